Context: an optimization exercise on an open-source flow, tuned for a short achievable clock period and few clock cycles. The choices shown serve that exercise and are no tape-out recipe. RTL that was checked went through simulation tests only; none was proved equivalent to the original. Order is by start time. A run may have started before the one above it ended, and the first run may already hold edits. The series may have gaps, and a smaller design here may also do less where the tests do not look. Only the layout flow was run in run 2; the RTL was not checked for function there. Power and IR drop assume default switching activity.

==> design/flow/design.v <==
module Mux(Out,I0,I1,Sel);
output [31:0] Out;
input  [31:0] I0,I1;
input  Sel;
assign Out=(~Sel)?I0:I1;
endmodule
module Mux5(Out,I0,I1,Sel);
output [4:0] Out;
input  [4:0] I0,I1;
input  Sel;
assign Out=(~Sel)?I0:I1;
endmodule
module Mux6(Out,I0,I1,Sel);
output [5:0] Out;
input  [5:0] I0,I1;
input  Sel;
assign Out=(~Sel)?I0:I1;
endmodule
module SignExt(Out,In);
output [31:0] Out;
input  [15:0] In;
assign Out=In[15]?{16'hFFFF,In}:{16'h0000,In};
endmodule
module Shft2(Out,In);
output [31:0] Out;
input  [31:0] In;
assign Out={In[29:0],2'b00};
endmodule
module Shft2Jump(Out,In);
output [27:0] Out;
input  [25:0] In;
assign Out={In[25:0],2'b00};
endmodule
module ALU(Zero,ALUresult,A,B,Shamt,AluOp);
output			Zero;
output	reg	[31:0]	ALUresult; 
input  		[31:0]	A,B;
input  		[ 4:0]	Shamt;
input 		[ 3:0]	AluOp;
assign Zero = (ALUresult==0);
always@(*)
	begin
		case (AluOp)
			4'b0000 : ALUresult = A&B;   	 	 
			4'b0001 : ALUresult = A|B;		 
			4'b0010 : ALUresult = A+B;			 
			4'b0110 : ALUresult = A-B;		 
			4'b0111 : ALUresult = ($signed(A)<$signed(B))?32'd1:32'd0;	 
			4'b1100 : ALUresult = ~(A|B);	 
			4'b1101 : ALUresult = B<<Shamt; 	 
			4'b1110 : ALUresult = B>>Shamt;			 
			4'b1000 : ALUresult = $unsigned($signed(B)>>>Shamt);	 
			default : ALUresult = 32'd0;
		endcase
	end
endmodule
module Add(Result,A,B);
	output      [31:0] Result;
	input 		[31:0] A,B;
assign Result=A+B;
endmodule
module Control(Instruction,ALUsrc,RegWrite,MemWrite,ALUOp,MemtoReg,MemRead,RegDst,Branch,Jump);
output 	reg ALUsrc,RegWrite,MemWrite,MemtoReg,MemRead,RegDst,Branch,Jump;
output [1:0] ALUOp;
input  [5:0] Instruction;
reg ALUOp1,ALUOp0;
assign ALUOp= {ALUOp1,ALUOp0};
	always@(*)
	begin
		RegDst 		= 1'b1;
		ALUsrc 		= 1'b0;
		MemtoReg	= 1'b0;
		RegWrite 	= 1'b0;
		MemRead 	= 1'b0;
		MemWrite	= 1'b0;
		Branch		= 1'b0;
		Jump 		= 1'b0;
		ALUOp1		= 1'b1;
		ALUOp0		= 1'b0;
		case(Instruction)
			6'b000000 : 	 
				begin
					RegDst 		= 1'b1;	
					MemtoReg	= 1'b1;
					RegWrite 	= 1'b1;
				end
			6'b001000, 	 
			6'b001100, 	 
			6'b001101, 	 
			6'b001010 : 	 
				begin
					RegDst 		= 1'b0;		 
					ALUsrc 		= 1'b1;
					MemtoReg	= 1'b1;
					RegWrite 	= 1'b1;
					ALUOp1		= 1'b1;
					ALUOp0		= 1'b1;							
				end
			6'b000010 : 	 
				begin									
					Jump 		= 1'b1;
				end
			6'b100011 :	 
				begin
					RegDst 		= 1'b0;
					ALUsrc 		= 1'b1;
					MemtoReg	= 1'b0;
					RegWrite 	= 1'b1;
					MemRead 	= 1'b1;
					ALUOp1		= 1'b0;
					ALUOp0		= 1'b0;							
				end
			6'b101011 :  
				begin
					ALUsrc 		= 1'b1;
					MemWrite	= 1'b1;
					ALUOp1		= 1'b0;
					ALUOp0		= 1'b0;
				end
			6'b000100,  
			6'b000101 :  
				begin
					Branch		= 1'b1;
					ALUOp1		= 1'b0;
					ALUOp0		= 1'b1;
				end
			default: ;
		endcase		
	end			
endmodule
module ALUControl(ALUCnt,AluOp,Funct,Imm);		 
output reg 	[3:0] ALUCnt;
input  		[5:0] Funct,Imm;
input  		[1:0] AluOp;
	always@(*)
		begin
		case(AluOp)
			2'b00 :  
				ALUCnt = 4'b0010;
			2'b01 :  
				ALUCnt = 4'b0110;
			2'b10 :  
				begin
					case(Funct)
						6'b000000 :   
							ALUCnt = 4'b1101;
						6'b000010 :   
							ALUCnt = 4'b1110;
						6'b000011 :   
							ALUCnt = 4'b1000;
						6'b100000 :	 
							ALUCnt = 4'b0010;
						6'b100010 :  
							ALUCnt = 4'b0110;
						6'b100100 :  
							ALUCnt = 4'b0000;
						6'b100101 :  
							ALUCnt = 4'b0001;
						6'b100111 :  
							ALUCnt = 4'b1100;
						6'b101010 :  
							ALUCnt = 4'b0111;
						default: 
							ALUCnt = 4'b1111;	 
					endcase
				end
			default :  
				begin
					case(Imm)
						6'b001100 :  
							ALUCnt = 4'b0000;
						6'b001101 :  
							ALUCnt = 4'b0001;
						6'b001010 :  
							ALUCnt = 4'b0111;
						default:	 
							ALUCnt = 4'b0010;
					endcase
				end
			endcase
		end
endmodule
module HazardUnit(hazard,flush,EX_Rd,MEM_Rd,ID_Rt,ID_Rs,EX_regWen,EX_memRead,MEM_regWen,branch,jump);
	output	reg			hazard;
	output  reg 		flush;
	input 		[4:0] 	EX_Rd,MEM_Rd,ID_Rs,ID_Rt;
	input       		EX_regWen,MEM_regWen,EX_memRead;
	input				branch,jump;
always@(*)
	begin
		flush = (jump||branch);
	end
always@(*)
	begin	
		hazard = 1'b0;
		if(EX_regWen && (EX_Rd != 5'd0) && ((EX_Rd==ID_Rs)||(EX_Rd==ID_Rt)))		 
			hazard = 1'b1;
		if(MEM_regWen && (MEM_Rd != 5'd0) && ((MEM_Rd==ID_Rs)||(MEM_Rd==ID_Rt)))	 
			hazard = 1'b1;
		if(EX_memRead && (EX_Rd != 5'd0) && ((EX_Rd==ID_Rs)||(EX_Rd==ID_Rt)))		 
			hazard = 1'b1;
	end  
endmodule
module pipeRegControl(nop,stall,flushIF,hazard,flush);
	output 	reg 	[4:0] 	stall;			 
	output 	reg 			nop;			 
	output 					flushIF;		 
	input 					hazard;
	input					flush;		 
assign flushIF	= flush;
always@(*)
	begin 
		if(hazard)	 
			begin
				nop 		= 1'b1;
				stall[0]	= 1'b1; 	 
	 			stall[1]	= 1'b1;	 
	 			stall[2]	= 1'b0;	 
	 			stall[3]	= 1'b0;	 
	 			stall[4]	= 1'b0;	 
	 		end
		else	 
			begin
				nop 		= 1'b0;
				stall		= 5'b00000;
			end
	end
endmodule
module RegisterFile(data1,data2,read1,read2,writeReg,writeData,Clk,regWen);
	output      [31:0] data1,data2;
	input 		[31:0] writeData;
	input      	[ 4:0] read1,read2,writeReg;
	input 	    	  Clk,regWen;
	reg       	 [31:0] registerbank [1:31];
	assign data1 = (read1==5'd0) ? 32'd0 : (regWen && writeReg==read1) ? writeData : registerbank[read1];
	assign data2 = (read2==5'd0) ? 32'd0 : (regWen && writeReg==read2) ? writeData : registerbank[read2];
	always @(posedge Clk) 
	begin
		if(regWen && writeReg!=5'd0)
			registerbank[writeReg] <= writeData;
	end
endmodule
module PipelinedMIPS(Clk,Rst,imem_addr,imem_rdata,dmem_addr,dmem_wdata,dmem_we,dmem_rdata);
input Clk,Rst;
output [31:0] imem_addr;		 
input  [31:0] imem_rdata;		 
output [31:0] dmem_addr;		 
output [31:0] dmem_wdata;		 
output        dmem_we;			 
input  [31:0] dmem_rdata;		 
reg  [ 63:0] IF_ID_pipereg; 
reg  [119:0] ID_EX_pipereg;
reg  [ 72:0] EX_MEM_pipereg;
reg  [ 70:0] MEM_WB_pipereg;
reg  [ 31:0] PC_reg;
wire [ 31:0] Instruction,inc4_PC,PCout,DO,PCin;
wire [ 31:0] data1,data2,writeData,Extdata,SExtdata;
wire [ 31:0] ALUresult,B,ImOffset,Offset_add;
wire [ 31:0] JuOffset32,JA_BA; 
wire [ 27:0] JuOffset28;
wire [  7:0] ControlWire1;
wire [  3:0] ControlWire2;
wire [  5:0] opCode,opCode_nop;
wire [  4:0] writeReg,writeReg2,writeReg3;
wire [  4:0] rsSel,rtSel,rdSel,stall;
wire [  3:0] ALUCnt;
wire [  1:0] ALUOp;
wire [  1:0] ControlWire3;
wire 	     ALUsrc,regWrite,memWrite,memtoreg,memRead,regDst,branch,PCsrc,jump,zero_eqdet,branch_zero,Zero,zeroExt;
wire 		 MEM_memRead,MEM_memWrite;
wire 		 flush,flushIF; 
wire 		 nop,hazard;
	HazardUnit 			HazUnit 			(hazard,flush,writeReg ,writeReg2,rtSel,rsSel,ControlWire2[3],ControlWire2[0],ControlWire3[1],branch_zero,jump);
	pipeRegControl 		pipRegCntrl 		(nop,stall,flushIF,hazard,flush);
always @(posedge Clk)
 	begin
 		if(Rst)
 			PC_reg	<= 32'd0;				 
 		else if(stall[0]==1'b0)                    
			PC_reg	<= PCin ;				 
		else
			PC_reg	<= PC_reg;				 
end
assign PCout=PC_reg;						 
assign imem_addr=PC_reg;
assign Instruction=imem_rdata;
	Mux 					PCSelect 			(PCin,inc4_PC,JA_BA,PCsrc); 
	Add 			  		PCAddressIncrement	(inc4_PC,PCout,32'd4);		 
always@(posedge Clk)
	begin 
		if(Rst || flushIF==1'b1)
		 		IF_ID_pipereg 	<= {32'd0,6'd63,26'd0};	 
		else if(stall[1]==1'b0)					 
		 begin
			IF_ID_pipereg[31: 0] <= Instruction;		 
			IF_ID_pipereg[63:32] <= inc4_PC;			 
		 end
	 	else
	 		IF_ID_pipereg	<= IF_ID_pipereg;
	end
assign rsSel  	 = IF_ID_pipereg[25:21];    
assign rtSel  	 = IF_ID_pipereg[20:16];	 
assign rdSel  	 = IF_ID_pipereg[15:11];	 
assign opCode 	 = IF_ID_pipereg[31:26];	 
assign writeReg3 = MEM_WB_pipereg[68:64];    
assign JuOffset32={IF_ID_pipereg[63:60],JuOffset28};	 
assign PCsrc 	 = flush;   
assign ControlWire1	={ALUsrc,regWrite,memWrite,ALUOp,memtoreg,memRead,regDst};   
assign zero_eqdet= ~(|(data1^data2));
assign branch_zero= (branch&&(zero_eqdet^IF_ID_pipereg[26])); 
assign zeroExt   = (opCode==6'b001100) || (opCode==6'b001101);	 
assign Extdata   = zeroExt ? {16'd0,IF_ID_pipereg[15:0]} : SExtdata;
	RegisterFile		Registers 			(data1,data2,rsSel,rtSel,writeReg3,writeData,Clk,MEM_WB_pipereg[70]);
	SignExt 			SignExtend 			(SExtdata,IF_ID_pipereg[15:0]);
	Shft2Jump 			Shiftby2Jump		(JuOffset28,IF_ID_pipereg[25:0]);
	Shft2 				Shiftby2 			(ImOffset,SExtdata); 
	Add  				ImmAddressAdder		(Offset_add,IF_ID_pipereg[63:32],ImOffset);
	Mux 				JumpAddressSel 		(JA_BA,JuOffset32,Offset_add,branch);
	Control 			CUnit 				(opCode_nop ,ALUsrc,regWrite,memWrite,ALUOp,memtoreg,memRead,regDst,branch,jump);			 
	Mux6 				NOPinsert 			(opCode_nop,opCode,6'b111111,nop); 
always@(posedge Clk)
	begin 
		if(Rst)
		 		ID_EX_pipereg	<= {6'd63,8'd0,5'd0,5'd0,32'd0,32'd0,32'd0};  
		else if(stall[2]==1'b0)		 
		 begin
			ID_EX_pipereg[ 31:  0] <= data1;			 
			ID_EX_pipereg[ 63: 32] <= data2;			 
			ID_EX_pipereg[ 95: 64] <= Extdata;			 
			ID_EX_pipereg[105: 96] <= {rtSel,rdSel};	 
			ID_EX_pipereg[113:106] <= ControlWire1;		 
			ID_EX_pipereg[119:114] <= opCode_nop;		 
		 end
		else
		 		ID_EX_pipereg	<= ID_EX_pipereg;
	end
assign ControlWire2={ID_EX_pipereg[112:111],ID_EX_pipereg[108:107]}; 
	ALU 			ALU0 					(Zero,ALUresult,ID_EX_pipereg[31:0],B,ID_EX_pipereg[74:70],ALUCnt);		
	ALUControl 		ALU1 					(ALUCnt,ID_EX_pipereg[110:109],ID_EX_pipereg[69:64],ID_EX_pipereg[119:114]);
	Mux 			InputSelectALU 			(B,ID_EX_pipereg[63:32],ID_EX_pipereg[95:64],ID_EX_pipereg[113]); 	
	Mux5 			RdRtSelRF 				(writeReg,ID_EX_pipereg[105:101],ID_EX_pipereg[100:96],ID_EX_pipereg[106]); 
always@(posedge Clk)
	begin
		if(Rst)
				EX_MEM_pipereg			<= 73'd0;
		else if(stall[3]==1'b0)
		 begin
			EX_MEM_pipereg[ 31:  0] <= ALUresult;	 
			EX_MEM_pipereg[ 63: 32] <= ID_EX_pipereg[63:32];  
			EX_MEM_pipereg[ 67: 64] <= ControlWire2; 
			EX_MEM_pipereg[ 72: 68] <= writeReg;	 
		 end
		else
				EX_MEM_pipereg			<=EX_MEM_pipereg;
	end
assign MEM_memRead  = EX_MEM_pipereg[64];
assign MEM_memWrite = EX_MEM_pipereg[66];
assign ControlWire3 = {EX_MEM_pipereg[67],EX_MEM_pipereg[65]};  
assign writeReg2    =  EX_MEM_pipereg[72:68];
assign dmem_addr  = EX_MEM_pipereg[31:0];
assign dmem_wdata = EX_MEM_pipereg[63:32];
assign dmem_we    = MEM_memWrite;
assign DO         = dmem_rdata;
always@(posedge Clk)
	begin
		if(Rst)
			MEM_WB_pipereg		<= 71'd0;
		else if(stall[4]==1'b0)
		 begin
			MEM_WB_pipereg[ 31:  0]  <= DO;						 
			MEM_WB_pipereg[ 63: 32]  <= EX_MEM_pipereg[ 31: 0];	 
			MEM_WB_pipereg[ 68: 64]  <= writeReg2;   
			MEM_WB_pipereg[ 70: 69]  <= ControlWire3;			 
		end
		else
			MEM_WB_pipereg		<= MEM_WB_pipereg;
	end
	Mux 					MemorySelMux 			(writeData,MEM_WB_pipereg[31:0],MEM_WB_pipereg[63:32],MEM_WB_pipereg[69]);
endmodule
==> design/flow/run.sh <==
#!/bin/bash
# synth_recipe.tcl (not shown) runs the flow's synth.tcl, then flattens the netlist and writes it again
# the make line also repeats each setting of config.mk as NAME=value (left out here)
make -C /OpenROAD-flow-scripts/flow DESIGN_CONFIG=/design/flow/config.mk WORK_HOME=/design/flow/orfs CLKGATE_MAP_FILE= SYNTH_SCRIPT=/design/flow/synth_recipe.tcl finish
==> design/flow/config.mk <==
export PLATFORM = sky130hd
export DESIGN_NAME = PipelinedMIPS
export DESIGN_NICKNAME = PipelinedMIPS
export VERILOG_FILES = /design/flow/design.v
export SDC_FILE = /design/flow/constraint.sdc
export NUM_CORES = 4
export LEC_CHECK = 0
export CAP_MARGIN = 40
export CORE_MARGIN = 2
export CORE_UTILIZATION = 40
export SLEW_MARGIN = 40
==> design/flow/constraint.sdc <==
create_clock -name core_clock -period 10.0 [get_ports {Clk}]
set_input_delay 2.0000 -clock core_clock [delete_from_list [all_inputs] [get_ports {Clk}]]
set_output_delay 2.0000 -clock core_clock [all_outputs]
set_load 0.01 [all_outputs]
==> results of run 1 <==
==> stage by stage <==
stage	hold WS, ps	std cells	power [mW]	setup WS (ps)	area [µm²]
after floorplan	403	5516	7.41	5310	69800
after global placement	428	7651	8.09	3080	73100
after detailed placement	434	7660	8.10	3470	73400
after CTS	444	7927	13.6	3460	78300
after global routing	456	7931	14.0	3340	78400
final	443	7932	13.6	3240	78400
==> final cells by class <==
| cell class | count | area, µm² | area share (%) |
|---|---|---|---|
| antenna | 1 | 2.50 | 0.00319 |
| clock buffer | 186 | 4040 | 5.15 |
| clock inverter | 81 | 862 | 1.10 |
| inverter | 159 | 597 | 0.761 |
| multi-input combinational | 3531 | 30200 | 38.5 |
| sequential | 1341 | 36800 | 46.9 |
| tap | 2325 | 2910 | 3.71 |
| timing repair buffer | 308 | 3040 | 3.87 |
==> layer usage <==
metal / up-vias / GRT usage (%) / part of all wire, % / wire length (µm)
met5: - / 0 / 0.034 / 88
met4: 12 / 17.2 / 7.0 / 18000
met3: 752 / 7.59 / 11 / 29200
met2: 3237 / 43.6 / 45 / 116000
met1: 25700 / 35.9 / 37 / 95000
li1: 21300 / - / - / -
==> worst max-delay path: cells and delay by family (launching register included) <==
| kind | cells | cell delay (ps) |
|---|---|---|
| mux | 1 | 230 |
| buf+inv | 2 | 1270 |
| simple gates | 4 | 2260 |
| flops | 1 | 750 |
| compound gates | 6 | 1710 |
| xor+xnor | 1 | 260 |
==> where the power goes <==
part	switching (mW)	internal [mW]
sequential	0.146	6.05
combinational	1.18	0.661
clock	2.33	3.23
total	3.66	9.95
==> synth_stat cells, types with 93 or more instances <==
cell      number
clkbuf_1     256
buf_4         93
o22ai_1      114
edfxtp_1     992
dfxtp_1      349
ha_1         126
nand2_1      250
mux4_2       407
nor2_1       495
a22oi_1      101
o21ai_0      187
nor2b_1      154
inv_1        153
a21oi_1      274
mux2i_1      266
a211oi_1     127
==> cell families (layout without fill, tap and decap cells) <==
| logic type | Yosys count | in the layout |
|---|---|---|
| DFF | 1341 | 1341 |
| and+or+nand+nor | 1283 | 1283 |
| AOI/OAI and AO/OA | 1282 | 1282 |
| muxes | 721 | 721 |
| buffers and inverters | 644 | 734 |
| adders and majority gates | 129 | 129 |
| xor gates and xnor gates | 116 | 116 |
| other | 0 | 1 |
==> path summary, 6_finish.rpt <==
check                        to                from  cells after the start  slack, ps
max                  PC_reg[11]           flip-flop                     14       3240
min          MEM_WB_pipereg[69]  EX_MEM_pipereg[65]                      1        440
max reg2reg          PC_reg[11]           flip-flop                     14       3240
min reg2reg  MEM_WB_pipereg[69]  EX_MEM_pipereg[65]                      1        440
==> results.sh, run 1 <==
export IMPL_outcome="no timing/DRC/antenna violations"
export IMPL_dp_hpwl_mm=168
export IMPL_mostFrequentLayoutCell="edfxtp_1"
export IMPL_final_cell_mix="edfxtp_1, nor2_1, mux4_2, dfxtp_1, a21oi_1"
export IMPL_netlist_top_cells_area="edfxtp_1, mux4_2, dfxtp_1, mux2i_1, nor2_1"
export IMPL_drt_first_pass_iters=9
export IMPL_grt_use_total_pct=28.4
export IMPL_yosysWarnings=7
export IMPL_clk_latency_ps=810
export IMPL_wl_per_cell_um=32.6
export IMPL_fillers=15500
export IMPL_drc=0
export IMPL_hold_violations=0
export IMPL_leakagePower_nw=26.9
export IMPL_place_congestion=0.998
export IMPL_io_pins=163
export IMPL_layout_nets=5682
export IMPL_maxCapViolCount=0
export IMPL_hold_path_class="reg2reg"
export IMPL_fin_crit_sh_pct=67.6
export IMPL_yosysSeqAreaShare_pct=52.7
export IMPL_p_per_area_nw_per_um2=173
export IMPL_post_cts_setup_buffer_count=0
export IMPL_die_h_um=422
export IMPL_synthCells=5516
export IMPL_drtIter0Drc=7486
export IMPL_path_max_fanout=80
export IMPL_synth_seq_cells=1341
export IMPL_cts_tree="yes"
export IMPL_synth_distinct_cells=88
export IMPL_coreArea_um2=174000
export IMPL_largestRegisters="Registers.registerbank: 992 flops, ID_EX_pipereg: 100 flops, EX_MEM_pipereg: 72 flops"
export IMPL_drive_gt1_share_pct=17.1
export IMPL_vias=51000
export IMPL_initial_core_util_pct=40.2
export IMPL_synth_ff_type="edfxtp_1"
export IMPL_path_cells="buf_4, nand2_1, o22ai_1, o31ai_1, o21ai_0, xor2_1, nor4_2, nand4_1, nor3_2, mux2i_1, o21ai_4, buf_4, a41oi_1, o311ai_0"
export IMPL_ir_drop_mv=0.194
export IMPL_cts_hold_buffers_added=0
export IMPL_slowest_delay_ps=760
export IMPL_grt_ovfl_total=0
export IMPL_path_class="reg2reg"
export IMPL_crit_arrival_ps=7440
export IMPL_h_tree_depth=4
export IMPL_rsz0062_at_grt="no"
export IMPL_die_w_um=422
export IMPL_cts_buffers=146
export IMPL_synthAdderAreaFrac_pct=2.35
export IMPL_post_synth_cell_area_avg_um2=12.7
export IMPL_max_slew_worst_pin_slew_ps=950
export IMPL_slew_violations=0
export IMPL_post_route_min_period_ps=6760
export IMPL_synth_edf_count=992
export IMPL_row_count=153
export IMPL_port_buffers=162
export IMPL_clk_path_buf_depth=3
export IMPL_crit_path_frequent_cell="buf_4"
export IMPL_critPathCaptureType="flip-flop"
export IMPL_tns_ps=0
export IMPL_netlist_area_leader_share_pct=42.7
export IMPL_worstPathRequired_ps=10680
export IMPL_synth_simple_area_share_pct=8.68
export IMPL_first_global_vias=48900
export IMPL_ys_async_sr_fraction_pct=0
export IMPL_clk_pin_slew_ps=60
export IMPL_setup_viol=0
export IMPL_crit_path_top_delay_cell="nor4_2"
export IMPL_fin_util_pct=45.2
export IMPL_grt_max_degree=103
export IMPL_cts_sinks=1341
export IMPL_cts_root_buf="clkbuf_16"
export IMPL_fmax_mhz=148
export IMPL_slew_limit_headroom_pct=36.7
export IMPL_largest_register="Registers.registerbank"
export IMPL_synth_mux_area_share_pct=17.7
export IMPL_viasPerCell=6.42
export IMPL_synth_compound_area_share_pct=12.4
export IMPL_synthXorXnorAreaFrac_pct=1.46
export IMPL_largest_reg_flops=992
export IMPL_antenna_found_initial=12
export IMPL_grt_pass1_wl_mm=364
export IMPL_wl_mm=259
export IMPL_clock_skew_ps=30.8
export IMPL_syn_cell_area_um2=69800
export IMPL_synth_top_family_by_area="multiplexers"
export IMPL_ant_nets=0
export IMPL_cp_start_kind="flip-flop"
export IMPL_dieArea_um2=178000
export IMPL_post_cts_resized=0
export IMPL_area_delta_synth_final_pct=12.4
export IMPL_yosys_area_top_type="edfxtp_1"
Testbench counts, summed over its fixed seeds: cycles 41,230.
==> inputs of run 2 (changes only) <==
==> design/flow/design.v (replaced) <==
module PipelinedMIPS(Clk,Rst,imem_addr,imem_rdata,dmem_addr,dmem_wdata,dmem_we,dmem_rdata);
input Clk,Rst;
output [31:0] imem_addr;
input  [31:0] imem_rdata;
output [31:0] dmem_addr;
output [31:0] dmem_wdata;
output        dmem_we;
input  [31:0] dmem_rdata;
localparam BI = 6;                  
localparam BN = 1 << BI;
reg  [31:2] pc;
reg  [BN-1:0] btb_v;
reg  [11:BI+2] btb_tag [0:BN-1];
reg  [11:2]    btb_tgt [0:BN-1];
reg  [1:0]     btb_ctr [0:BN-1];
reg         d_v;
reg  [31:0] d_ins;
reg  [31:2] d_pc4;
reg  [11:2] d_pcl;
reg         d_pt, d_hit;
reg  [1:0]  d_ctr;
reg  [31:2] d_ptgt;
reg         e_v;
reg  [31:0] e_a, e_b, e_sd;
reg         e_fa, e_fb, e_fs;
reg         e_add, e_sub, e_and, e_or, e_nor, e_slt, e_sll, e_srl, e_sra;
reg  [4:0]  e_sh;
reg  [4:0]  e_dst;
reg         e_rw, e_ld, e_st, e_beq, e_bne, e_j;
reg  [31:2] e_pc4, e_tgt;
reg  [11:2] e_pcl;
reg         e_pt, e_tmis, e_hit;
reg  [1:0]  e_ctr;
reg  [31:0] m_res, m_sd;
reg  [4:0]  m_dst;
reg         m_rw, m_ld, m_we;
reg  [31:0] rf [1:31];
wire [BI-1:0] f_idx = pc[BI+1:2];
wire          f_hit = btb_v[f_idx] && (btb_tag[f_idx] == pc[11:BI+2]);
wire [1:0]    f_ctr = btb_ctr[f_idx];
wire          f_pt  = f_hit && f_ctr[1];
wire [31:2]   f_ptgt = {pc[31:12], btb_tgt[f_idx]};
wire [31:2]   f_pc4 = pc + 30'd1;
assign imem_addr = {pc, 2'b00};
wire [5:0]  op  = d_ins[31:26];
wire [4:0]  rs  = d_ins[25:21];
wire [4:0]  rt  = d_ins[20:16];
wire [4:0]  rd  = d_ins[15:11];
wire [5:0]  fn  = d_ins[5:0];
wire [15:0] imm = d_ins[15:0];
wire is_r    = (op == 6'h00);
wire is_addi = (op == 6'h08);
wire is_slti = (op == 6'h0A);
wire is_andi = (op == 6'h0C);
wire is_ori  = (op == 6'h0D);
wire is_lw   = (op == 6'h23);
wire is_sw   = (op == 6'h2B);
wire is_beq  = (op == 6'h04);
wire is_bne  = (op == 6'h05);
wire is_j    = (op == 6'h02);
wire is_ialu = is_addi | is_slti | is_andi | is_ori;
wire is_shift = is_r && (fn == 6'h00 || fn == 6'h02 || fn == 6'h03);
wire uses_rs = (is_r && !is_shift) || is_ialu || is_lw || is_sw || is_beq || is_bne;
wire uses_rt = is_r || is_sw || is_beq || is_bne;
wire use_imm = is_ialu || is_lw || is_sw;
wire [4:0] d_dst = is_r ? rd : (is_ialu || is_lw) ? rt : 5'd0;
wire       d_rw  = (d_dst != 5'd0);
wire [31:0] sext = {{16{imm[15]}}, imm};
wire [31:0] zext = {16'd0, imm};
wire [31:0] d_imm = (is_andi || is_ori) ? zext : sext;
wire [31:0] m_val = m_ld ? dmem_rdata : m_res;
wire [31:0] rs_val = (rs == 5'd0) ? 32'd0 : (m_rw && m_dst == rs) ? m_val : rf[rs];
wire [31:0] rt_val = (rt == 5'd0) ? 32'd0 : (m_rw && m_dst == rt) ? m_val : rf[rt];
wire fwd_s = e_v && e_rw && (e_dst == rs);
wire fwd_t = e_v && e_rw && (e_dst == rt);
wire stall = d_v && e_ld && ((uses_rs && fwd_s) || (uses_rt && fwd_t));
wire [31:2] d_jtgt = {d_pc4[31:28], d_ins[25:0]};
wire [31:2] d_btgt = d_pc4 + {{14{imm[15]}}, imm};
wire [31:2] d_tgt  = is_j ? d_jtgt : d_btgt;
wire        d_tmis = d_pt && (d_ptgt != d_tgt);
wire        d_redir = d_v && is_j && (!d_pt || d_tmis);
wire [31:0] A  = e_fa ? m_res : e_a;
wire [31:0] B  = e_fb ? m_res : e_b;
wire [31:0] SD = e_fs ? m_res : e_sd;
wire [31:0] sum  = A + B;
wire [31:0] diff = A - B;
wire        lt   = (A[31] != B[31]) ? A[31] : diff[31];
wire [31:0] shl  = B << e_sh;
wire [63:0] shx  = {{32{e_sra & B[31]}}, B} >> e_sh;
wire [31:0] shr  = shx[31:0];
wire [31:0] res = ({32{e_add}} & sum) | ({32{e_sub}} & diff) | ({32{e_and}} & (A & B)) |
                  ({32{e_or}} & (A | B)) | ({32{e_nor}} & ~(A | B)) | ({32{e_slt}} & {31'd0, lt}) |
                  ({32{e_sll}} & shl) | ({32{e_srl | e_sra}} & shr);
wire        eq     = (A == B);
wire        taken  = e_j || (e_beq && eq) || (e_bne && !eq);
wire        e_mis  = e_v && (e_pt ? (!taken || e_tmis) : taken);
wire [31:2] e_rtgt = taken ? e_tgt : e_pc4;
wire        e_ctl  = e_v && (e_beq || e_bne || e_j);
assign dmem_addr  = m_res;
assign dmem_wdata = m_sd;
assign dmem_we    = m_we;
always @(posedge Clk) begin
  if (Rst)
    pc <= 30'd0;
  else if (e_mis)
    pc <= e_rtgt;
  else if (stall)
    pc <= pc;
  else if (d_redir)
    pc <= d_jtgt;
  else
    pc <= f_pt ? f_ptgt : f_pc4;
end
always @(posedge Clk) begin
  if (Rst || e_mis || (d_redir && !stall))
    d_v <= 1'b0;
  else if (!stall)
    d_v <= 1'b1;
  if (!stall) begin
    d_ins  <= imem_rdata;
    d_pc4  <= f_pc4;
    d_pcl  <= pc[11:2];
    d_pt   <= f_pt;
    d_hit  <= f_hit;
    d_ctr  <= f_ctr;
    d_ptgt <= f_ptgt;
  end
end
always @(posedge Clk) begin
  if (Rst || e_mis || stall)
    e_v <= 1'b0;
  else
    e_v <= d_v;
  e_a   <= rs_val;
  e_b   <= use_imm ? d_imm : rt_val;
  e_sd  <= rt_val;
  e_fa  <= fwd_s;
  e_fb  <= fwd_t && !use_imm;
  e_fs  <= fwd_t;
  e_add <= (is_r && fn == 6'h20) || is_addi || is_lw || is_sw;
  e_sub <= is_r && fn == 6'h22;
  e_and <= (is_r && fn == 6'h24) || is_andi;
  e_or  <= (is_r && fn == 6'h25) || is_ori;
  e_nor <= is_r && fn == 6'h27;
  e_slt <= (is_r && fn == 6'h2A) || is_slti;
  e_sll <= is_r && fn == 6'h00;
  e_srl <= is_r && fn == 6'h02;
  e_sra <= is_r && fn == 6'h03;
  e_sh  <= d_ins[10:6];
  e_dst <= d_dst;
  e_rw  <= d_rw;
  e_ld  <= is_lw;
  e_st  <= is_sw;
  e_beq <= is_beq;
  e_bne <= is_bne;
  e_j   <= is_j;
  e_pc4 <= d_pc4;
  e_tgt <= d_tgt;
  e_pcl <= d_pcl;
  e_pt  <= d_pt || d_redir;
  e_tmis <= d_tmis && !d_redir;
  e_hit <= d_hit;
  e_ctr <= d_ctr;
end
always @(posedge Clk) begin
  if (Rst) begin
    m_rw <= 1'b0;
    m_we <= 1'b0;
  end else begin
    m_rw <= e_v && e_rw;
    m_we <= e_v && e_st;
  end
  m_ld  <= e_ld;
  m_res <= res;
  m_sd  <= SD;
  m_dst <= e_dst;
end
always @(posedge Clk) begin
  if (m_rw)
    rf[m_dst] <= m_val;
end
wire [BI-1:0] u_idx = e_pcl[BI+1:2];
always @(posedge Clk) begin
  if (Rst)
    btb_v <= {BN{1'b0}};
  else if (e_ctl && (e_hit || taken))
    btb_v[u_idx] <= 1'b1;
end
always @(posedge Clk) begin
  if (e_ctl && (e_hit || taken)) begin
    btb_tag[u_idx] <= e_pcl[11:BI+2];
    btb_tgt[u_idx] <= e_tgt[11:2];
    if (e_j)
      btb_ctr[u_idx] <= 2'b11;
    else if (!e_hit)
      btb_ctr[u_idx] <= 2'b10;
    else if (taken)
      btb_ctr[u_idx] <= (e_ctr == 2'b11) ? 2'b11 : e_ctr + 2'd1;
    else
      btb_ctr[u_idx] <= (e_ctr == 2'b00) ? 2'b00 : e_ctr - 2'd1;
  end
end
endmodule
--- a/design/flow/config.mk
+++ b/design/flow/config.mk
@@ -5,7 +5,9 @@
 export SDC_FILE = /design/flow/constraint.sdc
 export NUM_CORES = 4
 export LEC_CHECK = 0
+export ABC_CLOCK_PERIOD_IN_PS = 2500
 export CAP_MARGIN = 40
 export CORE_MARGIN = 2
 export CORE_UTILIZATION = 40
+export SETUP_SLACK_MARGIN = 5
 export SLEW_MARGIN = 40
==> results.sh, run 2 <==
export IMPL_maxCapViolCount=0
export IMPL_ant_nets=0
export IMPL_viasPerCell=6.18
export IMPL_power_frac_seq_pct=47.3
export IMPL_leakagePower_nw=44.1
export IMPL_syn_cell_area_um2=114000
export IMPL_cp_start_kind="flip-flop"
export IMPL_rsz0062_at_grt="yes"
export IMPL_netlist_area_leader_share_pct=56.0
export IMPL_wl_mm=364
export IMPL_critPathCaptureType="flip-flop"
export IMPL_mostFrequentLayoutCell="edfxtp_1"
export IMPL_grt_busiest_layer="met2"
export IMPL_dieArea_um2=289000
export IMPL_grt_pass1_wl_mm=512
export IMPL_coreArea_um2=283000
export IMPL_cts_tree="yes"
export IMPL_p_comb_share_pct=12.0
export IMPL_path_class="reg2reg"
export IMPL_grtUsageMet3_pct=3.59
export IMPL_grt_ovfl_total=0
export IMPL_outcome="no timing/DRC/antenna violations"
export IMPL_grt_use_total_pct=24.7
export IMPL_vias=69800
export IMPL_drt_first_pass_iters=8
export IMPL_multi_input_area_um2=40500
export IMPL_yosys_area_top_type="edfxtp_1"
export IMPL_crit_arrival_ps=5510
export IMPL_h_tree_depth=5
export IMPL_final_cell_mix="edfxtp_1, mux4_2, nor2_1, mux2i_1, nand2_1"
export IMPL_place_congestion=0.948
export IMPL_use_met2_pct=39.0
export IMPL_slew_violations=0
export IMPL_power_internal_mw=18.9
export IMPL_row_count=195
export IMPL_post_route_min_period_ps=4970
export IMPL_grt_max_degree=112
export IMPL_io_pins=163
export IMPL_yosysSeqAreaShare_pct=62.7
export IMPL_synth_edf_count=2122
export IMPL_drtIter0Drc=8842
export IMPL_dp_hpwl_mm=225
export IMPL_yosysWarnings=1
export IMPL_netlist_top_cells_area="edfxtp_1, mux4_2, dfxtp_1, mux2i_1, nor2_1"
export IMPL_largest_register="rf"
export IMPL_use_met1_pct=33.5
export IMPL_ys_async_sr_fraction_pct=0
export IMPL_max_slew_worst_pin_slew_ps=976
export IMPL_largest_reg_flops=992
export IMPL_hold_path_class="reg2reg"
export IMPL_slew_limit_headroom_pct=34.3
export IMPL_fmax_mhz=201
export IMPL_totalPowerFinal_mw=25.4
export IMPL_initial_core_util_pct=40.2
export IMPL_synth_ff_type="edfxtp_1"
export IMPL_cts_buffers=275
export IMPL_drc=0
export IMPL_first_global_vias=68400
export IMPL_drive_gt1_share_pct=24.6
export IMPL_clk_latency_ps=910
export IMPL_clock_skew_ps=58.0
export IMPL_port_buffers=160
export IMPL_hold_violations=0
export IMPL_fin_crit_sh_pct=49.7
export IMPL_clk_pin_slew_ps=60
export IMPL_post_synth_cell_area_avg_um2=16.0
export IMPL_synthCells=7105
export IMPL_area_delta_synth_final_pct=15.1
export IMPL_ir_drop_mv=0.159
export IMPL_tns_ps=0
export IMPL_wl_per_cell_um=32.2
export IMPL_antenna_found_initial=21
export IMPL_power_switching_mw=6.47
export IMPL_synth_seq_cells=2500
export IMPL_die_w_um=537
export IMPL_clk_path_buf_depth=4
export IMPL_synth_distinct_cells=95
export IMPL_p_per_area_nw_per_um2=194
export IMPL_largestRegisters="rf: 992 flops, btb_tgt: 640 flops, btb_tag: 256 flops"
export IMPL_reg2reg_depth=16
export IMPL_yosysMostFrequentCell="edfxtp_1"
export IMPL_worstPathRequired_ps=10540
export IMPL_layout_nets=7507
export IMPL_setup_viol=0
export IMPL_holdPathStages=0
export IMPL_p_clk_share_pct=40.8
export IMPL_cts_root_buf="clkbuf_16"
export IMPL_netlist_top_cells_count="edfxtp_1, mux4_2, nor2_1, mux2i_1, dfxtp_1"
export IMPL_path_max_fanout=19
export IMPL_cts_sinks=2500
export IMPL_swShare_pct=25.5
export IMPL_fillers=24200
export IMPL_die_h_um=537
export IMPL_seq_area_um2=71400
[run 2: cell types whose count changed after synthesis, sizes merged, moves of 33 or more]
cell	change
nor2b	-112
a22oi	-92
nor2	+58
buf	-40
nand2	+106
edfxtp	+1130
mux2i	+168
mux4	+437
o22ai	-47
a211o	-33
clkbuf	+84
a21oi	+37
mux2	+59
[run 2: repair_timing]
action / 4_1_cts / 5_1_grt
gates cloned: 5 / 0
resized for setup: 55 / 48
hold buffers: 0 / 0
pin swaps: 5 / 4
endpoints found under the setup margin: 1195 / 265
setup buffers: 26 / 7
[run 2: worst paths after layout]
| kind | startpoint | endpoint | slack [ps] |
|---|---|---|---|
| min | d_pcl[9] | e_pcl[9] | 340 |
| min reg2reg | d_pcl[9] | e_pcl[9] | 340 |
| max | e_fb | btb_tgt[41][1] | 5030 |
| max reg2reg | e_fb | btb_tgt[41][1] | 5030 |
[run 2: area by class of cell]
cell class,instances,share of cell area (%)
inverters,136,0.395
clock buffers,365,5.80
multi-input cells,3941,31.0
diodes,18,0.0344
repair buffers,454,3.47
flip-flops and latches,2500,54.5
clock inverters,134,1.21
well taps,3743,3.58
[run 2: cells by family after synthesis]
family | Yosys count | share of synthesized area (%)
compound gates | 1051 | 6.09
xor+xnor | 101 | 0.803
fa+ha+maj | 133 | 1.49
buf+inv | 665 | 2.39
flops | 2500 | 62.7
mux | 1385 | 21.6
other cells | 1 | 0.00330
simple gates | 1269 | 4.94
[run 2: per-stage QoR]
| step | utilization [%] | cells | setup slack (ps) | area (µm²) | hold WS [ps] |
|---|---|---|---|---|---|
| floorplan | - | 7106 | 5000 | 114000 | 323 |
| global placement | 42.5 | 10700 | 3270 | 120000 | 327 |
| detailed placement | 42.7 | 10700 | 3710 | 121000 | 328 |
| CTS | 46.2 | 11300 | 4980 | 130000 | 335 |
| global route | 46.3 | 11300 | 4860 | 131000 | 348 |
| finish | 46.3 | 11300 | 5030 | 131000 | 340 |
[run 2: worst max-delay path: stages (launching register included)]
cell	delay [ps]
dfxtp_4	440
buf_12	150
buf_4	130
mux2_2	370
inv_1	110
ha_1	400
nor4_4	520
nand4_1	240
nor3_2	360
mux2i_1	150
nand2b_2	90
buf_6	270
o21a_4	300
nand4_1	250
buf_4	300
nor2_1	180
buf_4	290
[run 2: per-layer routing]
| metal | wire length (µm) | part of all wire [%] |
|---|---|---|
| met1 | 145000 | 40 |
| met2 | 170000 | 47 |
| met3 | 28500 | 7.8 |
| met4 | 20300 | 5.6 |
| met5 | 55 | 0.015 |
[run 2: power groups by stage]
stage	clock network [mW]	logic [mW]	registers, mW
2_1_floorplan	0	1.76	12.1
3_3_place_gp	0	2.81	12.3
3_5_place_dp	0	2.86	12.3
4_1_cts	10.5	2.93	12.1
5_1_grt	10.9	3.21	12.0
6_report	10.4	3.04	12.0
==> inputs of run 3 (changes only) <==
==> design/flow/design.v (replaced) <==
module KSAdd #(parameter W = 32) (S, CO, A, B, CI);
output [W-1:0] S;
output         CO;
input  [W-1:0] A, B;
input          CI;
wire [W-1:0] p0 = A ^ B;
wire [W:0]   gl [0:6];
wire [W:0]   pl [0:6];
assign gl[0] = {A & B, CI};
assign pl[0] = {p0, 1'b0};
genvar l, i;
generate
  for (l = 0; l < 6; l = l + 1) begin : lev
    for (i = 0; i <= W; i = i + 1) begin : bit_
      if (i >= (1 << l)) begin : comb
        assign gl[l+1][i] = gl[l][i] | (pl[l][i] & gl[l][i - (1 << l)]);
        assign pl[l+1][i] = pl[l][i] & pl[l][i - (1 << l)];
      end else begin : pass
        assign gl[l+1][i] = gl[l][i];
        assign pl[l+1][i] = pl[l][i];
      end
    end
  end
endgenerate
assign S  = p0 ^ gl[6][W-1:0];
assign CO = gl[6][W];
endmodule
module PipelinedMIPS(Clk,Rst,imem_addr,imem_rdata,dmem_addr,dmem_wdata,dmem_we,dmem_rdata);
input Clk,Rst;
output [31:0] imem_addr;
input  [31:0] imem_rdata;
output [31:0] dmem_addr;
output [31:0] dmem_wdata;
output        dmem_we;
input  [31:0] dmem_rdata;
localparam BI = 6;                  
localparam BN = 1 << BI;
reg  [31:2] pc;
reg  [BN-1:0] bp_v;                 
reg  [BN-1:0] bp_t;                 
reg         d_v;
reg  [31:0] d_ins;
reg  [31:1] d_rso, d_rto;           
reg  [31:2] d_pc4;
reg  [BI-1:0] d_pci;
reg         d_pred;                 
reg         d_late;                 
reg         e_v;
reg  [31:0] e_a, e_b, e_sd;
reg         e_fa, e_fb, e_fs;
reg         e_add, e_sub, e_and, e_or, e_nor, e_slt, e_sll, e_srl, e_sra;
reg  [4:0]  e_sh;
reg  [4:0]  e_dst;
reg         e_rw, e_ld, e_st, e_br, e_beq, e_meq, e_mne;
reg  [31:2] e_rtgt;
reg  [BI-1:0] e_pci;
reg  [31:0] m_res, m_sd;
reg  [4:0]  m_dst;
reg         m_rw, m_ld, m_we;
reg  [31:0] rf [1:31];
integer k;
wire [31:0] fi = imem_rdata;
wire        f_j  = (fi[31:26] == 6'h02);
wire        f_br = (fi[31:27] == 5'b00010);           
wire [31:2] pc4  = pc + 30'd1;
wire [31:2] f_jtgt = {pc4[31:28], fi[25:0]};
reg  [31:2] f_near;
always @(*) begin
  f_near = pc4;
  for (k = 1; k < 8; k = k + 1)
    if (fi[2:0] == k) f_near = pc4 + k;
end
wire        f_short = (fi[15:3] == 13'd0);
wire [BI-1:0] f_pci = pc[BI+1:2];
wire        f_pred = f_br && (bp_v[f_pci] ? bp_t[f_pci] : fi[15]);
wire [31:2] f_npc = f_j ? f_jtgt : (f_pred && f_short) ? f_near : pc4;
reg  [31:1] f_rso, f_rto;
always @(*) begin
  for (k = 1; k < 32; k = k + 1) begin
    f_rso[k] = (fi[25:21] == k);
    f_rto[k] = (fi[20:16] == k);
  end
end
wire [5:0]  op  = d_ins[31:26];
wire [4:0]  rs  = d_ins[25:21];
wire [4:0]  rt  = d_ins[20:16];
wire [4:0]  rd  = d_ins[15:11];
wire [5:0]  fn  = d_ins[5:0];
wire [15:0] imm = d_ins[15:0];
wire is_r    = (op == 6'h00);
wire is_addi = (op == 6'h08);
wire is_slti = (op == 6'h0A);
wire is_andi = (op == 6'h0C);
wire is_ori  = (op == 6'h0D);
wire is_lw   = (op == 6'h23);
wire is_sw   = (op == 6'h2B);
wire is_beq  = (op == 6'h04);
wire is_bne  = (op == 6'h05);
wire is_br   = is_beq | is_bne;
wire is_ialu = is_addi | is_slti | is_andi | is_ori;
wire is_shift = is_r && (fn == 6'h00 || fn == 6'h02 || fn == 6'h03);
wire uses_rs = (is_r && !is_shift) || is_ialu || is_lw || is_sw || is_br;
wire uses_rt = is_r || is_sw || is_br;
wire use_imm = is_ialu || is_lw || is_sw;
wire [4:0] d_dst = is_r ? rd : (is_ialu || is_lw) ? rt : 5'd0;
wire [31:0] sext  = {{16{imm[15]}}, imm};
wire [31:0] d_imm = (is_andi || is_ori) ? {16'd0, imm} : sext;
wire [31:0] m_val = m_ld ? dmem_rdata : m_res;
reg  [31:0] rs_rf, rt_rf;
always @(*) begin
  rs_rf = 32'd0;
  rt_rf = 32'd0;
  for (k = 1; k < 32; k = k + 1) begin
    rs_rf = rs_rf | ({32{d_rso[k]}} & rf[k]);
    rt_rf = rt_rf | ({32{d_rto[k]}} & rf[k]);
  end
end
wire [31:0] rs_val = (m_rw && m_dst == rs) ? m_val : rs_rf;
wire [31:0] rt_val = (m_rw && m_dst == rt) ? m_val : rt_rf;
wire fwd_s = e_rw && (e_dst == rs);
wire fwd_t = e_rw && (e_dst == rt);
wire stall = d_v && e_ld && ((uses_rs && fwd_s) || (uses_rt && fwd_t));
wire [31:2] d_btgt = d_pc4 + {{14{imm[15]}}, imm};
wire        d_redir = d_v && d_late;
wire [31:0] A  = e_fa ? m_res : e_a;
wire [31:0] B  = e_fb ? m_res : e_b;
wire [31:0] SD = e_fs ? m_res : e_sd;
wire [31:0] sum, diff;
wire        sum_co, diff_co;
KSAdd #(32) add_u (sum, sum_co, A, B, 1'b0);
KSAdd #(32) sub_u (diff, diff_co, A, ~B, 1'b1);
wire        lt   = (A[31] != B[31]) ? A[31] : diff[31];
wire [31:0] shl  = B << e_sh;
wire [63:0] shx  = {{32{e_sra & B[31]}}, B} >> e_sh;
wire [31:0] shr  = shx[31:0];
wire [31:0] res = ({32{e_add}} & sum) | ({32{e_sub}} & diff) | ({32{e_and}} & (A & B)) |
                  ({32{e_or}} & (A | B)) | ({32{e_nor}} & ~(A | B)) | ({32{e_slt}} & {31'd0, lt}) |
                  ({32{e_sll}} & shl) | ({32{e_srl | e_sra}} & shr);
wire eq00  = (e_a == e_b);
wire eq10  = (m_res == e_b);
wire eq01  = (e_a == m_res);
wire eq    = e_fa ? (e_fb ? 1'b1 : eq10) : (e_fb ? eq01 : eq00);
wire e_mis = eq ? e_meq : e_mne;
wire taken = eq ? e_beq : !e_beq;
assign imem_addr  = {pc, 2'b00};
assign dmem_addr  = m_res;
assign dmem_wdata = m_sd;
assign dmem_we    = m_we;
always @(posedge Clk) begin
  if (Rst)
    pc <= 30'd0;
  else if (e_mis)
    pc <= e_rtgt;
  else if (stall)
    pc <= pc;
  else if (d_redir)
    pc <= d_btgt;
  else
    pc <= f_npc;
end
always @(posedge Clk) begin
  if (Rst || e_mis || (d_redir && !stall))
    d_v <= 1'b0;
  else if (!stall)
    d_v <= 1'b1;
  if (!stall) begin
    d_ins  <= fi;
    d_rso  <= f_rso;
    d_rto  <= f_rto;
    d_pc4  <= pc4;
    d_pci  <= f_pci;
    d_pred <= f_pred;
    d_late <= f_pred && !f_short;
  end
end
wire d_go = d_v && !e_mis && !stall && !Rst;
always @(posedge Clk) begin
  if (Rst)
    e_v <= 1'b0;
  else
    e_v <= d_go;
  e_rw  <= d_go && (d_dst != 5'd0);
  e_st  <= d_go && is_sw;
  e_br  <= d_go && is_br;
  e_meq <= d_go && is_br && (is_beq ^ d_pred);
  e_mne <= d_go && is_br && (is_bne ^ d_pred);
  e_a   <= rs_val;
  e_b   <= use_imm ? d_imm : rt_val;
  e_sd  <= rt_val;
  e_fa  <= fwd_s;
  e_fb  <= fwd_t && !use_imm;
  e_fs  <= fwd_t;
  e_add <= (is_r && fn == 6'h20) || is_addi || is_lw || is_sw;
  e_sub <= is_r && fn == 6'h22;
  e_and <= (is_r && fn == 6'h24) || is_andi;
  e_or  <= (is_r && fn == 6'h25) || is_ori;
  e_nor <= is_r && fn == 6'h27;
  e_slt <= (is_r && fn == 6'h2A) || is_slti;
  e_sll <= is_r && fn == 6'h00;
  e_srl <= is_r && fn == 6'h02;
  e_sra <= is_r && fn == 6'h03;
  e_sh  <= d_ins[10:6];
  e_dst <= d_dst;
  e_ld  <= is_lw;
  e_beq <= is_beq;
  e_rtgt <= d_pred ? d_pc4 : d_btgt;
  e_pci <= d_pci;
end
always @(posedge Clk) begin
  if (Rst) begin
    m_rw <= 1'b0;
    m_we <= 1'b0;
  end else begin
    m_rw <= e_rw;
    m_we <= e_st;
  end
  m_ld  <= e_ld;
  m_res <= res;
  m_sd  <= SD;
  m_dst <= e_dst;
end
always @(posedge Clk) begin
  if (m_rw)
    rf[m_dst] <= m_val;
end
reg          u_en, u_t;
reg [BI-1:0] u_i;
always @(posedge Clk) begin
  u_en <= !Rst && e_br;
  u_t  <= taken;
  u_i  <= e_pci;
end
always @(posedge Clk) begin
  if (Rst)
    bp_v <= {BN{1'b0}};
  else if (u_en)
    bp_v[u_i] <= 1'b1;
  if (u_en)
    bp_t[u_i] <= u_t;
end
endmodule
==> design/flow/flow/run.sh (new file) <==
#!/bin/bash
# Standard ORFS layout, with timing repair pushed past the 10 ns target (setup margin) and
# without the full-adder cell mapping, whose cells split the adders into slow ripple chains.
set -euo pipefail
bash standard.sh SETUP_SLACK_MARGIN=6.7 ADDER_MAP_FILE= finish > flow_make.log 2>&1
==> design/flow/standard.sh (new file) <==
#!/bin/bash
# synth_recipe.tcl (not shown) runs the flow's synth.tcl, then flattens the netlist and writes it again
# the make line also repeats each setting of config.mk as NAME=value (left out here)
make -C /OpenROAD-flow-scripts/flow DESIGN_CONFIG=/design/flow/config.mk WORK_HOME=/design/flow/orfs CLKGATE_MAP_FILE= SYNTH_SCRIPT=/design/flow/synth_recipe.tcl "${@:-finish}"
==> design/flow/config.mk (replaced) <==
export PLATFORM = sky130hd
export DESIGN_NAME = PipelinedMIPS
export DESIGN_NICKNAME = PipelinedMIPS
export VERILOG_FILES = /design/flow/design.v
export SDC_FILE = /design/flow/constraint.sdc
export NUM_CORES = 4
export LEC_CHECK = 0
export CAP_MARGIN = 40
export CORE_MARGIN = 2
export CORE_UTILIZATION = 40
export SLEW_MARGIN = 40
removed: design/flow/run.sh
==> results.sh, run 3 <==
export IMPL_outcome="no timing/DRC/antenna violations"
export IMPL_netlist_top_cells_area="edfxtp_1, dfxtp_1, a221oi_1, a22o_1, mux2_2"
export IMPL_netlist_top_cells_count="edfxtp_1, a221oi_1, a22o_1, nor2_1, clkbuf_1"
export IMPL_synth_distinct_cells=109
export IMPL_hold_path_class="reg2reg"
export IMPL_use_met2_pct=51.4
export IMPL_yosysMostFrequentCell="edfxtp_1"
export IMPL_p_per_area_nw_per_um2=180
export IMPL_path_max_fanout=6
export IMPL_drtIter0Drc=13600
export IMPL_layout_cells_non_filler=8856
export IMPL_hold_violations=0
export IMPL_r2r_start="e_fb"
export IMPL_critPathCaptureType="flip-flop"
export IMPL_largestRegisters="rf: 992 flops, bp_t: 64 flops, bp_v: 64 flops"
export IMPL_post_synth_cell_area_avg_um2=12.3
export IMPL_place_inst=8218
export IMPL_worstSetupStartpoint="e_fb"
export IMPL_holdCritStartpoint="e_pci[4]"
export IMPL_yosysSeqAreaShare_pct=58.3
export IMPL_cts_buffers=160
export IMPL_largest_register="rf"
export IMPL_netlist_area_leader_share_pct=49.1
export IMPL_drc=0
export IMPL_clk_pin_slew_ps=70
export IMPL_first_global_vias=60100
export IMPL_initial_core_util_pct=40.2
export IMPL_largest_reg_flops=992
export IMPL_hold_slack_ps=327
export IMPL_grtUsageMet3_pct=13.5
export IMPL_syn_cell_area_um2=72700
export IMPL_port_buffers=160
export IMPL_row_count=156
export IMPL_power_switching_mw=4.57
export IMPL_synth_edf_count=1188
export IMPL_final_cell_mix="edfxtp_1, a221oi_1, a22o_1, buf_4, nor2_1"
export IMPL_fillers=15600
export IMPL_synth_ff_type="edfxtp_1"
export IMPL_vias=64200
export IMPL_area_delta_synth_final_pct=22.5
export IMPL_max_slew_worst_pin_slew_ps=1070
export IMPL_ir_drop_mv=0.149
export IMPL_post_route_min_period_ps=4070
export IMPL_setup_viol=0
export IMPL_power_frac_seq_pct=44.7
export IMPL_p_comb_share_pct=16.8
export IMPL_wl_per_cell_um=40.1
export IMPL_clk_path_buf_depth=3
export IMPL_maxCapViolCount=0
export IMPL_drt_first_pass_iters=12
export IMPL_wl_mm=355
export IMPL_power_internal_mw=11.5
export IMPL_antenna_found_initial=13
export IMPL_yosysWarnings=2
export IMPL_ys_async_sr_fraction_pct=0
export IMPL_dieArea_um2=185000
export IMPL_ant_nets=0
export IMPL_rsz0062_at_grt="yes"
export IMPL_p_clk_share_pct=38.5
export IMPL_fmax_mhz=246
export IMPL_mostFrequentLayoutCell="edfxtp_1"
export IMPL_die_h_um=430
export IMPL_swShare_pct=28.5
export IMPL_worstPathRequired_ps=10760
export IMPL_tns_ps=0
export IMPL_clk_latency_ps=860
export IMPL_synthCells=5921
export IMPL_drive_gt1_share_pct=25.0
export IMPL_clock_skew_ps=53.6
export IMPL_cts_tree="yes"
export IMPL_cts_sinks=1524
export IMPL_dp_hpwl_mm=208
export IMPL_grt_pass1_wl_mm=479
export IMPL_die_w_um=430
export IMPL_cts_hold_buffers_added=0
export IMPL_grt_ovfl_total=0
export IMPL_grt_busiest_layer="met2"
export IMPL_fin_crit_sh_pct=40.7
export IMPL_path_class="reg2reg"
export IMPL_slew_limit_headroom_pct=26.9
export IMPL_cts_root_buf="clkbuf_16"
export IMPL_cp_start_kind="flip-flop"
export IMPL_h_tree_depth=4
export IMPL_use_met1_pct=47.6
export IMPL_yosys_area_top_type="edfxtp_1"
export IMPL_leakagePower_nw=30.5
export IMPL_crit_arrival_ps=4830
export IMPL_viasPerCell=7.25
export IMPL_place_congestion=1.02
export IMPL_io_pins=163
export IMPL_synth_seq_cells=1524
export IMPL_grt_use_total_pct=36.8
export IMPL_slew_violations=0
export IMPL_layout_nets=6412
export IMPL_coreArea_um2=181000
export IMPL_grt_max_degree=86
-- run 3: changes by cell type in the layout (fill, tap and decap cells not counted), moves of 99 or more --
cell and change:
a22o_1 +457, a221oi_1 +427, buf_4 +192, clkdlybuf4s50_1 -114, nor2_1 -192, clkbuf_16 -124
dfxtp_1 -99, xnor2_1 +109, nand4_1 +125, mux4_2 -794, a211oi_1 -111, mux2i_1 -294
ha_1 -124, edfxtp_1 -934
-- run 3: metal layers --
metal / routed length (µm) / vias up
met5: 151 / -
met4: 31400 / 10
met3: 55700 / 1736
met2: 142000 / 6501
met1: 126000 / 31200
li1: - / 24700
-- run 3: cell type report --
| cell class | count | area, µm² | area share, % |
|---|---|---|---|
| Antenna cell | 13 | 32.5 | 0.0365 |
| Clock buffer | 192 | 4220 | 4.74 |
| Clock inverter | 97 | 1090 | 1.22 |
| Inverter | 83 | 369 | 0.415 |
| Multi-Input combinational cell | 3875 | 30800 | 34.6 |
| Sequential cell | 1524 | 42700 | 47.9 |
| Tap cell | 2370 | 2970 | 3.33 |
| Timing Repair Buffer | 694 | 6780 | 7.61 |
| Timing Repair inverter | 8 | 58.8 | 0.0661 |
-- run 3: timing repair --
action | in CTS | in global routing
cloned | 20 | 9
pin swaps | 115 | 98
buffers inserted | 242 | 55
gates resized for setup | 916 | 228
endpoints found under the setup margin | 428 | 554
-- run 3: cells by family (layout without fill, tap and decap cells) --
logic type	count (synthesis)	count (layout)	share of synthesized area [%]
AOI/OAI and AO/OA	1832	1832	19.3
DFF	1524	1524	58.3
and+or+nand+nor	1314	1316	8.72
buffers and inverters	525	1074	2.91
muxes	395	395	6.68
xor gates and xnor gates	294	294	3.55
adders and majority gates	36	36	0.510
other	1	15	0.00516
-- run 3: path summary, 6_finish.rpt --
check           end  slack [ps]  cells past startpoint
min          u_i[4]         330                      0
max reg2reg  pc[27]        5930                     14
max          pc[27]        5930                     14
min reg2reg  u_i[4]         330                      0
-- run 3: stage by stage --
stage / worst slack, ps / util (%) / power [mW] / area (µm²)
2_1_floorplan: 5770 / - / 8.55 / 73200
3_3_place_gp: 4500 / 42.9 / 9.43 / 77600
3_5_place_dp: 4510 / 43.1 / 9.43 / 77900
4_1_cts: 6180 / 48.2 / 15.8 / 87200
5_1_grt: 5970 / 49.2 / 16.3 / 89000
6_report: 5930 / 49.2 / 16.0 / 89000
-- run 3: power by group through the flow --
stage,Sequential [mW],Clock (mW),Combinational [mW]
after CTS,7.16,6.16,2.43
after floorplan,7.21,0,1.33
after global routing,7.17,6.40,2.77
after global placement,7.31,0,2.12
final,7.17,6.17,2.69
after detailed placement,7.31,0,2.12
-- run 3: critical path: stages (launching register included) --
cell,delay (ps)
dfxtp_4,390
buf_12,160
buf_6,180
mux2_4,380
xnor2_4,190
nand4_1,270
nor4_2,240
nand4_1,360
o41a_1,630
mux2i_4,260
buf_12,170
and2_4,190
nand2b_4,120
o32ai_2,290
a31o_1,120
Testbench counts for the RTL of run 3, summed over its fixed seeds: cycles 30,107.
==> inputs of run 4 (changes only) <==
==> design/flow/design.v (replaced) <==
module KSAdd #(parameter W = 32) (S, CO, A, B, CI);
output [W-1:0] S;
output         CO;
input  [W-1:0] A, B;
input          CI;
wire [W-1:0] p0 = A ^ B;
wire [W:0]   gl [0:6];
wire [W:0]   pl [0:6];
assign gl[0] = {A & B, CI};
assign pl[0] = {p0, 1'b0};
genvar l, i;
generate
  for (l = 0; l < 6; l = l + 1) begin : lev
    for (i = 0; i <= W; i = i + 1) begin : bit_
      if (i >= (1 << l)) begin : comb
        PGCell pg (gl[l+1][i], pl[l+1][i], gl[l][i], pl[l][i], gl[l][i - (1 << l)], pl[l][i - (1 << l)]);
      end else begin : pass
        assign gl[l+1][i] = gl[l][i];
        assign pl[l+1][i] = pl[l][i];
      end
    end
  end
endgenerate
assign S  = p0 ^ gl[6][W-1:0];
assign CO = gl[6][W];
endmodule
module PGCell(g, p, gh, ph, gl, pl);
output g, p;
input  gh, ph, gl, pl;
assign g = gh | (ph & gl);
assign p = ph & pl;
endmodule
module PipelinedMIPS(Clk,Rst,imem_addr,imem_rdata,dmem_addr,dmem_wdata,dmem_we,dmem_rdata);
input Clk,Rst;
output [31:0] imem_addr;
input  [31:0] imem_rdata;
output [31:0] dmem_addr;
output [31:0] dmem_wdata;
output        dmem_we;
input  [31:0] dmem_rdata;
localparam BI = 6;                  
localparam BN = 1 << BI;
reg  [31:2] pc;
reg  [BN-1:0] bp_v;                 
reg  [BN-1:0] bp_t;                 
reg  [BN-1:0] bp_s;                 
reg         d_v;
reg  [31:0] d_ins;
reg  [31:1] d_rso, d_rto;           
reg  [31:2] d_pc4;
reg  [BI-1:0] d_pci;
reg         d_pred;                 
reg         d_near;                 
reg         e_v;
reg  [31:0] e_a, e_b, e_sd;
reg         e_fa, e_fb, e_fs;
reg         e_and, e_or, e_nor, e_sll, e_srl, e_sra;
reg         e_add_nn, e_add_fn, e_add_nf, e_add_ff, e_sub_nn, e_sub_fn, e_sub_nf;
reg         e_slt_nn, e_slt_fn, e_slt_nf;
reg  [4:0]  e_sh;
reg  [4:0]  e_dst;
reg         e_rw, e_ld, e_st, e_br, e_beq, e_meq, e_mne;
reg         e_fa2, e_fb2, e_short;
reg  [31:2] e_rtgt;
reg  [BI-1:0] e_pci;
reg  [31:0] m_res, m_sd;
reg  [4:0]  m_dst;
reg         m_rw, m_ld, m_we;
reg  [31:0] rf [1:31];
integer k;
wire [31:0] fi = imem_rdata;
wire        f_j  = (fi[31:26] == 6'h02);
wire        f_br = (fi[31:27] == 5'b00010);           
wire [31:5] pch  = pc[31:5];
wire [31:5] pchi = pc[31:5] + 27'd1;
wire [3:0]  pcl4 = {1'b0, pc[4:2]} + 4'd1;
wire [31:2] pc4  = {pcl4[3] ? pchi : pch, pcl4[2:0]};
wire [31:2] f_jtgt = {pc4[31:28], fi[25:0]};
wire [3:0]  nl4 = {1'b0, pc[4:2]} + {1'b0, fi[2:0]} + 4'd1;
wire [31:2] f_near = {nl4[3] ? pchi : pch, nl4[2:0]};
wire [BI-1:0] f_pci = pc[BI+1:2];
wire        f_pred = f_br && (bp_v[f_pci] ? bp_t[f_pci] : fi[15]);
wire        f_tnear = bp_v[f_pci] && bp_t[f_pci] && bp_s[f_pci];
wire [31:2] f_npc;
FetchSel fsel_u (f_npc, fi[31:26], f_jtgt, f_tnear, f_near, pc4);
reg  [31:1] f_rso, f_rto;
always @(*) begin
  for (k = 1; k < 32; k = k + 1) begin
    f_rso[k] = (fi[25:21] == k);
    f_rto[k] = (fi[20:16] == k);
  end
end
wire [5:0]  op  = d_ins[31:26];
wire [4:0]  rs  = d_ins[25:21];
wire [4:0]  rt  = d_ins[20:16];
wire [4:0]  rd  = d_ins[15:11];
wire [5:0]  fn  = d_ins[5:0];
wire [15:0] imm = d_ins[15:0];
wire is_r    = (op == 6'h00);
wire is_addi = (op == 6'h08);
wire is_slti = (op == 6'h0A);
wire is_andi = (op == 6'h0C);
wire is_ori  = (op == 6'h0D);
wire is_lw   = (op == 6'h23);
wire is_sw   = (op == 6'h2B);
wire is_beq  = (op == 6'h04);
wire is_bne  = (op == 6'h05);
wire is_br   = is_beq | is_bne;
wire is_ialu = is_addi | is_slti | is_andi | is_ori;
wire is_shift = is_r && (fn == 6'h00 || fn == 6'h02 || fn == 6'h03);
wire uses_rs = (is_r && !is_shift) || is_ialu || is_lw || is_sw || is_br;
wire uses_rt = is_r || is_sw || is_br;
wire use_imm = is_ialu || is_lw || is_sw;
wire [4:0] d_dst = is_r ? rd : (is_ialu || is_lw) ? rt : 5'd0;
wire [31:0] sext  = {{16{imm[15]}}, imm};
wire [31:0] d_imm = (is_andi || is_ori) ? {16'd0, imm} : sext;
wire [31:0] m_val = m_ld ? dmem_rdata : m_res;
reg  [31:0] rs_rf, rt_rf;
always @(*) begin
  rs_rf = 32'd0;
  rt_rf = 32'd0;
  for (k = 1; k < 32; k = k + 1) begin
    rs_rf = rs_rf | ({32{d_rso[k]}} & rf[k]);
    rt_rf = rt_rf | ({32{d_rto[k]}} & rf[k]);
  end
end
wire [31:0] rs_val = (m_rw && m_dst == rs) ? m_val : rs_rf;
wire [31:0] rt_val = (m_rw && m_dst == rt) ? m_val : rt_rf;
wire fwd_s = e_v && e_rw && (e_dst == rs);
wire fwd_t = e_v && e_rw && (e_dst == rt);
wire fwd_b = fwd_t && !use_imm;
wire d_add = (is_r && fn == 6'h20) || is_addi || is_lw || is_sw;
wire d_sub = is_r && fn == 6'h22;
wire d_slt = (is_r && fn == 6'h2A) || is_slti;
wire stall = d_v && e_ld && ((uses_rs && fwd_s) || (uses_rt && fwd_t));
wire [31:2] d_btgt;
wire        d_btgt_co;
KSAdd #(30) btgt_u (d_btgt, d_btgt_co, d_pc4, {{14{imm[15]}}, imm}, 1'b0);
wire        d_short = (imm[15:3] == 13'd0);
wire        d_redir = d_v && d_pred && !(d_near && d_short);
wire [31:0] A  = e_fa ? m_res : e_a;
wire [31:0] B  = e_fb ? m_res : e_b;
wire [31:0] SD = e_fs ? m_res : e_sd;
wire [31:0] s_nn, s_fn, s_nf, d_nn, d_fn, d_nf;
wire        c0, c1, c2, c3, c4, c5;
KSAdd #(32) add_nn (s_nn, c0, e_a,   e_b,    1'b0);
KSAdd #(32) add_fn (s_fn, c1, m_res, e_b,    1'b0);
KSAdd #(32) add_nf (s_nf, c2, e_a,   m_res,  1'b0);
KSAdd #(32) sub_nn (d_nn, c3, e_a,   ~e_b,   1'b1);
KSAdd #(32) sub_fn (d_fn, c4, m_res, ~e_b,   1'b1);
KSAdd #(32) sub_nf (d_nf, c5, e_a,   ~m_res, 1'b1);
wire lt_nn = (e_a[31]   != e_b[31])   ? e_a[31]   : d_nn[31];
wire lt_fn = (m_res[31] != e_b[31])   ? m_res[31] : d_fn[31];
wire lt_nf = (e_a[31]   != m_res[31]) ? e_a[31]   : d_nf[31];
wire [31:0] shl  = B << e_sh;
wire [63:0] shx  = {{32{e_sra & B[31]}}, B} >> e_sh;
wire [31:0] shr  = shx[31:0];
wire [31:0] res_o = ({32{e_add_ff}} & {m_res[30:0], 1'b0}) |
                    ({32{e_and}} & (A & B)) | ({32{e_or}} & (A | B)) | ({32{e_nor}} & ~(A | B)) |
                    ({32{e_sll}} & shl) | ({32{e_srl | e_sra}} & shr);
wire [31:0] res;
ResMux resmux_u (res, res_o,
                 e_add_nn, s_nn, e_add_fn, s_fn, e_add_nf, s_nf,
                 e_sub_nn, d_nn, e_sub_fn, d_fn, e_sub_nf, d_nf,
                 e_slt_nn, lt_nn, e_slt_fn, lt_fn, e_slt_nf, lt_nf);
wire eq00, eq10, eq01;
Eq32 eq00_u (eq00, e_a, e_b);
Eq32 eq10_u (eq10, m_res, e_b);
Eq32 eq01_u (eq01, e_a, m_res);
wire eq    = e_fa2 ? (e_fb2 ? 1'b1 : eq10) : (e_fb2 ? eq01 : eq00);
wire e_mis = e_v && (eq ? e_meq : e_mne);
wire taken = eq ? e_beq : !e_beq;
assign imem_addr  = {pc, 2'b00};
assign dmem_addr  = m_res;
assign dmem_wdata = m_sd;
assign dmem_we    = m_we;
wire [31:2] pc_next;
PcSel pcsel_u (pc_next, Rst, e_mis, e_rtgt, stall, pc, d_redir, d_btgt, f_npc);
always @(posedge Clk)
  pc <= pc_next;
always @(posedge Clk) begin
  if (Rst || e_mis || (d_redir && !stall))
    d_v <= 1'b0;
  else if (!stall)
    d_v <= 1'b1;
  if (!stall) begin
    d_ins  <= fi;
    d_rso  <= f_rso;
    d_rto  <= f_rto;
    d_pc4  <= pc4;
    d_pci  <= f_pci;
    d_pred <= f_pred;
    d_near <= f_tnear && f_br;
  end
end
always @(posedge Clk) begin
  if (Rst || e_mis || stall)
    e_v <= 1'b0;
  else
    e_v <= d_v;
  e_rw  <= (d_dst != 5'd0);
  e_st  <= is_sw;
  e_br  <= is_br;
  e_meq <= is_br && (is_beq ^ d_pred);
  e_mne <= is_br && (is_bne ^ d_pred);
  e_fa2 <= fwd_s && is_br;
  e_fb2 <= fwd_t && is_br;
  e_a   <= rs_val;
  e_b   <= use_imm ? d_imm : rt_val;
  e_sd  <= rt_val;
  e_fa  <= fwd_s;
  e_fb  <= fwd_b;
  e_fs  <= fwd_t;
  e_add_nn <= d_add && !fwd_s && !fwd_b;
  e_add_fn <= d_add &&  fwd_s && !fwd_b;
  e_add_nf <= d_add && !fwd_s &&  fwd_b;
  e_add_ff <= d_add &&  fwd_s &&  fwd_b;
  e_sub_nn <= d_sub && !fwd_s && !fwd_b;
  e_sub_fn <= d_sub &&  fwd_s && !fwd_b;
  e_sub_nf <= d_sub && !fwd_s &&  fwd_b;
  e_slt_nn <= d_slt && !fwd_s && !fwd_b;
  e_slt_fn <= d_slt &&  fwd_s && !fwd_b;
  e_slt_nf <= d_slt && !fwd_s &&  fwd_b;
  e_and <= (is_r && fn == 6'h24) || is_andi;
  e_or  <= (is_r && fn == 6'h25) || is_ori;
  e_nor <= is_r && fn == 6'h27;
  e_sll <= is_r && fn == 6'h00;
  e_srl <= is_r && fn == 6'h02;
  e_sra <= is_r && fn == 6'h03;
  e_sh  <= d_ins[10:6];
  e_dst <= d_dst;
  e_ld  <= is_lw;
  e_beq <= is_beq;
  e_rtgt <= d_pred ? d_pc4 : d_btgt;
  e_short <= d_short;
  e_pci <= d_pci;
end
always @(posedge Clk) begin
  if (Rst) begin
    m_rw <= 1'b0;
    m_we <= 1'b0;
  end else begin
    m_rw <= e_v && e_rw;
    m_we <= e_v && e_st;
  end
  m_ld  <= e_ld;
  m_res <= res;
  m_sd  <= SD;
  m_dst <= e_dst;
end
always @(posedge Clk) begin
  if (m_rw)
    rf[m_dst] <= m_val;
end
reg          u_en, u_t, u_s;
reg [BI-1:0] u_i;
always @(posedge Clk) begin
  u_en <= !Rst && e_v && e_br;
  u_t  <= taken;
  u_s  <= e_short;
  u_i  <= e_pci;
end
always @(posedge Clk) begin
  if (Rst)
    bp_v <= {BN{1'b0}};
  else if (u_en)
    bp_v[u_i] <= 1'b1;
  if (u_en) begin
    bp_t[u_i] <= u_t;
    bp_s[u_i] <= u_s;
  end
end
endmodule
module FetchSel(npc, op, jtgt, tnear, near, pc4);
output [31:2] npc;
input  [5:0]  op;
input  [31:2] jtgt, near, pc4;
input         tnear;
wire j  = (op == 6'h02);
wire br = (op[5:1] == 5'b00010);
assign npc = j ? jtgt : (br && tnear) ? near : pc4;
endmodule
module PcSel(npc, rst, emis, etgt, stall, pc, dredir, dtgt, fnpc);
output [31:2] npc;
input         rst, emis, stall, dredir;
input  [31:2] etgt, pc, dtgt, fnpc;
assign npc = rst ? 30'd0 : emis ? etgt : stall ? pc : dredir ? dtgt : fnpc;
endmodule
module Eq32(eq, a, b);
output eq;
input [31:0] a, b;
assign eq = (a == b);
endmodule
module ResMux(res, other, a0, s0, a1, s1, a2, s2, b0, d0, b1, d1, b2, d2, c0, l0, c1, l1, c2, l2);
output [31:0] res;
input  [31:0] other, s0, s1, s2, d0, d1, d2;
input         a0, a1, a2, b0, b1, b2, c0, c1, c2, l0, l1, l2;
assign res = other | ({32{a0}} & s0) | ({32{a1}} & s1) | ({32{a2}} & s2) |
             ({32{b0}} & d0) | ({32{b1}} & d1) | ({32{b2}} & d2) |
             {31'd0, (c0 & l0) | (c1 & l1) | (c2 & l2)};
endmodule
--- a/design/flow/config.mk
+++ b/design/flow/config.mk
@@ -9,3 +9,4 @@
 export CORE_MARGIN = 2
 export CORE_UTILIZATION = 40
 export SLEW_MARGIN = 40
+export SYNTH_HIERARCHICAL = 1
==> results.sh, run 4 <==
export IMPL_wl_mm=473
export IMPL_fin_crit_sh_pct=36.2
export IMPL_fmax_mhz=277
export IMPL_clk_pin_slew_ps=60
export IMPL_wl_per_cell_um=40.8
export IMPL_reg2reg_depth=17
export IMPL_critPathCaptureType="flip-flop"
export IMPL_use_met1_pct=46.4
export IMPL_clock_skew_ps=33.0
export IMPL_mostFrequentLayoutCell="edfxtp_1"
export IMPL_coreArea_um2=232000
export IMPL_die_w_um=487
export IMPL_cts_hold_buffers_added=0
export IMPL_final_cell_mix="edfxtp_1, a21o_1, and2_1, a22o_1, a221oi_1"
export IMPL_cts_sinks=1600
export IMPL_max_slew_worst_pin_slew_ps=1050
export IMPL_dieArea_um2=237000
export IMPL_outcome="no timing/DRC/antenna violations"
export IMPL_io_pins=163
export IMPL_grt_ovfl_total=0
export IMPL_p_comb_share_pct=26.5
export IMPL_grt_max_degree=80
export IMPL_power_switching_mw=6.09
export IMPL_row_count=177
export IMPL_cts_root_buf="clkbuf_16"
export IMPL_leakagePower_nw=45.8
export IMPL_largest_register="rf"
export IMPL_use_met2_pct=55.0
export IMPL_p_per_area_nw_per_um2=175
export IMPL_rsz0062_at_grt="yes"
export IMPL_antenna_found_initial=24
export IMPL_synthCells=7907
export IMPL_holdCritStartpoint="e_short"
export IMPL_place_congestion=1.02
export IMPL_ir_drop_mv=0.186
export IMPL_grt_busiest_layer="met2"
export IMPL_multi_input_area_um2=47700
export IMPL_power_internal_mw=13.3
export IMPL_tns_ps=0
export IMPL_grt_pass1_wl_mm=633
export IMPL_port_buffers=160
export IMPL_p_clk_share_pct=34.6
export IMPL_first_global_vias=78100
export IMPL_viasPerCell=7.14
export IMPL_crit_arrival_ps=4330
export IMPL_clk_latency_ps=860
export IMPL_path_max_fanout=8
export IMPL_drive_gt1_share_pct=21.5
export IMPL_drtIter0Drc=16600
export IMPL_fillers=20600
export IMPL_slew_limit_headroom_pct=29.7
export IMPL_layout_nets=8452
export IMPL_swShare_pct=31.5
export IMPL_initial_core_util_pct=40.2
export IMPL_maxCapViolCount=0
export IMPL_seq_area_um2=44900
export IMPL_grt_use_total_pct=38.3
export IMPL_worstSetupStartpoint="pc[6]"
export IMPL_r2r_start="pc[6]"
export IMPL_cts_buffers=169
export IMPL_place_area_um2=99500
export IMPL_h_tree_depth=4
export IMPL_syn_cell_area_um2=93300
export IMPL_drc=0
export IMPL_post_synth_cell_area_avg_um2=11.8
export IMPL_clk_path_buf_depth=3
export IMPL_hold_violations=0
export IMPL_post_route_min_period_ps=3620
export IMPL_cp_start_kind="flip-flop"
export IMPL_vias=82800
export IMPL_worstPathRequired_ps=10720
export IMPL_grtUsageMet3_pct=14.9
export IMPL_drt_first_pass_iters=14
export IMPL_ant_nets=0
export IMPL_path_class="reg2reg"
export IMPL_setup_viol=0
export IMPL_die_h_um=487
export IMPL_dp_hpwl_mm=287
export IMPL_area_delta_synth_final_pct=18.4
export IMPL_largest_reg_flops=992
export IMPL_cts_tree="yes"
export IMPL_hold_path_class="reg2reg"
export IMPL_final_area_um2=110000
export IMPL_power_frac_seq_pct=38.8
export IMPL_holdPathStages=0
export IMPL_yosysWarnings=9
export IMPL_slew_violations=0
[run 4: final cells by class]
| type | instances | share of cell area (%) |
|---|---|---|
| repair inverters | 9 | 0.0612 |
| clock inverters | 90 | 1.01 |
| inverters | 122 | 0.545 |
| flip-flops and latches | 1600 | 40.7 |
| multi-input cells | 5776 | 43.2 |
| clock buffers | 224 | 4.26 |
| repair buffers | 708 | 6.73 |
| well taps | 3043 | 3.45 |
| diodes | 26 | 0.0589 |
[run 4: repair_timing]
action,4_1_cts,5_1_grt
pin swaps,28,44
gates resized for setup,952,207
endpoints found under the setup margin,393,554
setup buffers,217,28
gates cloned,23,10
[run 4: per-layer routing]
metal	routed length, µm	part of all wire, %
met1	161000	34
met2	193000	41
met3	72400	15
met4	46100	9.7
met5	179	0.038
[run 4: final timing paths]
| path | end | slack [ps] |
|---|---|---|
| max | pc[18] | 6380 |
| min | u_s | 330 |
| max reg2reg | pc[18] | 6380 |
| min reg2reg | u_s | 330 |
[run 4: worst max-delay path, cell delays in order (launching register included)]
cell and delay [ps]:
dfxtp_4 400, buf_4 160, inv_1 170, nor2_1 410
a41oi_2 230, a22oi_2 200, o211ai_1 150, or3_4 440
nor2b_4 160, buf_12 130, nand3b_1 90, buf_6 160
buf_12 130, buf_16 150, o21ai_2 100, a31oi_1 80
mux2i_1 180, o221ai_2 130
[run 4: power by group through the flow]
stage                     combinational [mW]  clock [mW]  sequential, mW
after floorplan                         2.64           0            7.69
after CTS                               4.77        6.71            7.50
after detailed placement                4.39           0            7.69
after global routing                    5.20        6.94            7.51
final                                   5.13        6.70            7.51
after global placement                  4.39           0            7.69
[run 4: per-stage QoR]
step / total power, mW / hold slack, ps / instances / setup slack (ps) / utilization (%)
finish: 19.3 / 328 / 11600 / 6380 / 47.5
CTS: 19.0 / 331 / 11500 / 6480 / 46.9
floorplan: 10.3 / 310 / 7949 / 6050 / -
global route: 19.7 / 338 / 11600 / 6280 / 47.5
global placement: 12.1 / 313 / 10900 / 5160 / 42.7
detailed placement: 12.1 / 312 / 11000 / 5160 / 42.8
Testbench counts for the RTL of run 4, summed over its fixed seeds: cycles 30,107.
==> inputs of run 5 (changes only) <==
--- a/design/flow/design.v
+++ b/design/flow/design.v
@@ -1,34 +1,46 @@
-module KSAdd #(parameter W = 32) (S, CO, A, B, CI);
+module KSAdd #(parameter W = 32) (S, CM, A, B, CI);
 output [W-1:0] S;
-output         CO;
+output         CM;                 
 input  [W-1:0] A, B;
 input          CI;
+localparam L = (W > 32) ? 6 : (W > 16) ? 5 : (W > 8) ? 4 : 3;
 wire [W-1:0] p0 = A ^ B;
-wire [W:0]   gl [0:6];
-wire [W:0]   pl [0:6];
-assign gl[0] = {A & B, CI};
-assign pl[0] = {p0, 1'b0};
+wire [W-1:0] gl [0:L];
+wire [W-1:0] pl [0:L];
+assign gl[0] = {A[W-2:0] & B[W-2:0], CI};
+assign pl[0] = {p0[W-2:0], 1'b0};
 genvar l, i;
 generate
-  for (l = 0; l < 6; l = l + 1) begin : lev
-    for (i = 0; i <= W; i = i + 1) begin : bit_
+  for (l = 0; l < L; l = l + 1) begin : lev
+    for (i = 0; i < W; i = i + 1) begin : bit_
       if (i >= (1 << l)) begin : comb
-        PGCell pg (gl[l+1][i], pl[l+1][i], gl[l][i], pl[l][i], gl[l][i - (1 << l)], pl[l][i - (1 << l)]);
+        if (l % 2 == 0) begin : n
+          PGCellN pg (gl[l+1][i], pl[l+1][i], gl[l][i], pl[l][i], gl[l][i - (1 << l)], pl[l][i - (1 << l)]);
+        end else begin : p
+          PGCellP pg (gl[l+1][i], pl[l+1][i], gl[l][i], pl[l][i], gl[l][i - (1 << l)], pl[l][i - (1 << l)]);
+        end
       end else begin : pass
-        assign gl[l+1][i] = gl[l][i];
-        assign pl[l+1][i] = pl[l][i];
+        assign gl[l+1][i] = ~gl[l][i];
+        assign pl[l+1][i] = ~pl[l][i];
       end
     end
   end
 endgenerate
-assign S  = p0 ^ gl[6][W-1:0];
-assign CO = gl[6][W];
+wire [W-1:0] c = (L % 2 == 1) ? ~gl[L] : gl[L];
+assign S  = p0 ^ c;
+assign CM = c[W-1];
 endmodule
-module PGCell(g, p, gh, ph, gl, pl);
-output g, p;
+module PGCellN(gn, pn, gh, ph, gl, pl);
+output gn, pn;
 input  gh, ph, gl, pl;
-assign g = gh | (ph & gl);
-assign p = ph & pl;
+assign gn = ~(gh | (ph & gl));
+assign pn = ~(ph & pl);
+endmodule
+module PGCellP(g, p, ghn, phn, gln, pln);
+output g, p;
+input  ghn, phn, gln, pln;
+assign g = ~(ghn & (phn | gln));
+assign p = ~(phn | pln);
 endmodule
 module PipelinedMIPS(Clk,Rst,imem_addr,imem_rdata,dmem_addr,dmem_wdata,dmem_we,dmem_rdata);
 input Clk,Rst;
@@ -44,6 +56,7 @@
 reg  [BN-1:0] bp_v;                 
 reg  [BN-1:0] bp_t;                 
 reg  [BN-1:0] bp_s;                 
+reg  [4*BN-1:0] bp_n;               
 reg         d_v;
 reg  [31:0] d_ins;
 reg  [31:1] d_rso, d_rto;           
@@ -51,6 +64,7 @@
 reg  [BI-1:0] d_pci;
 reg         d_pred;                 
 reg         d_near;                 
+reg  [3:0]  d_nl;
 reg         e_v;
 reg  [31:0] e_a, e_b, e_sd;
 reg         e_fa, e_fb, e_fs;
@@ -61,6 +75,7 @@
 reg  [4:0]  e_dst;
 reg         e_rw, e_ld, e_st, e_br, e_beq, e_meq, e_mne;
 reg         e_fa2, e_fb2, e_short;
+reg  [3:0]  e_t4;
 reg  [31:2] e_rtgt;
 reg  [BI-1:0] e_pci;
 reg  [31:0] m_res, m_sd;
@@ -76,13 +91,15 @@
 wire [3:0]  pcl4 = {1'b0, pc[4:2]} + 4'd1;
 wire [31:2] pc4  = {pcl4[3] ? pchi : pch, pcl4[2:0]};
 wire [31:2] f_jtgt = {pc4[31:28], fi[25:0]};
-wire [3:0]  nl4 = {1'b0, pc[4:2]} + {1'b0, fi[2:0]} + 4'd1;
-wire [31:2] f_near = {nl4[3] ? pchi : pch, nl4[2:0]};
 wire [BI-1:0] f_pci = pc[BI+1:2];
 wire        f_pred = f_br && (bp_v[f_pci] ? bp_t[f_pci] : fi[15]);
 wire        f_tnear = bp_v[f_pci] && bp_t[f_pci] && bp_s[f_pci];
+wire [3:0]  f_nl = bp_n[4*f_pci +: 4];
 wire [31:2] f_npc;
-FetchSel fsel_u (f_npc, fi[31:26], f_jtgt, f_tnear, f_near, pc4);
+wire [31:2] f_near = {f_nl[3] ? pchi : pch, f_nl[2:0]};
+FetchSel #(10) fsel_h (f_npc[31:22], fi[31:26], f_tnear, f_jtgt[31:22], f_near[31:22], pc4[31:22]);
+FetchSel #(10) fsel_m (f_npc[21:12], fi[31:26], f_tnear, f_jtgt[21:12], f_near[21:12], pc4[21:12]);
+FetchSel #(10) fsel_l (f_npc[11:2],  fi[31:26], f_tnear, f_jtgt[11:2],  f_near[11:2],  pc4[11:2]);
 reg  [31:1] f_rso, f_rto;
 always @(*) begin
   for (k = 1; k < 32; k = k + 1) begin
@@ -134,24 +151,25 @@
 wire d_slt = (is_r && fn == 6'h2A) || is_slti;
 wire stall = d_v && e_ld && ((uses_rs && fwd_s) || (uses_rt && fwd_t));
 wire [31:2] d_btgt;
-wire        d_btgt_co;
-KSAdd #(30) btgt_u (d_btgt, d_btgt_co, d_pc4, {{14{imm[15]}}, imm}, 1'b0);
+wire        d_btgt_cm;
+KSAdd #(30) btgt_u (d_btgt, d_btgt_cm, d_pc4, {{14{imm[15]}}, imm}, 1'b0);
 wire        d_short = (imm[15:3] == 13'd0);
-wire        d_redir = d_v && d_pred && !(d_near && d_short);
+wire [3:0]  d_t4 = {1'b0, d_pci[2:0]} + {1'b0, imm[2:0]} + 4'd1;
+wire        d_redir = d_v && d_pred && !(d_near && d_short && d_nl == d_t4);
 wire [31:0] A  = e_fa ? m_res : e_a;
 wire [31:0] B  = e_fb ? m_res : e_b;
 wire [31:0] SD = e_fs ? m_res : e_sd;
 wire [31:0] s_nn, s_fn, s_nf, d_nn, d_fn, d_nf;
-wire        c0, c1, c2, c3, c4, c5;
-KSAdd #(32) add_nn (s_nn, c0, e_a,   e_b,    1'b0);
-KSAdd #(32) add_fn (s_fn, c1, m_res, e_b,    1'b0);
-KSAdd #(32) add_nf (s_nf, c2, e_a,   m_res,  1'b0);
-KSAdd #(32) sub_nn (d_nn, c3, e_a,   ~e_b,   1'b1);
-KSAdd #(32) sub_fn (d_fn, c4, m_res, ~e_b,   1'b1);
-KSAdd #(32) sub_nf (d_nf, c5, e_a,   ~m_res, 1'b1);
-wire lt_nn = (e_a[31]   != e_b[31])   ? e_a[31]   : d_nn[31];
-wire lt_fn = (m_res[31] != e_b[31])   ? m_res[31] : d_fn[31];
-wire lt_nf = (e_a[31]   != m_res[31]) ? e_a[31]   : d_nf[31];
+wire        m0, m1, m2, m3, m4, m5;
+KSAdd #(32) add_nn (s_nn, m0, e_a,   e_b,    1'b0);
+KSAdd #(32) add_fn (s_fn, m1, m_res, e_b,    1'b0);
+KSAdd #(32) add_nf (s_nf, m2, e_a,   m_res,  1'b0);
+KSAdd #(32) sub_nn (d_nn, m3, e_a,   ~e_b,   1'b1);
+KSAdd #(32) sub_fn (d_fn, m4, m_res, ~e_b,   1'b1);
+KSAdd #(32) sub_nf (d_nf, m5, e_a,   ~m_res, 1'b1);
+wire lt_nn = (e_a[31]   != e_b[31])   ? e_a[31]   : !m3;
+wire lt_fn = (m_res[31] != e_b[31])   ? m_res[31] : !m4;
+wire lt_nf = (e_a[31]   != m_res[31]) ? e_a[31]   : !m5;
 wire [31:0] shl  = B << e_sh;
 wire [63:0] shx  = {{32{e_sra & B[31]}}, B} >> e_sh;
 wire [31:0] shr  = shx[31:0];
@@ -175,7 +193,9 @@
 assign dmem_wdata = m_sd;
 assign dmem_we    = m_we;
 wire [31:2] pc_next;
-PcSel pcsel_u (pc_next, Rst, e_mis, e_rtgt, stall, pc, d_redir, d_btgt, f_npc);
+PcSel #(10) pcsel_h (pc_next[31:22], Rst, e_mis, e_rtgt[31:22], stall, pc[31:22], d_redir, d_btgt[31:22], f_npc[31:22]);
+PcSel #(10) pcsel_m (pc_next[21:12], Rst, e_mis, e_rtgt[21:12], stall, pc[21:12], d_redir, d_btgt[21:12], f_npc[21:12]);
+PcSel #(10) pcsel_l (pc_next[11:2],  Rst, e_mis, e_rtgt[11:2],  stall, pc[11:2],  d_redir, d_btgt[11:2],  f_npc[11:2]);
 always @(posedge Clk)
   pc <= pc_next;
 always @(posedge Clk) begin
@@ -191,6 +211,7 @@
     d_pci  <= f_pci;
     d_pred <= f_pred;
     d_near <= f_tnear && f_br;
+    d_nl   <= f_nl;
   end
 end
 always @(posedge Clk) begin
@@ -233,6 +254,7 @@
   e_beq <= is_beq;
   e_rtgt <= d_pred ? d_pc4 : d_btgt;
   e_short <= d_short;
+  e_t4 <= d_t4;
   e_pci <= d_pci;
 end
 always @(posedge Clk) begin
@@ -253,11 +275,13 @@
     rf[m_dst] <= m_val;
 end
 reg          u_en, u_t, u_s;
+reg [3:0]    u_t4;
 reg [BI-1:0] u_i;
 always @(posedge Clk) begin
   u_en <= !Rst && e_v && e_br;
   u_t  <= taken;
   u_s  <= e_short;
+  u_t4 <= e_t4;
   u_i  <= e_pci;
 end
 always @(posedge Clk) begin
@@ -268,23 +292,24 @@
   if (u_en) begin
     bp_t[u_i] <= u_t;
     bp_s[u_i] <= u_s;
+    bp_n[4*u_i +: 4] <= u_t4;
   end
 end
 endmodule
-module FetchSel(npc, op, jtgt, tnear, near, pc4);
-output [31:2] npc;
-input  [5:0]  op;
-input  [31:2] jtgt, near, pc4;
-input         tnear;
+module FetchSel #(parameter W = 30) (npc, op, tnear, jtgt, near, pc4);
+output [W-1:0] npc;
+input  [5:0]   op;
+input          tnear;
+input  [W-1:0] jtgt, near, pc4;
 wire j  = (op == 6'h02);
 wire br = (op[5:1] == 5'b00010);
 assign npc = j ? jtgt : (br && tnear) ? near : pc4;
 endmodule
-module PcSel(npc, rst, emis, etgt, stall, pc, dredir, dtgt, fnpc);
-output [31:2] npc;
-input         rst, emis, stall, dredir;
-input  [31:2] etgt, pc, dtgt, fnpc;
-assign npc = rst ? 30'd0 : emis ? etgt : stall ? pc : dredir ? dtgt : fnpc;
+module PcSel #(parameter W = 30) (npc, rst, emis, etgt, stall, pc, dredir, dtgt, fnpc);
+output [W-1:0] npc;
+input          rst, emis, stall, dredir;
+input  [W-1:0] etgt, pc, dtgt, fnpc;
+assign npc = rst ? {W{1'b0}} : emis ? etgt : stall ? pc : dredir ? dtgt : fnpc;
 endmodule
 module Eq32(eq, a, b);
 output eq;
==> design/flow/flow/run.sh (replaced) <==
#!/bin/bash
set -euo pipefail
bash standard.sh SETUP_SLACK_MARGIN=6.7 ADDER_MAP_FILE= \
  "BUFFER_PORTS_ARGS=-buffer_cell sky130_fd_sc_hd__buf_6" finish > flow_make.log 2>&1
==> results.sh, run 5 <==
export IMPL_row_count=189
export IMPL_drtIter0Drc=16400
export IMPL_drc=0
export IMPL_largest_reg_flops=992
export IMPL_rr_endpoint="pc[11]"
export IMPL_clk_path_buf_depth=4
export IMPL_grt_ovfl_total=0
export IMPL_drt_first_pass_iters=11
export IMPL_post_synth_cell_area_avg_um2=12.3
export IMPL_io_pins=163
export IMPL_rsz0062_at_grt="yes"
export IMPL_drive_gt1_share_pct=34.1
export IMPL_mostFrequentLayoutCell="edfxtp_1"
export IMPL_final_cell_mix="edfxtp_1, nand2_1, nor2_1, a21oi_2, a22o_1"
export IMPL_wl_mm=500
export IMPL_post_route_min_period_ps=3680
export IMPL_hold_violations=0
export IMPL_vias=90200
export IMPL_antenna_found_initial=35
export IMPL_wl_per_cell_um=38.6
export IMPL_ant_nets=0
export IMPL_slew_violations=0
export IMPL_endpoint="pc[11]"
export IMPL_cp_start_kind="flip-flop"
export IMPL_cts_tree="yes"
export IMPL_fillers=23600
export IMPL_synthCells=8706
export IMPL_worstSetupStartpoint="pc[2]"
export IMPL_tns_ps=0
export IMPL_yosysWarnings=9
export IMPL_grt_use_total_pct=35.3
export IMPL_path_max_fanout=8
export IMPL_dieArea_um2=271000
export IMPL_leakagePower_nw=44.0
export IMPL_coreArea_um2=265000
export IMPL_clk_latency_ps=930
export IMPL_crit_arrival_ps=4430
export IMPL_p_per_area_nw_per_um2=174
export IMPL_cts_hold_buffers_added=0
export IMPL_critPathCaptureType="flip-flop"
export IMPL_fin_crit_sh_pct=36.8
export IMPL_cts_root_buf="clkbuf_16"
export IMPL_largestRegisters="rf: 992 flops, bp_n: 256 flops"
export IMPL_clock_skew_ps=105
export IMPL_die_h_um=521
export IMPL_setup_viol=0
export IMPL_r2r_start="pc[2]"
export IMPL_path_class="reg2reg"
export IMPL_clk_pin_slew_ps=60
export IMPL_cts_sinks=1868
export IMPL_reg2reg_depth=17
export IMPL_outcome="no timing/DRC/antenna violations"
export IMPL_worstPathRequired_ps=10750
export IMPL_preCtsSetupSlack_ps=5090
export IMPL_holdCritStartpoint="e_pci[5]"
export IMPL_syn_cell_area_um2=107000
export IMPL_layout_nets=9271
export IMPL_max_slew_worst_pin_slew_ps=1130
export IMPL_place_congestion=1.04
export IMPL_grt_max_degree=105
export IMPL_area_delta_synth_final_pct=18.2
export IMPL_viasPerCell=6.98
export IMPL_ir_drop_mv=0.162
export IMPL_cts_buffers=205
export IMPL_h_tree_depth=4
export IMPL_largest_register="rf"
export IMPL_fmax_mhz=272
export IMPL_initial_core_util_pct=40.3
export IMPL_hold_path_class="reg2reg"
export IMPL_dp_hpwl_mm=297
export IMPL_maxCapViolCount=0
export IMPL_slew_limit_headroom_pct=24.8
export IMPL_first_global_vias=84500
export IMPL_fin_ws_ps=6320
export IMPL_port_buffers=160
export IMPL_r2r_slack_ps=6320
export IMPL_die_w_um=521
export IMPL_grt_pass1_wl_mm=677
[run 5: area by class of cell]
cell class | count | area (µm²) | share of cell area (%)
clock buffer | 278 | 5600 | 4.43
multi-input combinational | 6150 | 53000 | 42.0
sequential | 1868 | 52900 | 41.9
timing repair inverter | 1 | 5.00 | 0.00397
antenna | 22 | 55.1 | 0.0436
inverter | 199 | 891 | 0.706
clock inverter | 96 | 898 | 0.712
timing repair buffer | 780 | 8450 | 6.70
tap | 3533 | 4420 | 3.50
[run 5: how the worst min path moves through the flow]
stage / end / slack [ps] / cells past startpoint
2_1_floorplan: u_i[0] / 310 / 0
3_3_place_gp: u_s / 310 / 0
3_5_place_dp: u_i[1] / 310 / 0
4_1_cts: m_dst[1] / 320 / 0
5_1_grt: u_s / 330 / 0
6_report: u_i[5] / 320 / 0
[run 5: report_power, final]
part	internal (mW)	switching, mW
clock	4.24	3.28
sequential	8.54	0.179
combinational	2.10	3.57
[run 5: worst max-delay path: stages, from the launching register on]
cell and delay [ps]:
dfxtp_4 420, buf_16 180, buf_8 130, buf_6 110, mux2i_1 110, a221o_1 380, a31oi_2 220, a211oi_2 150
or4_4 570, nor3_4 170, buf_12 140, buf_12 130, nand3b_1 130, buf_6 180, o21ai_2 150, a2bb2oi_2 60
mux2i_1 170, o221ai_2 130
[run 5: timing repair]
| item | 4_1_cts | 5_1_grt |
|---|---|---|
| pin swaps | 60 | 99 |
| gates cloned | 17 | 5 |
| setup buffers | 213 | 92 |
| resized for setup | 428 | 271 |
| endpoints found under the setup margin | 273 | 390 |
[run 5: metal layers]
layer,wire (µm),global-route usage (%),up-vias
li1,-,-,35300
met1,174000,43.6,44300
met2,211000,52.1,8239
met3,70100,12.0,2335
met4,44100,24.2,28
met5,333,0.0878,-
[run 5: through the flow]
stage	hold slack, ps	total power, mW	area [µm²]	cells	util (%)
2_1_floorplan	310	12.0	107000	8741	-
3_3_place_gp	314	13.8	113000	12200	42.7
3_5_place_dp	312	13.8	114000	12200	42.9
4_1_cts	321	21.4	124000	12800	46.7
5_1_grt	329	22.3	126000	12900	47.6
6_report	319	21.9	126000	12900	47.6
Testbench counts for the RTL of run 5, summed over its fixed seeds: cycles 30,119.
==> inputs of run 6 (changes only) <==
--- a/design/flow/design.v
+++ b/design/flow/design.v
@@ -53,13 +53,15 @@
 localparam BI = 6;                  
 localparam BN = 1 << BI;
 reg  [31:2] pc;
+reg  [BI+1:2] pcx;                  
 reg  [BN-1:0] bp_v;                 
 reg  [BN-1:0] bp_t;                 
-reg  [BN-1:0] bp_s;                 
+reg  [BN-1:0] bp_tn;                
 reg  [4*BN-1:0] bp_n;               
 reg         d_v;
 reg  [31:0] d_ins;
 reg  [31:1] d_rso, d_rto;           
+reg         d_wts, d_wtt;           
 reg  [31:2] d_pc4;
 reg  [BI-1:0] d_pci;
 reg         d_pred;                 
@@ -92,9 +94,10 @@
 wire [31:2] pc4  = {pcl4[3] ? pchi : pch, pcl4[2:0]};
 wire [31:2] f_jtgt = {pc4[31:28], fi[25:0]};
 wire [BI-1:0] f_pci = pc[BI+1:2];
-wire        f_pred = f_br && (bp_v[f_pci] ? bp_t[f_pci] : fi[15]);
-wire        f_tnear = bp_v[f_pci] && bp_t[f_pci] && bp_s[f_pci];
-wire [3:0]  f_nl = bp_n[4*f_pci +: 4];
+wire [BI-1:0] f_tix = pcx;          
+wire        f_pred = f_br && (bp_v[f_tix] ? bp_t[f_tix] : fi[15]);
+wire        f_tnear = bp_tn[f_tix];
+wire [3:0]  f_nl = bp_n[4*f_tix +: 4];
 wire [31:2] f_npc;
 wire [31:2] f_near = {f_nl[3] ? pchi : pch, f_nl[2:0]};
 FetchSel #(10) fsel_h (f_npc[31:22], fi[31:26], f_tnear, f_jtgt[31:22], f_near[31:22], pc4[31:22]);
@@ -141,8 +144,8 @@
     rt_rf = rt_rf | ({32{d_rto[k]}} & rf[k]);
   end
 end
-wire [31:0] rs_val = (m_rw && m_dst == rs) ? m_val : rs_rf;
-wire [31:0] rt_val = (m_rw && m_dst == rt) ? m_val : rt_rf;
+wire [31:0] rs_val = d_wts ? m_val : rs_rf;
+wire [31:0] rt_val = d_wtt ? m_val : rt_rf;
 wire fwd_s = e_v && e_rw && (e_dst == rs);
 wire fwd_t = e_v && e_rw && (e_dst == rt);
 wire fwd_b = fwd_t && !use_imm;
@@ -196,20 +199,31 @@
 PcSel #(10) pcsel_h (pc_next[31:22], Rst, e_mis, e_rtgt[31:22], stall, pc[31:22], d_redir, d_btgt[31:22], f_npc[31:22]);
 PcSel #(10) pcsel_m (pc_next[21:12], Rst, e_mis, e_rtgt[21:12], stall, pc[21:12], d_redir, d_btgt[21:12], f_npc[21:12]);
 PcSel #(10) pcsel_l (pc_next[11:2],  Rst, e_mis, e_rtgt[11:2],  stall, pc[11:2],  d_redir, d_btgt[11:2],  f_npc[11:2]);
-always @(posedge Clk)
-  pc <= pc_next;
+wire [BI+1:2] pcx_next;
+PcSel #(BI) pcsel_x (pcx_next, 1'b0, e_mis, e_rtgt[BI+1:2], stall, pcx, d_redir, d_btgt[BI+1:2], f_npc[BI+1:2]);
+always @(posedge Clk) begin
+  pc  <= pc_next;
+  pcx <= pcx_next;
+end
 always @(posedge Clk) begin
   if (Rst || e_mis || (d_redir && !stall))
     d_v <= 1'b0;
   else if (!stall)
     d_v <= 1'b1;
+  if (stall) begin
+    d_wts <= !Rst && e_v && e_rw && (e_dst == rs);
+    d_wtt <= !Rst && e_v && e_rw && (e_dst == rt);
+  end else begin
+    d_wts <= !Rst && e_v && e_rw && (e_dst == fi[25:21]);
+    d_wtt <= !Rst && e_v && e_rw && (e_dst == fi[20:16]);
+  end
   if (!stall) begin
     d_ins  <= fi;
     d_rso  <= f_rso;
     d_rto  <= f_rto;
     d_pc4  <= pc4;
     d_pci  <= f_pci;
-    d_pred <= f_pred;
+    d_pred <= f_pred || (f_tnear && f_br);
     d_near <= f_tnear && f_br;
     d_nl   <= f_nl;
   end
@@ -285,13 +299,15 @@
   u_i  <= e_pci;
 end
 always @(posedge Clk) begin
-  if (Rst)
-    bp_v <= {BN{1'b0}};
-  else if (u_en)
-    bp_v[u_i] <= 1'b1;
+  if (Rst) begin
+    bp_v  <= {BN{1'b0}};
+    bp_tn <= {BN{1'b0}};
+  end else if (u_en) begin
+    bp_v[u_i]  <= 1'b1;
+    bp_tn[u_i] <= u_t && u_s;
+  end
   if (u_en) begin
     bp_t[u_i] <= u_t;
-    bp_s[u_i] <= u_s;
     bp_n[4*u_i +: 4] <= u_t4;
   end
 end
==> results.sh, run 6 <==
export IMPL_drtIter0Drc=17600
export IMPL_grt_use_total_pct=36.7
export IMPL_ir_drop_mv=0.172
export IMPL_worstPathRequired_ps=8000
export IMPL_fillers=23800
export IMPL_critPathCaptureType="output pin"
export IMPL_initial_core_util_pct=40.1
export IMPL_slew_violations=0
export IMPL_io_pins=163
export IMPL_synthCells=9073
export IMPL_path_class="reg2out"
export IMPL_p_per_area_nw_per_um2=177
export IMPL_layout_nets=9651
export IMPL_cts_hold_buffers_added=0
export IMPL_mostFrequentLayoutCell="edfxtp_1"
export IMPL_slew_limit_headroom_pct=28.4
export IMPL_syn_cell_area_um2=107000
export IMPL_path_cells="buf_12, buf_6"
export IMPL_tns_ps=0
export IMPL_coreArea_um2=267000
export IMPL_largest_reg_flops=992
export IMPL_clk_path_buf_depth=4
export IMPL_crit_arrival_ps=1550
export IMPL_totalPowerFinal_mw=22.5
export IMPL_die_h_um=522
export IMPL_fin_crit_sh_pct=35.5
export IMPL_wl_mm=522
export IMPL_r2r_slack_ps=6460
export IMPL_cts_root_buf="clkbuf_16"
export IMPL_clk_latency_ps=940
export IMPL_fin_ws_ps=6450
export IMPL_die_w_um=522
export IMPL_post_synth_cell_area_avg_um2=11.8
export IMPL_place_area_um2=114000
export IMPL_first_global_vias=87200
export IMPL_drt_first_pass_iters=13
export IMPL_antenna_found_initial=29
export IMPL_layout_cells_non_filler=13300
export IMPL_holdCritStartpoint="e_t4[0]"
export IMPL_largestRegisters="rf: 992 flops, bp_n: 256 flops"
export IMPL_cts_tree="yes"
export IMPL_outcome="no timing/DRC/antenna violations"
export IMPL_final_cell_mix="edfxtp_1, nand2_1, nor2_1, a21oi_2, buf_4"
export IMPL_reg2reg_depth=7
export IMPL_dp_hpwl_mm=316
export IMPL_fin_util_pct=47.7
export IMPL_hold_violations=0
export IMPL_row_count=190
export IMPL_vias=93000
export IMPL_slowest_delay_ps=370
export IMPL_ant_nets=0
export IMPL_place_congestion=1.04
export IMPL_preCtsSetupSlack_ps=4980
export IMPL_rr_endpoint="e_b[15]"
export IMPL_cp_start_kind="flip-flop"
export IMPL_cts_buffers=204
export IMPL_holdPathStages=0
export IMPL_post_route_min_period_ps=3550
export IMPL_place_inst=12600
export IMPL_yosysWarnings=9
export IMPL_hold_slack_ps=327
export IMPL_r2r_start="d_rto[7]"
export IMPL_h_tree_depth=4
export IMPL_area_delta_synth_final_pct=18.8
export IMPL_port_buffers=160
export IMPL_final_area_um2=127000
export IMPL_max_slew_worst_pin_slew_ps=1070
export IMPL_leakagePower_nw=44.3
export IMPL_grt_ovfl_total=0
export IMPL_cts_sinks=1876
export IMPL_viasPerCell=6.98
export IMPL_drive_gt1_share_pct=33.0
export IMPL_largest_register="rf"
export IMPL_grt_max_degree=96
export IMPL_whs_endpoint="u_t4[0]"
export IMPL_setup_viol=0
export IMPL_rsz0062_at_grt="yes"
export IMPL_hold_path_class="reg2reg"
export IMPL_dieArea_um2=272000
export IMPL_fmax_mhz=282
export IMPL_crit_path_top_delay_cell="dfxtp_4"
export IMPL_path_max_fanout=2
export IMPL_maxCapViolCount=0
export IMPL_clk_pin_slew_ps=70
export IMPL_clock_skew_ps=123
export IMPL_wl_per_cell_um=39.2
export IMPL_drc=0
export IMPL_grt_pass1_wl_mm=702
## run 6: worst max-delay path by stage
stage	to	slack (ps)	start	cells after the start
floorplan	bp_tn[13]	6230	u_en	6
global placement	pc[17]	4750	pcx[2]	14
detailed placement	pc[30]	4980	pcx[2]	14
CTS	dmem_addr[17]	6440	m_res[17]	2
global route	dmem_addr[17]	6440	m_res[17]	2
finish	dmem_addr[17]	6450	m_res[17]	2
## run 6: worst max-delay path: cells and delay by family (launching register included)
kind / cells / cell delay (ps)
flip-flops: 1 / 370
buffers and inverters: 2 / 260
## run 6: final cells by class
class | instances | area (µm²) | area share, %
Multi-Input combinational cell | 6528 | 54300 | 42.6
Timing Repair Buffer | 776 | 8550 | 6.70
Antenna cell | 18 | 45.0 | 0.0353
Sequential cell | 1876 | 52400 | 41.1
Tap cell | 3552 | 4440 | 3.49
Clock inverter | 89 | 1050 | 0.827
Clock buffer | 281 | 5840 | 4.58
Inverter | 199 | 858 | 0.673
## run 6: per-layer routing
layer	global-route usage [%]	wire [µm]
met5	0	246
met4	24.1	43600
met3	13.0	78600
met2	51.2	211000
met1	47.6	189000
## run 6: what timing repair did
action	4_1_cts	5_1_grt
pin swaps	30	118
setup buffers	212	58
gates cloned	19	11
gates resized for setup	476	232
endpoints found under the hold margin	0	0
setup endpoints to repair	255	165
## run 6: power by group
| part | leakage, nW | switching (mW) | internal (mW) |
|---|---|---|---|
| clock | 3.37 | 3.33 | 4.62 |
| sequential | 17.2 | 0.196 | 8.54 |
| combinational | 23.8 | 3.72 | 2.13 |
Testbench counts for the RTL of run 6, summed over its fixed seeds: cycles 30,119.
==> inputs of run 7 (changes only) <==
--- a/design/flow/design.v
+++ b/design/flow/design.v
@@ -53,6 +53,7 @@
 localparam BI = 6;                  
 localparam BN = 1 << BI;
 reg  [31:2] pc;
+reg  [31:2] pco;                    
 reg  [BI+1:2] pcx;                  
 reg  [BN-1:0] bp_v;                 
 reg  [BN-1:0] bp_t;                 
@@ -81,6 +82,7 @@
 reg  [31:2] e_rtgt;
 reg  [BI-1:0] e_pci;
 reg  [31:0] m_res, m_sd;
+reg  [31:0] m_addr;                 
 reg  [4:0]  m_dst;
 reg         m_rw, m_ld, m_we;
 reg  [31:0] rf [1:31];
@@ -191,8 +193,8 @@
 wire eq    = e_fa2 ? (e_fb2 ? 1'b1 : eq10) : (e_fb2 ? eq01 : eq00);
 wire e_mis = e_v && (eq ? e_meq : e_mne);
 wire taken = eq ? e_beq : !e_beq;
-assign imem_addr  = {pc, 2'b00};
-assign dmem_addr  = m_res;
+assign imem_addr  = {pco, 2'b00};
+assign dmem_addr  = m_addr;
 assign dmem_wdata = m_sd;
 assign dmem_we    = m_we;
 wire [31:2] pc_next;
@@ -201,9 +203,14 @@
 PcSel #(10) pcsel_l (pc_next[11:2],  Rst, e_mis, e_rtgt[11:2],  stall, pc[11:2],  d_redir, d_btgt[11:2],  f_npc[11:2]);
 wire [BI+1:2] pcx_next;
 PcSel #(BI) pcsel_x (pcx_next, 1'b0, e_mis, e_rtgt[BI+1:2], stall, pcx, d_redir, d_btgt[BI+1:2], f_npc[BI+1:2]);
+wire [31:2] pco_next;
+PcSel #(10) pcselo_h (pco_next[31:22], Rst, e_mis, e_rtgt[31:22], stall, pco[31:22], d_redir, d_btgt[31:22], f_npc[31:22]);
+PcSel #(10) pcselo_m (pco_next[21:12], Rst, e_mis, e_rtgt[21:12], stall, pco[21:12], d_redir, d_btgt[21:12], f_npc[21:12]);
+PcSel #(10) pcselo_l (pco_next[11:2],  Rst, e_mis, e_rtgt[11:2],  stall, pco[11:2],  d_redir, d_btgt[11:2],  f_npc[11:2]);
 always @(posedge Clk) begin
   pc  <= pc_next;
   pcx <= pcx_next;
+  pco <= pco_next;
 end
 always @(posedge Clk) begin
   if (Rst || e_mis || (d_redir && !stall))
@@ -281,6 +288,7 @@
   end
   m_ld  <= e_ld;
   m_res <= res;
+  m_addr <= e_fa ? s_fn : s_nn;
   m_sd  <= SD;
   m_dst <= e_dst;
 end
==> results.sh, run 7 <==
export IMPL_first_global_vias=88100
export IMPL_largestRegisters="rf: 992 flops, bp_n: 256 flops"
export IMPL_drt_first_pass_iters=12
export IMPL_yosysWarnings=9
export IMPL_cp_start_kind="flip-flop"
export IMPL_outcome="no timing/DRC/antenna violations"
export IMPL_grt_pass1_wl_mm=706
export IMPL_syn_cell_area_um2=110000
export IMPL_mostFrequentLayoutCell="edfxtp_1"
export IMPL_final_area_um2=129000
export IMPL_largest_register="rf"
export IMPL_final_cell_mix="edfxtp_1, nand2_1, nor2_1, a21oi_2, mux2_2"
export IMPL_h_tree_depth=4
export IMPL_setup_viol=0
export IMPL_cts_sinks=1938
export IMPL_slew_limit_headroom_pct=30.2
export IMPL_crit_family="compound AO/OA/AOI/OAI gates"
export IMPL_ir_drop_mv=0.196
export IMPL_slowest_delay_ps=700
export IMPL_max_slew_worst_pin_slew_ps=1050
export IMPL_hold_path_class="reg2reg"
export IMPL_io_pins=163
export IMPL_vias=92600
export IMPL_grt_use_total_pct=35.9
export IMPL_antenna_found_initial=27
export IMPL_grt_ovfl_total=0
export IMPL_fin_crit_sh_pct=34.7
export IMPL_viasPerCell=6.88
export IMPL_clk_path_buf_depth=4
export IMPL_clk_pin_slew_ps=60
export IMPL_grt_max_degree=141
export IMPL_row_count=192
export IMPL_dieArea_um2=279000
export IMPL_drc=0
export IMPL_crit_arrival_ps=4220
export IMPL_area_delta_synth_final_pct=17.4
export IMPL_maxCapViolCount=0
export IMPL_p_per_area_nw_per_um2=182
export IMPL_critPathCaptureType="flip-flop"
export IMPL_cts_tree="yes"
export IMPL_drtIter0Drc=16100
export IMPL_rsz0062_at_grt="yes"
export IMPL_dp_hpwl_mm=324
export IMPL_path_max_fanout=25
export IMPL_port_buffers=160
export IMPL_fmax_mhz=288
export IMPL_post_route_min_period_ps=3470
export IMPL_wl_mm=521
export IMPL_layout_nets=9720
export IMPL_fillers=24400
export IMPL_place_congestion=0.997
export IMPL_leakagePower_nw=44.6
export IMPL_path_class="reg2reg"
export IMPL_largest_reg_flops=992
export IMPL_die_w_um=528
export IMPL_place_area_um2=117000
export IMPL_clock_skew_ps=118
export IMPL_cts_buffers=215
export IMPL_synthCells=9250
export IMPL_hold_violations=0
export IMPL_clk_latency_ps=960
export IMPL_path_cells="buf_4, a22o_1, a221oi_1, nand4_1, nor3_1, a21oi_1, a21o_1"
export IMPL_crit_path_top_delay_cell="edfxtp_1"
export IMPL_coreArea_um2=274000
export IMPL_slew_violations=0
export IMPL_worstPathRequired_ps=10750
export IMPL_wl_per_cell_um=38.7
export IMPL_drive_gt1_share_pct=32.4
export IMPL_initial_core_util_pct=40.2
export IMPL_ant_nets=0
export IMPL_cts_root_buf="clkbuf_16"
export IMPL_die_h_um=528
export IMPL_post_synth_cell_area_avg_um2=11.9
export IMPL_tns_ps=0
export IMPL_critPathBufInv=1
## run 7: through the flow
| step | total power, mW | instances | hold slack, ps | utilization [%] | setup WS, ps |
|---|---|---|---|---|---|
| floorplan | 12.5 | 9293 | 310 | - | 6190 |
| global placement | 14.7 | 12800 | 313 | 42.6 | 5330 |
| detailed placement | 14.7 | 12800 | 312 | 42.8 | 5600 |
| CTS | 23.2 | 13400 | 326 | 46.6 | 6510 |
| global route | 24.0 | 13400 | 336 | 47.2 | 6510 |
| finish | 23.5 | 13500 | 321 | 47.2 | 6530 |
## run 7: area by class of cell
| type | instances | area, µm² | share of cell area (%) |
|---|---|---|---|
| antenna | 27 | 67.6 | 0.0523 |
| clock buffer | 301 | 6020 | 4.66 |
| clock inverter | 103 | 1330 | 1.03 |
| inverter | 207 | 852 | 0.660 |
| multi-input combinational | 6613 | 55300 | 42.8 |
| sequential | 1938 | 53600 | 41.5 |
| tap | 3589 | 4490 | 3.48 |
| timing repair buffer | 679 | 7450 | 5.77 |
## run 7: worst paths after layout
kind                                from      end  slack [ps]  cells past startpoint
worst max register to register  d_rto[2]  e_b[23]        6530                      7
worst min-delay path             e_t4[1]  u_t4[1]         320                      0
worst min register to register   e_t4[1]  u_t4[1]         320                      0
worst max-delay path            d_rto[2]  e_b[23]        6530                      7
## run 7: worst register-to-register path: stages (launching register included)
cell and delay (ps):
edfxtp_1 700, buf_4 530, a22o_1 350, a221oi_1 310, nand4_1 170, nor3_1 630
a21oi_1 320, a21o_1 360
## run 7: power by group
group	internal, mW	switching, mW
sequential	8.89	0.257
clock	4.82	3.52
combinational	2.21	3.82
total	15.9	7.60
## run 7: per-layer routing
metal  part of all wire [%]  global-route usage [%]  vias to the layer above
li1                       -                       -                    36800
met1                     35                    44.9                    45400
met2                     41                    52.3                     8085
met3                     14                    11.3                     2356
met4                    9.1                    25.8                       18
met5                  0.037                   0.398                        -
## run 7: timing repair
| action | in CTS | in global routing |
|---|---|---|
| setup buffers | 120 | 51 |
| hold buffers | 0 | 0 |
| resized for setup | 408 | 180 |
| pin swaps | 56 | 91 |
| endpoints found under the setup margin | 332 | 205 |
| cloned | 24 | 3 |
Testbench counts for the RTL of run 7, summed over its fixed seeds: cycles 30,119.
==> inputs of run 8 (changes only) <==
==> design/flow/flow/run.sh (replaced) <==
#!/bin/bash
set -euo pipefail
bash standard.sh SETUP_SLACK_MARGIN=6.7 ADDER_MAP_FILE= MATCH_CELL_FOOTPRINT=0 \
  "BUFFER_PORTS_ARGS=-buffer_cell sky130_fd_sc_hd__buf_6" finish > flow_make.log 2>&1
==> results.sh, run 8 <==
export IMPL_worstPathRequired_ps=8000
export IMPL_crit_arrival_ps=1490
export IMPL_first_global_vias=87600
export IMPL_cts_hold_buffers_added=0
export IMPL_slew_limit_headroom_pct=27.6
export IMPL_path_cells="buf_6"
export IMPL_drt_first_pass_iters=12
export IMPL_critPathCaptureType="output pin"
export IMPL_largest_register="rf"
export IMPL_hold_path_class="reg2reg"
export IMPL_coreArea_um2=274000
export IMPL_slowest_delay_ps=400
export IMPL_port_buffers=160
export IMPL_vias=92400
export IMPL_whs_endpoint="u_t4[0]"
export IMPL_rr_endpoint="m_res[26]"
export IMPL_clock_skew_ps=79.2
export IMPL_tns_ps=0
export IMPL_clk_path_buf_depth=4
export IMPL_r2r_start="e_b[8]"
export IMPL_p_per_area_nw_per_um2=182
export IMPL_critPathBufInv=1
export IMPL_fmax_mhz=287
export IMPL_setup_viol=0
export IMPL_grt_max_degree=117
export IMPL_post_route_min_period_ps=3490
export IMPL_crit_path_top_delay_cell="dfxtp_4"
export IMPL_place_area_um2=117000
export IMPL_ir_drop_mv=0.152
export IMPL_yosysWarnings=9
export IMPL_max_slew_worst_pin_slew_ps=1090
export IMPL_drtIter0Drc=16900
export IMPL_outcome="no timing/DRC/antenna violations"
export IMPL_initial_core_util_pct=40.2
export IMPL_final_area_um2=128000
export IMPL_path_class="reg2out"
export IMPL_syn_cell_area_um2=110000
export IMPL_clk_latency_ps=960
export IMPL_mostFrequentLayoutCell="edfxtp_1"
export IMPL_path_max_fanout=2
export IMPL_ant_nets=0
export IMPL_cp_start_kind="flip-flop"
export IMPL_clk_pin_slew_ps=60
export IMPL_slew_violations=0
export IMPL_largestRegisters="rf: 992 flops, bp_n: 256 flops"
export IMPL_cts_sinks=1938
export IMPL_drive_gt1_share_pct=31.7
export IMPL_leakagePower_nw=44.1
export IMPL_h_tree_depth=4
export IMPL_cts_root_buf="clkbuf_16"
export IMPL_grt_pass1_wl_mm=694
export IMPL_fin_crit_sh_pct=34.9
export IMPL_io_pins=163
export IMPL_antenna_found_initial=29
export IMPL_row_count=192
export IMPL_rsz0062_at_grt="yes"
export IMPL_post_synth_cell_area_avg_um2=11.9
export IMPL_holdCritStartpoint="e_t4[0]"
export IMPL_reg2reg_depth=10
export IMPL_final_cell_mix="edfxtp_1, nand2_1, nor2_1, a21oi_2, mux2_2"
export IMPL_wl_mm=510
export IMPL_die_h_um=528
export IMPL_area_delta_synth_final_pct=16.2
export IMPL_dp_hpwl_mm=324
export IMPL_fillers=24400
export IMPL_drc=0
export IMPL_cts_buffers=211
export IMPL_die_w_um=528
export IMPL_layout_nets=9654
export IMPL_cts_tree="yes"
export IMPL_crit_family="flip-flops"
export IMPL_grt_ovfl_total=0
export IMPL_place_congestion=1.04
export IMPL_wl_per_cell_um=38.1
export IMPL_r2r_slack_ps=6560
export IMPL_dieArea_um2=279000
export IMPL_holdPathStages=0
export IMPL_hold_violations=0
export IMPL_synthCells=9250
export IMPL_maxCapViolCount=0
export IMPL_viasPerCell=6.91
export IMPL_grt_use_total_pct=35.1
export IMPL_worstSetupStartpoint="pco[6]"
export IMPL_largest_reg_flops=992
==> run 8: final cells by class <==
cell class / instances / area (µm²) / share of cell area, %
timing repair buffer: 618 / 6640 / 5.19
multi-input combinational: 6612 / 55000 / 43.0
inverter: 207 / 840 / 0.656
antenna: 28 / 70.1 / 0.0548
clock buffer: 272 / 5850 / 4.58
clock inverter: 118 / 1360 / 1.07
sequential: 1938 / 53600 / 41.9
tap: 3589 / 4490 / 3.51
==> run 8: report_power, final <==
group,internal [mW],switching [mW]
Combinational,2.13,3.74
Clock,4.77,3.51
Sequential,8.89,0.276
==> run 8: through the flow <==
stage / cells / total power [mW] / setup WS (ps) / hold slack [ps] / util [%]
after global routing: 13400 / 23.8 / 6490 / 334 / 46.7
after floorplan: 9293 / 12.5 / 6190 / 310 / -
after detailed placement: 12800 / 14.7 / 5640 / 314 / 42.9
after global placement: 12800 / 14.6 / 5310 / 314 / 42.6
final: 13400 / 23.3 / 6510 / 326 / 46.7
after CTS: 13300 / 23.0 / 6510 / 328 / 46.2
==> run 8: what timing repair did <==
item / CTS / global route
pin swaps: 31 / 78
resized for setup: 309 / 200
setup endpoints to repair: 265 / 190
gates cloned: 18 / 6
setup buffers: 64 / 43
==> run 8: how the worst max path moves through the flow <==
stage               slack [ps]  depth (start not counted)           end
floorplan                 6190                         10        pc[11]
detailed placement        5640                         14        pcx[5]
global route              6490                          1  imem_addr[3]
finish                    6510                          1  imem_addr[6]
CTS                       6510                          1  imem_addr[3]
global placement          5310                         13        pcx[5]
==> run 8: per-layer routing <==
metal | vias up | wire [µm] | global-route usage (%)
met4 | 12 | 44600 | 23.5
met5 | - | 148 | 0.242
met2 | 8284 | 212000 | 51.2
met3 | 2343 | 73000 | 12.2
li1 | 36600 | - | -
met1 | 45100 | 180000 | 43.8
==> inputs of run 9 (changes only) <==
--- a/design/flow/design.v
+++ b/design/flow/design.v
@@ -50,7 +50,7 @@
 output [31:0] dmem_wdata;
 output        dmem_we;
 input  [31:0] dmem_rdata;
-localparam BI = 6;                  
+localparam BI = 5;                  
 localparam BN = 1 << BI;
 reg  [31:2] pc;
 reg  [31:2] pco;                    
==> results.sh, run 9 <==
export IMPL_outcome="no timing/DRC/antenna violations"
export IMPL_cts_sinks=1710
export IMPL_largest_register="rf"
export IMPL_p_per_area_nw_per_um2=183
export IMPL_port_buffers=160
export IMPL_path_max_fanout=6
export IMPL_grt_use_total_pct=39.6
export IMPL_grt_ovfl_total=0
export IMPL_leakagePower_nw=42.5
export IMPL_wl_per_cell_um=42.0
export IMPL_clk_path_buf_depth=3
export IMPL_place_congestion=1.02
export IMPL_post_synth_cell_area_avg_um2=11.7
export IMPL_vias=89300
export IMPL_slew_limit_headroom_pct=28.5
export IMPL_cts_root_buf="clkbuf_16"
export IMPL_path_class="reg2reg"
export IMPL_tns_ps=0
export IMPL_largest_reg_flops=992
export IMPL_ir_drop_mv=0.205
export IMPL_row_count=184
export IMPL_critPathCaptureType="flip-flop"
export IMPL_clk_pin_slew_ps=60
export IMPL_clock_skew_ps=94.4
export IMPL_io_pins=163
export IMPL_worstPathRequired_ps=10660
export IMPL_viasPerCell=7.01
export IMPL_drtIter0Drc=16300
export IMPL_critPathBufInv=3
export IMPL_drt_first_pass_iters=13
export IMPL_wl_mm=534
export IMPL_synthCells=8664
export IMPL_crit_family="simple AND/OR/NAND/NOR gates"
export IMPL_max_slew_worst_pin_slew_ps=1070
export IMPL_cts_buffers=190
export IMPL_r2r_slack_ps=6550
export IMPL_fmax_mhz=290
export IMPL_drive_gt1_share_pct=34.5
export IMPL_fin_crit_sh_pct=34.5
export IMPL_power_switching_mw=7.60
export IMPL_clk_latency_ps=900
export IMPL_yosysWarnings=9
export IMPL_post_route_min_period_ps=3450
export IMPL_rsz0062_at_grt="yes"
export IMPL_grt_max_degree=147
export IMPL_area_delta_synth_final_pct=20.9
export IMPL_power_frac_seq_pct=36.2
export IMPL_slew_violations=0
export IMPL_hold_violations=0
export IMPL_swShare_pct=34.0
export IMPL_maxCapViolCount=0
export IMPL_path_cells="buf_12, buf_4, buf_12, a221oi_1, mux2i_1, o311ai_1, nor3_2, nand3_1, a21oi_1, nand3_1"
export IMPL_syn_cell_area_um2=101000
export IMPL_initial_core_util_pct=40.2
export IMPL_final_cell_mix="edfxtp_1, nand2_1, a21oi_2, nor2_1, buf_4"
export IMPL_crit_path_top_delay_cell="nor3_2"
export IMPL_cts_tree="yes"
export IMPL_grt_pass1_wl_mm=705
export IMPL_antenna_found_initial=35
export IMPL_h_tree_depth=4
export IMPL_p_clk_share_pct=34.6
export IMPL_setup_viol=0
export IMPL_dp_hpwl_mm=341
export IMPL_cts_hold_buffers_added=0
export IMPL_die_w_um=507
export IMPL_drc=0
export IMPL_layout_nets=9265
export IMPL_dieArea_um2=257000
export IMPL_largestRegisters="rf: 992 flops, bp_n: 128 flops"
export IMPL_hold_slack_ps=323
export IMPL_ant_nets=0
export IMPL_power_internal_mw=14.7
export IMPL_mostFrequentLayoutCell="edfxtp_1"
export IMPL_coreArea_um2=251000
export IMPL_cp_start_kind="flip-flop"
export IMPL_hold_path_class="reg2reg"
export IMPL_first_global_vias=83700
export IMPL_p_comb_share_pct=29.2
export IMPL_slowest_delay_ps=500
export IMPL_die_h_um=507
export IMPL_crit_arrival_ps=4110
run 9: worst reg2reg max path, cell delays in order (launching register included):
cell and delay, ps:
dfxtp_4 400, buf_12 180, buf_4 170, buf_12 160, a221oi_1 340, mux2i_1 230
o311ai_1 300, nor3_2 500, nand3_1 490, a21oi_1 310, nand3_1 200
run 9: worst paths after layout:
kind,startpoint,end,depth (start not counted)
worst min-delay path,e_pci[3],u_i[3],0
worst min register to register,e_pci[3],u_i[3],0
worst max register to register,m_res[7],m_res[7],10
worst max-delay path,m_res[7],m_res[7],10
run 9: power groups by stage:
stage / Combinational [mW] / Sequential [mW] / Clock [mW]
6_report: 6.52 / 8.09 / 7.71
5_1_grt: 6.61 / 8.10 / 7.99
4_1_cts: 5.85 / 8.08 / 7.73
3_5_place_dp: 5.54 / 8.21 / 0
3_3_place_gp: 5.55 / 8.21 / 0
2_1_floorplan: 3.11 / 8.32 / 0
run 9: per-stage QoR:
stage          total power [mW]  worst slack (ps)  instances  util (%)  area [µm²]
3_5_place_dp               13.8              5480      12000      43.1      108000
6_report                   22.3              6550      12700      48.6      122000
3_3_place_gp               13.8              5330      12000      42.9      108000
2_1_floorplan              11.4              6720       8706         -      101000
5_1_grt                    22.7              6590      12700      48.6      122000
4_1_cts                    21.7              6580      12500      47.0      118000
run 9: metal layers:
layer	wire, µm	part of all wire, %	track usage, %
met1	196000	37	51.2
met2	216000	40	55.6
met3	77000	14	14.3
met5	286	0.054	0.0926
met4	45300	8.5	25.7
run 9: area by class of cell:
type	instances	area [µm²]
fill	22300	129000
multi-input combinational	6270	53700
sequential	1710	47300
timing repair buffer	841	9230
clock buffer	220	5010
tap	3348	4190
clock inverter	139	1800
inverter	186	861
antenna	23	57.6
run 9: what timing repair did:
action                     4_1_cts  5_1_grt
resized for setup              474      323
setup buffers                   91      185
pin swaps                       34      103
cloned                          18       20
setup endpoints to repair      267      205
Testbench counts for the RTL of run 9, summed over its fixed seeds: cycles 30,312.

-- what the ideal ports hide --
The flow's constraints put no driver on any port. The routed layouts listed below were extracted and timed again, unchanged, in two steps.
Step 1, drivers: a clkbuf_16 drives Clk and a buf_2 each remaining input, both assumed.
Step 2 adds t to the input delays and takes it off the output delays; t is the mean of the earliest and latest rising clock arrival at the registers after step 1. Input paths then give back, and output paths get back, about the clock's delay inside the block.
Slacks: ideal / step 1 / step 2; pairs: ideal / step 1.
| run | shift t [ns] | setup slack, ns | latest minus earliest clock arrival (ns) | worst slew at a driven data input, ns |
|---|---|---|---|---|
| run 1 | 0.877 | 3.238 / 3.238 / 3.238 | 0.037 / 0.037 | 0.08 |
| run 2 | 0.981 | 5.031 / 5.031 / 5.031 | 0.059 / 0.059 | 0.07 |
| run 3 | 0.915 | 5.930 / 5.930 / 5.312 | 0.054 / 0.054 | 0.09 |
| run 4 | 0.921 | 6.385 / 6.385 / 5.654 | 0.035 / 0.036 | 0.12 |
| run 5 | 0.966 | 6.324 / 6.249 / 5.811 | 0.105 / 0.105 | 0.21 |
| run 6 | 0.973 | 6.450 / 6.352 / 5.743 | 0.124 / 0.124 | 0.06 |
| run 7 | 1.014 | 6.527 / 6.434 / 5.691 | 0.125 / 0.125 | 0.16 |
| run 8 | 1.010 | 6.515 / 6.431 / 5.760 | 0.083 / 0.083 | 0.15 |
| run 9 | 0.952 | 6.548 / 6.526 / 5.840 | 0.099 / 0.099 | 0.10 |
After both steps every run listed still meets setup and hold. The setup slack of run 7, which loses most, moves by -0.093 ns with the drivers and by -0.836 ns with both steps.
